This is an optimization exercise on Yosys and OpenROAD, whose aim is small area and a short achievable clock period, not a production implementation.
Function was checked by simulation only, so behaviour that the tests miss may differ from the original.
Order is by start time. A run may have started before the one above it ended, and the first run may already hold edits.
The series may have gaps, and a smaller design here may also do less where the tests do not look.

**flow/run.sh**
```bash
#!/bin/bash
# synth_recipe.tcl (not shown) runs the flow's synth.tcl, then flattens the netlist and writes it again
# the make line also repeats each setting of config.mk as NAME=value (left out here)
make -C /OpenROAD-flow-scripts/flow DESIGN_CONFIG=/design/flow/config.mk WORK_HOME=/design/flow/orfs CLKGATE_MAP_FILE= SYNTH_SCRIPT=/design/flow/synth_recipe.tcl finish
```
**flow/config.mk**
```make
export PLATFORM = sky130hd
export DESIGN_NAME = circuit6
export DESIGN_NICKNAME = circuit6
export VERILOG_FILES = /design/flow/design.v
export SDC_FILE = /design/flow/constraint.sdc
export NUM_CORES = 4
export LEC_CHECK = 0
export CAP_MARGIN = 40
export CORE_MARGIN = 2
export CORE_UTILIZATION = 40
export SLEW_MARGIN = 20
```
**flow/constraint.sdc**
```tcl
create_clock -name core_clock -period 350.0 [get_ports {clk}]
set_input_delay 70.0000 -clock core_clock [delete_from_list [all_inputs] [get_ports {clk}]]
set_output_delay 70.0000 -clock core_clock [all_outputs]
set_load 0.01 [all_outputs]
```
**flow/design.v**
```verilog
`timescale 1ns/1ns
module DEC(a,d);
    parameter DATAWIDTH = 32;
    input [DATAWIDTH-1:0] a;
    output reg [DATAWIDTH-1:0] d;
    always @(a) begin
        d <= a-1;
    end
endmodule
`timescale 1ns/1ns
module INC(a,d);
    parameter DATAWIDTH = 32;
    input [DATAWIDTH-1:0] a;
    output reg [DATAWIDTH-1:0] d;
    always @(a) begin
        d <= a+1;
    end
endmodule
`timescale 1ns/1ns
module MOD(a, b, rem);
    parameter DATAWIDTH = 32;
    input [DATAWIDTH-1:0] a;
    input [DATAWIDTH-1:0] b;
    output reg [DATAWIDTH-1:0] rem;
    always @(a,b) begin
        rem <= a % b;
    end
endmodule
`timescale 1ns/1ns
module COMP(a,b,gt,lt,eq);
    parameter DATAWIDTH = 32;
    input [DATAWIDTH-1:0] a;
    input [DATAWIDTH-1:0] b;
    output reg gt,lt,eq;
    always @(a,b) begin
        gt <= 0; lt <= 0; eq <= 0;
        if (b>a) begin
            gt <= 1;
        end
        else if (b<a) begin
            lt <= 1;
        end
        else begin
            eq <= 1;
        end
    end
endmodule
`timescale 1ns/1ns
module MUX2x1(a,b,sel,d);
    parameter DATAWIDTH = 32;
    input [DATAWIDTH-1:0] a;
    input [DATAWIDTH-1:0] b;
    input sel;
    output reg [DATAWIDTH-1:0] d;
    always @(a,b,sel)
        d = sel ? b : a;
endmodule
`timescale 1ns/1ns
module REG(q, d, Clk, Rst);
    parameter   DATAWIDTH = 32;
    input Clk;
    input Rst;
    input [DATAWIDTH-1:0] d;
    output reg [DATAWIDTH-1:0] q;
    always @(posedge Clk) begin
        if (Rst == 1)
            q <= 0;
        else
            q <= d;
    end
endmodule
`timescale 1ns / 1ns
module circuit6(a, b, c, zero, z, clk, rst);
        input  clk, rst;
        input  [63:0] a, b, c, zero;
        output [63:0] z;
        wire   [63:0] e, f, g, zwire;
        wire   gEQz;
        DEC    #(.DATAWIDTH(64)) DEC_1(a, e);                  
        INC    #(.DATAWIDTH(64)) INC_1(c, f);                  
        MOD    #(.DATAWIDTH(64)) MOD_1(a, c, g);               
        COMP   #(.DATAWIDTH(64)) COMP_1(g, zero, , ,gEQz);     
        MUX2x1 #(.DATAWIDTH(64)) MUX2x1_1(f, e, gEQz, zwire);  
        REG    #(.DATAWIDTH(64)) REG_1(z, zwire, clk, rst);    
endmodule
```
==> flow_summary.ini, run 1 <==
[outcome]
outcome = timing/DRC/antenna clean

[critical_path]
path_delay_family = compound AO/OA/AOI/OAI gates
timing.critical_path.to = REG_1.q[19]
cpPeakStageDelay_ps = 1010
crit_arrival_ps = 305220
cpMostUsedCell = o21ai_0
cp.required_ps = 350170
worstPathMaxFanout = 88
end_kind = flop
cp_slowest_cell = a2111oi_0
crit_path_start_kind = primary input
startpoint = c[33]
worst-setup-path-type = primary input to flop
cp.depth = 1158
critPathBufInv = 133

[synth]
ys_seq_elements = 64
yosysTopAreaCellShare_pct = 20.6
avgSynthCellArea_um2 = 6.55
synth_cell_type_count = 105
yosysWarnings = 6
synthAdderAreaFrac_pct = 20.6
synth-edff-count = 0
ys_seq_area_share_pct = 0.983
synth_compound_area_share_pct = 34.3
synthCells = 19900
synth_top_family_by_area = compound AO/OA/AOI/OAI gates
syn_area_mm2 = 0.130
async_flop_share_pct = 0
synthMuxAreaShare_pct = 1.91
synthSimpleGateAreaFrac_pct = 26.6
yosys.area_share.xor_xnor_pct = 11.6
ys_top_cells_by_area = ha_1 (21%), a21oi_1 (7.4%), xnor2_1 (7.2%), nand2_1 (7.1%), nor2_1 (6.1%)
synth_ff_type = dfxtp_1
synth_top_area_cell = ha_1

[clocking]
root_buffer = clkbuf_16
clkSlewWorstSetupHoldPaths_ps = 50
clock-sinks = 64
cts_buffer_depth = 2
cts_tree = done
ctsResizeCount = 0
cts_buffers = 9
cts_setup_buffers = 0
ctsHtreeMaxLevel = 3
hold_buffers = 0

[final_layout]
syn_to_final_growth_pct = 8.62
multi_input_area_mm2 = 0.125
regArea_mm2 = 0.00128
largestRegisters = REG_1.q: 64 flops
drive_gt1_share_pct = 6.08
largest_reg_flops = 64
regMostFlops = REG_1.q
nFillCells = 34800
fin_nets = 22500

[routing]
via_count = 164000
drt-total-wl_mm = 750
vias_per_cell = 6.70
first_pass_iters = 9
drt_iter0_drc = 23200
drc = 0
wl_met3_mm = 99.0
dr_wl_met2_mm = 290
wl_per_cell_um = 30.6
postRouteAntennaNets = 0
top_layer = met5
drt-met1-wl_mm = 296

[grt]
grt_pass1_wl_mm = 1050
overflow = 0
antenna_found_initial = 59
grtUsageTotal_pct = 42.8
grt_max_degree = 90
first_global_vias = 146000

[hold_path]
hold_path_depth = 3
hp-start = rst
min_path_type = primary input to flop
worstHoldEndpoint = REG_1.q[1]

[die]
die_w_um = 575
fp.coreArea_mm2 = 0.324
pin_count = 322
fp.dieArea_mm2 = 0.330
dieHeight_um = 575
start_util_pct = 40.2
num_rows = 209

[place]
dp_hpwl_mm = 607
portBuffers = 257
routabilityCongestion = 1.09

[sta]
rsz0062_at_grt = no
drv_slew = 0
fmaxAchievable_ghz = 0.00328
fin_tns_setup_ps = 0
setup_viol = 0
tightestPinTransition_ps = 1080
fin_crit_ps = 305050
relSlewSlack_pct = 27.6
fin_crit_sh_pct = 87.2
hold_viol = 0

[run]
max-cap-violations = 0
-- cells in the final DEF, fill, tap and decap left out, types with 465 or more instances in the layout --
master and count:
nand2_1 2482, ha_1 2148, nor2_1 2121, a21oi_1 1919, o21ai_0 1203, xnor2_1 1068, a21o_1 813, xor2_1 658
inv_1 654, nand3_1 569, nor3_1 528, buf_4 522, o21a_1 465
-- layer usage --
metal  vias to the layer above  track usage [%]
li1                      74500                -
met1                     76600             55.4
met2                     10600             60.6
met3                      2395             11.7
met4                        32             30.8
met5                         -                0
-- final cells by class --
type	count	area share [%]
multi-input cells	18500	88.0
repair buffers	874	5.13
well taps	4325	3.82
inverters	697	1.89
flip-flops and latches	64	0.905
clock buffers	10	0.162
clock inverters	6	0.0592
diodes	32	0.0566
-- cells by family after synthesis --
logic type	Yosys count
AND/OR/NAND/NOR	7515
multiplexers	233
AO/OA/AOI/OAI	6855
adder cells (fa/ha/maj)	2149
XOR/XNOR	1726
buffers and inverters	1351
flip-flops	64
-- Yosys cell counts, types with 52 or more instances --
cell and count:
a21boi_0 76, a31o_2 61, or4_1 52, o21a_1 470, xor2_1 658, and3_1 147, a21o_1 815, a31oi_1 293
a211oi_1 265, xnor2_1 1068, mux2i_1 102, ha_1 2148, or3_1 210, o31ai_1 170, nor3_1 537, and2_1 147
nand4_1 295, o2111ai_1 66, nand2b_1 185, a311oi_1 65, a21oi_1 1928, o31a_1 56, o221ai_1 55, buf_1 109
a2111oi_0 71, nor2b_1 230, a211o_1 73, o21bai_1 229, a221oi_1 80, nand3_1 569, a22oi_1 53, nand2_1 2483
o22ai_1 68, dfxtp_1 64, and4_1 76, or2_2 154, inv_1 697, o211ai_1 212, clkbuf_1 516, mux2_2 131
nor2_1 2132, o21ai_0 1222, nor4_1 136
-- stage by stage --
step                area [µm²]  hold WS, ps  util [%]  setup slack, ps  cells
detailed placement      141000        70640      43.5            55180  24400
global placement        140000        70640      43.2            49900  24300
finish                  142000        70340      43.7            44950  24500
CTS                     141000        70330      43.6            54670  24400
floorplan               130000        70160         -            98180  19900
global route            142000        70380      43.6            40230  24500
Power of run 1 is not shown: the default activity estimate is doubtful for this run.
==> run 2, diff against run 1 <==
==> flow/design.v (replaced) <==
`timescale 1ns/1ns
module DEC(a,d);
    parameter DATAWIDTH = 32;
    input  [DATAWIDTH-1:0] a;
    output [DATAWIDTH-1:0] d;
    assign d = a - 1'b1;
endmodule
`timescale 1ns/1ns
module INC(a,d);
    parameter DATAWIDTH = 32;
    input  [DATAWIDTH-1:0] a;
    output [DATAWIDTH-1:0] d;
    assign d = a + 1'b1;
endmodule
`timescale 1ns/1ns
module MOD(a, c, zero, eq);
    parameter DATAWIDTH = 32;
    localparam N = DATAWIDTH;
    input  [N-1:0] a;
    input  [N-1:0] c;
    input  [N-1:0] zero;
    output eq;
    genvar i, j;
    wire [N:0]   sc;
    wire [N-1:0] x;
    assign sc[0] = 1'b1;
    generate for (j = 0; j < N; j = j + 1) begin : g_sub
        wire nz = ~zero[j];
        assign x[j]    = a[j] ^ nz ^ sc[j];
        assign sc[j+1] = (a[j] & nz) | (a[j] & sc[j]) | (nz & sc[j]);
    end endgenerate
    wire ge = sc[N];
    wire [N:0] lt;
    assign lt[0] = 1'b0;
    generate for (j = 0; j < N; j = j + 1) begin : g_lt
        assign lt[j+1] = (~zero[j] & c[j]) | (~(zero[j] ^ c[j]) & lt[j]);
    end endgenerate
    wire zlt = lt[N];
    wire [N-1:0] cz;    
    assign cz[0] = ~c[0];
    generate for (j = 1; j < N; j = j + 1) begin : g_cz
        assign cz[j] = cz[j-1] & ~c[j];
    end endgenerate
    wire lowok = ~|((a ^ zero) & cz);
    localparam L = (N > 32) ? 6 : (N > 16) ? 5 : (N > 8) ? 4 : (N > 4) ? 3 : (N > 2) ? 2 : (N > 1) ? 1 : 0;
    wire [N-1:0] v [0:L];
    assign v[L] = c;
    generate for (i = 0; i < L; i = i + 1) begin : g_norm
        localparam integer S = 1 << i;
        wire lowz = ~|v[i+1][S-1:0];
        assign v[i] = lowz ? (v[i+1] >> S) : v[i+1];
    end endgenerate
    wire [N-1:0] m = v[0];
    wire [N-1:0] ho;
    assign ho[N-1] = m[N-1];
    generate for (j = 0; j < N - 1; j = j + 1) begin : g_ho
        assign ho[j] = ho[j+1] | m[j];
    end endgenerate
    wire [N+1:0] r [0:N+1];
    wire [N+1:0] mx = {2'b00, m};
    assign r[0] = {2'b00, x};
    generate for (i = 0; i <= N; i = i + 1) begin : g_step
        localparam integer W = N + 2 - i;
        wire q = r[i][0];
        wire [W-1:0] nm;             
        wire [W:0]   cy;
        wire [W-1:0] s;
        assign cy[1] = 1'b1;
        assign s[0]  = 1'b0;
        for (j = 1; j < W; j = j + 1) begin : g_bit
            assign nm[j]   = ~(q & mx[j]);
            assign s[j]    = r[i][j] ^ nm[j] ^ cy[j];
            assign cy[j+1] = (r[i][j] & nm[j]) | (r[i][j] & cy[j]) | (nm[j] & cy[j]);
        end
        assign r[i+1] = {{(N+2-W+1){1'b0}}, s[W-1:1]};
    end endgenerate
    wire [N+1:0] bad;
    assign bad[0] = 1'b0;
    generate for (j = 1; j <= N; j = j + 1) begin : g_bad
        assign bad[j] = r[j][0] & ho[N-j];
    end endgenerate
    assign bad[N+1] = r[N+1][0];
    wire div = ~|bad;
    assign eq = zlt & ge & lowok & div;
endmodule
`timescale 1ns/1ns
module COMP(a,b,gt,lt,eq);
    parameter DATAWIDTH = 32;
    input [DATAWIDTH-1:0] a;
    input [DATAWIDTH-1:0] b;
    output reg gt,lt,eq;
    always @(a,b) begin
        gt <= 0; lt <= 0; eq <= 0;
        if (b>a) begin
            gt <= 1;
        end
        else if (b<a) begin
            lt <= 1;
        end
        else begin
            eq <= 1;
        end
    end
endmodule
`timescale 1ns/1ns
module MUX2x1(a,b,sel,d);
    parameter DATAWIDTH = 32;
    input [DATAWIDTH-1:0] a;
    input [DATAWIDTH-1:0] b;
    input sel;
    output [DATAWIDTH-1:0] d;
    assign d = sel ? b : a;
endmodule
`timescale 1ns/1ns
module REG(q, d, Clk, Rst);
    parameter   DATAWIDTH = 32;
    input Clk;
    input Rst;
    input [DATAWIDTH-1:0] d;
    output reg [DATAWIDTH-1:0] q;
    always @(posedge Clk) begin
        if (Rst == 1)
            q <= 0;
        else
            q <= d;
    end
endmodule
`timescale 1ns / 1ns
module circuit6(a, b, c, zero, z, clk, rst);
        input  clk, rst;
        input  [63:0] a, b, c, zero;
        output [63:0] z;
        wire   [63:0] e, f, zwire;
        wire   gEQz;
        DEC    #(.DATAWIDTH(64)) DEC_1(a, e);                   
        INC    #(.DATAWIDTH(64)) INC_1(c, f);                   
        MOD    #(.DATAWIDTH(64)) MOD_1(a, c, zero, gEQz);       
        MUX2x1 #(.DATAWIDTH(64)) MUX2x1_1(f, e, gEQz, zwire);   
        REG    #(.DATAWIDTH(64)) REG_1(z, zwire, clk, rst);     
endmodule
==> flow_summary.ini, run 2 <==
[critical_path]
path_delay_family = adder cells
cpMostUsedCell = fa_1
startpoint = c[26]
crit_arrival_ps = 139570
critPathBufInv = 17
cpPeakStageDelay_ps = 860
worst-setup-path-type = primary input to flop
cp.required_ps = 350130
cp_slowest_cell = or4_1
crit_path_start_kind = primary input
end_kind = flop
worstPathMaxFanout = 64

[clocking]
hold_buffers = 0
ctsResizeCount = 0
cts_setup_buffers = 0
cts_buffer_depth = 2
root_buffer = clkbuf_16
ctsHtreeMaxLevel = 3
clock-sinks = 64
cts_tree = done
cts_buffers = 9
clkSlewWorstSetupHoldPaths_ps = 70

[synth]
ys_seq_area_share_pct = 1.88
yosysWarnings = 2
async_flop_share_pct = 0
synth_top_area_cell = fa_1
synthCells = 6907
synthMuxAreaShare_pct = 1.88
yosysTopAreaCellShare_pct = 60.9
synthSimpleGateAreaFrac_pct = 16.8
synth_compound_area_share_pct = 7.15
synthAdderAreaFrac_pct = 64.5
synth_ff_type = dfxtp_1
ys_top_cells_by_area = fa_1 (61%), nor2_1 (12%), ha_1 (3.6%), clkbuf_1 (2.5%), xnor2_1 (2.0%)
syn_area_mm2 = 0.0683
synth_cell_type_count = 104
avgSynthCellArea_um2 = 9.89
yosys-top-cells-count = nor2_1 (2230), fa_1 (2078), clkbuf_1 (456)
ys_seq_elements = 64
yosysMostFrequentCell = nor2_1
synth-edff-count = 0
synth_top_family_by_area = adder cells
yosys.area_share.xor_xnor_pct = 3.20

[die]
pin_count = 322
fp.dieArea_mm2 = 0.174
num_rows = 151
die_w_um = 417
fp.coreArea_mm2 = 0.169
start_util_pct = 40.3
dieHeight_um = 417

[grt]
antenna_found_initial = 9
met1_usage_pct = 28.6
grt.busiest_layer = met2
overflow = 0
grtUsageTotal_pct = 23.1
groute.layer.met3.usage_pct = 2.92
grt_max_degree = 65
first_global_vias = 55900
gr-usage-met2_pct = 42.0
grt_pass1_wl_mm = 314

[final_layout]
drive_gt1_share_pct = 5.25
layout_common_cells = nor2_1 (2229), fa_1 (2078), clkdlybuf4s50_1 (256)
largestRegisters = REG_1.q: 64 flops
regMostFlops = REG_1.q
nFillCells = 16500
final_common_cell = nor2_1
syn_to_final_growth_pct = 7.47
fin_nets = 9274
largest_reg_flops = 64

[place]
routabilityCongestion = 0.944
portBuffers = 257
dp_hpwl_mm = 162

[sta]
rsz0062_at_grt = no
hold_viol = 0
fin_crit_sh_pct = 39.8
fin_tns_setup_ps = 0
fmaxAchievable_ghz = 0.00717
tightestPinTransition_ps = 984
relSlewSlack_pct = 34.4
setup_viol = 0
drv_slew = 0
fin_crit_ps = 139440

[run]
max-cap-violations = 0

[hold_path]
worstHoldEndpoint = REG_1.q[0]
hp-start = a[0]
hold_path_depth = 2
min_path_type = primary input to flop

[routing]
drt-total-wl_mm = 196
postRouteAntennaNets = 0
wl_per_cell_um = 21.9
vias_per_cell = 5.64
via_count = 50600
drt_iter0_drc = 3078
drc = 0
first_pass_iters = 6

[outcome]
outcome = timing/DRC/antenna clean
[run 2: cell count changes after synthesis, moves of 515 or more]
| cell | delta |
|---|---|
| nand2_1 | -2335 |
| fa_1 | +2077 |
| ha_1 | -1954 |
| a21oi_1 | -1772 |
| o21ai_0 | -1152 |
| xnor2_1 | -913 |
| a21o_1 | -784 |
| xor2_1 | -610 |
| inv_1 | -518 |
| nand3_1 | -515 |
[run 2: stage by stage]
step | std cells | instance area (µm²) | utilization [%] | hold slack, ps | worst slack [ps]
finish | 8974 | 73400 | 43.3 | 70360 | 210560
global route | 8969 | 73400 | 43.3 | 70360 | 207530
CTS | 8958 | 73200 | 43.2 | 70330 | 209820
detailed placement | 8942 | 72900 | 43.0 | 70710 | 209410
global placement | 8918 | 72600 | 42.9 | 70700 | 207660
floorplan | 6907 | 68300 | - | 70100 | 216220
[run 2: cells by family after synthesis]
| logic type | count (synthesis) |
|---|---|
| AOI/OAI and AO/OA | 678 |
| and+or+nand+nor | 2772 |
| adders and majority gates | 2272 |
| buffers and inverters | 791 |
| DFF | 64 |
| xor gates and xnor gates | 221 |
| muxes | 109 |
[run 2: worst max-delay path by stage]
stage               slack, ps           to  cells after the start
floorplan              216220   REG_1.q[3]                    172
global placement       207660  REG_1.q[58]                    168
detailed placement     209410  REG_1.q[61]                    166
CTS                    209820  REG_1.q[61]                    166
global route           207530  REG_1.q[41]                    168
finish                 210560  REG_1.q[61]                    166
[run 2: area by class of cell]
cell class                 count  area, µm²  share of cell area, %
multi-input combinational   6052      64200                   87.5
timing repair buffer         438       4120                   5.61
tap                         2218       2780                   3.78
sequential                    64       1280                   1.75
inverter                     179        672                  0.915
clock buffer                  10        239                  0.326
clock inverter                 6       90.1                  0.123
antenna                        7       17.5                 0.0239
[run 2: per-layer routing]
layer / vias to the layer above / part of all wire, %
met5: - / 0.023
met4: 6 / 3.3
li1: 21600 / -
met2: 1350 / 52
met1: 27400 / 39
met3: 282 / 5.5
Power of run 2 is left out: the tool's default activity adds up to more than one toggle a clock period on the data nets, which glitch-free logic cannot reach.
==> run 3, diff against run 2 <==
--- a/flow/design.v
+++ b/flow/design.v
@@ -53,31 +53,54 @@
     wire [N-1:0] m = v[0];
-    wire [N-1:0] ho;
-    assign ho[N-1] = m[N-1];
-    generate for (j = 0; j < N - 1; j = j + 1) begin : g_ho
+    wire [N:0] ho;
+    assign ho[N] = 1'b0;
+    generate for (j = 0; j < N; j = j + 1) begin : g_ho
         assign ho[j] = ho[j+1] | m[j];
     end endgenerate
-    wire [N+1:0] r [0:N+1];
-    wire [N+1:0] mx = {2'b00, m};
+    wire [N-1:0] par;
+    generate for (j = 0; j < N; j = j + 1) begin : g_par
+        if (((j + 1) % 2) == (N % 2)) begin : g_y
+            assign par[j] = ho[j] & ~ho[j+1];
+        end else begin : g_n
+            assign par[j] = 1'b0;
+        end
+    end endgenerate
+    wire P = |par;
+    wire [N+2:0] M1 = {3'b000, m};
+    wire [N+2:0] M2 = {2'b00, m, 1'b0};
+    wire [N+2:0] M3;
+    wire [N+3:0] c3;
+    assign c3[0] = 1'b0;
+    generate for (j = 0; j < N + 3; j = j + 1) begin : g_m3
+        assign M3[j]   = M1[j] ^ M2[j] ^ c3[j];
+        assign c3[j+1] = (M1[j] & M2[j]) | (M1[j] & c3[j]) | (M2[j] & c3[j]);
+    end endgenerate
+    localparam K = (N + 1) / 2;
+    wire [N+1:0] r [0:K];
     assign r[0] = {2'b00, x};
-    generate for (i = 0; i <= N; i = i + 1) begin : g_step
-        localparam integer W = N + 2 - i;
-        wire q = r[i][0];
-        wire [W-1:0] nm;             
+    generate for (i = 0; i < K; i = i + 1) begin : g_step
+        localparam integer W = N + 2 - 2 * i;
+        wire q0 = r[i][0];
+        wire q1 = r[i][1] ^ (r[i][0] & M1[1]);
+        wire s1 = q0 & ~q1;
+        wire s2 = ~q0 & q1;
+        wire s3 = q0 & q1;
+        wire [W-1:0] y;              
         wire [W:0]   cy;
         wire [W-1:0] s;
-        assign cy[1] = 1'b1;
-        assign s[0]  = 1'b0;
-        for (j = 1; j < W; j = j + 1) begin : g_bit
-            assign nm[j]   = ~(q & mx[j]);
-            assign s[j]    = r[i][j] ^ nm[j] ^ cy[j];
-            assign cy[j+1] = (r[i][j] & nm[j]) | (r[i][j] & cy[j]) | (nm[j] & cy[j]);
+        assign cy[2] = 1'b1;
+        for (j = 2; j < W; j = j + 1) begin : g_bit
+            assign y[j]    = ~((s1 & M1[j]) | (s2 & M2[j]) | (s3 & M3[j]));
+            assign s[j]    = r[i][j] ^ y[j] ^ cy[j];
+            assign cy[j+1] = (r[i][j] & y[j]) | (r[i][j] & cy[j]) | (y[j] & cy[j]);
         end
-        assign r[i+1] = {{(N+2-W+1){1'b0}}, s[W-1:1]};
+        assign r[i+1] = {{(N+2-W+2){1'b0}}, s[W-1:2]};
     end endgenerate
-    wire [N+1:0] bad;
-    assign bad[0] = 1'b0;
-    generate for (j = 1; j <= N; j = j + 1) begin : g_bad
-        assign bad[j] = r[j][0] & ho[N-j];
+    wire [2*K+1:0] bad;
+    generate for (i = 0; i <= K; i = i + 1) begin : g_bad
+        wire act = (N - 2 * i < 0) ? 1'b1 : ho[(N - 2 * i < 0) ? 0 : N - 2 * i];
+        wire n0  = (2 * i < N + 1) ? 1'b1 : (2 * i < N + 2) ? P : 1'b0;
+        wire n1  = (2 * i + 1 < N + 1) ? 1'b1 : (2 * i + 1 < N + 2) ? P : 1'b0;
+        assign bad[2*i]   = act & n0 & r[i][0];
+        assign bad[2*i+1] = act & n1 & r[i][1];
     end endgenerate
-    assign bad[N+1] = r[N+1][0];
     wire div = ~|bad;
==> flow_summary.ini, run 3 <==
[critical_path]
worstPathMaxFanout = 68
crit_path_start_kind = primary input
end_kind = flop
crit_arrival_ps = 130170
cp_slowest_cell = fa_1
cpPeakStageDelay_ps = 1130
cp.required_ps = 350230
worst-setup-path-type = primary input to flop
cpMostUsedCell = fa_1

[routing]
drt_iter0_drc = 6358
vias_per_cell = 6.23
via_count = 58200
wl_per_cell_um = 25.6
drc = 0
first_pass_iters = 7
drt-total-wl_mm = 239
postRouteAntennaNets = 0

[die]
fp.coreArea_mm2 = 0.148
die_w_um = 390
start_util_pct = 40.3
fp.dieArea_mm2 = 0.152
num_rows = 141
dieHeight_um = 390
pin_count = 322

[synth]
yosysMostFrequentCell = nor2_1
synth-edff-count = 0
ys_seq_elements = 64
yosysWarnings = 2
yosysTopAreaCellShare_pct = 37.4
avgSynthCellArea_um2 = 7.75
synth_ff_type = dfxtp_1
async_flop_share_pct = 0
syn_area_mm2 = 0.0596
ys_top_cells_by_area = fa_1 (37%), a21oi_1 (11%), nor2_1 (8.8%), a211oi_1 (7.8%), clkbuf_1 (4.5%)
yosys-top-cells-count = nor2_1 (1398), a21oi_1 (1300), fa_1 (1114)
ys_seq_area_share_pct = 2.15
synthCells = 7687
synth_top_area_cell = fa_1
synth_cell_type_count = 100

[sta]
hold_viol = 0
fin_crit_sh_pct = 37.1
rsz0062_at_grt = no
drv_slew = 0
setup_viol = 0
fin_crit_ps = 129940
fmaxAchievable_ghz = 0.00770
relSlewSlack_pct = 33.8
tightestPinTransition_ps = 983
fin_tns_setup_ps = 0
whs_ps = 70280

[place]
place_area_mm2 = 0.0642
dp_hpwl_mm = 192
routabilityCongestion = 0.985
portBuffers = 257

[outcome]
outcome = timing/DRC/antenna clean

[clocking]
cts_setup_buffers = 0
root_buffer = clkbuf_16
hold_buffers = 0
cts_buffer_depth = 2
ctsHtreeMaxLevel = 3
cts_tree = done
clkSlewWorstSetupHoldPaths_ps = 70
cts_buffers = 9
ctsResizeCount = 0
clock-sinks = 64

[final_layout]
regArea_mm2 = 0.00128
fin_nets = 8945
multi_input_area_mm2 = 0.0541
fin_area_mm2 = 0.0647
syn_to_final_growth_pct = 8.62
largest_reg_flops = 64
nFillCells = 14900
largestRegisters = REG_1.q: 64 flops
drive_gt1_share_pct = 6.88
regMostFlops = REG_1.q
layout_common_cells = nor2_1 (1392), a21oi_1 (1287), fa_1 (1110)
final_common_cell = nor2_1

[grt]
first_global_vias = 57300
grt_max_degree = 83
grtUsageTotal_pct = 31.0
overflow = 0
grt_pass1_wl_mm = 364
antenna_found_initial = 8

[run]
max-cap-violations = 0

[hold_path]
min_path_type = primary input to flop
[run 3: changes by cell type after synthesis, moves of 30 or more]
cell / before / now
a211oi_1: 110 / 618
a21oi_1: 156 / 1300
a22oi_1: 3 / 61
clkbuf_1: 456 / 708
fa_1: 2078 / 1114
inv_1: 179 / 378
mux2i_1: 74 / 186
nand2_1: 148 / 300
nor2_1: 2230 / 1398
o21ai_0: 70 / 162
o22ai_1: 12 / 90
xnor2_1: 155 / 125
xor2_1: 48 / 81
[run 3: metrics by stage]
stage,cells,setup WS [ps],utilization [%]
5_1_grt,9342,217430,43.8
6_report,9343,220060,43.8
3_5_place_dp,9313,220820,43.4
4_1_cts,9329,221110,43.7
3_3_place_gp,9286,219800,43.2
2_1_floorplan,7687,226710,-
[run 3: cells by family after synthesis]
| logic type | after synthesis | share of synthesized area, % |
|---|---|---|
| multiplexers | 235 | 4.09 |
| flip-flops | 64 | 2.15 |
| AND/OR/NAND/NOR | 2062 | 14.4 |
| XOR/XNOR | 222 | 3.57 |
| AO/OA/AOI/OAI | 2577 | 26.7 |
| adder cells (fa/ha/maj) | 1282 | 41.0 |
| buffers and inverters | 1245 | 8.14 |
[run 3: layout make-up]
type,instances,area share [%]
Antenna cell,3,0.0116
Clock inverter,6,0.180
Tap cell,1930,3.73
Multi-Input combinational cell,6378,83.7
Sequential cell,64,1.98
Timing Repair Buffer,564,7.77
Clock buffer,10,0.369
Inverter,388,2.26
[run 3: path summary, 6_finish.rpt]
| check | startpoint | to | slack [ps] | cells after the start |
|---|---|---|---|---|
| worst max-delay path | c[4] | REG_1.q[62] | 220060 | 187 |
| worst min-delay path | rst | REG_1.q[39] | 70280 | 3 |
[run 3: layer usage]
metal	up-vias	track usage (%)	wire length, µm
met4	6	10.8	10100
met5	-	0	40
li1	25900	-	-
met2	2608	50.9	111000
met1	29200	41.1	98100
met3	460	5.43	20300
[run 3: worst max-delay path: cells and delay by family]
family | cells | cell delay [ps]
and+or+nand+nor | 40 | 9370
adders and majority gates | 48 | 25000
muxes | 3 | 1780
AOI/OAI and AO/OA | 47 | 7770
xor gates and xnor gates | 11 | 2400
buffers and inverters | 38 | 13140
Power of run 3 is left out for the same reason.
==> run 4, diff against run 3 <==
--- a/flow/design.v
+++ b/flow/design.v
@@ -91,3 +91,3 @@
         for (j = 2; j < W; j = j + 1) begin : g_bit
-            assign y[j]    = ~((s1 & M1[j]) | (s2 & M2[j]) | (s3 & M3[j]));
+            SEL3 u_sel(.s1(s1), .s2(s2), .s3(s3), .a(M1[j]), .b(M2[j]), .c(M3[j]), .y(y[j]));
             assign s[j]    = r[i][j] ^ y[j] ^ cy[j];
@@ -107,2 +107,7 @@
     assign eq = zlt & ge & lowok & div;
+endmodule
+module SEL3(s1, s2, s3, a, b, c, y);
+    input  s1, s2, s3, a, b, c;
+    output y;
+    assign y = ~((s1 & a) | (s2 & b) | (s3 & c));
 endmodule
--- a/flow/config.mk
+++ b/flow/config.mk
@@ -11 +11,3 @@
 export SLEW_MARGIN = 20
+export SYNTH_HIERARCHICAL = 1
+export SYNTH_MINIMUM_KEEP_SIZE = 0
==> flow_summary.ini, run 4 <==
[outcome]
outcome = timing/DRC/antenna clean

[die]
fp.dieArea_mm2 = 0.131
dieHeight_um = 362
die_w_um = 362
fp.coreArea_mm2 = 0.127
pin_count = 322
start_util_pct = 40.2
num_rows = 131

[synth]
avgSynthCellArea_um2 = 10.9
yosys-top-cells-count = fa_1 (1114), a222oi_1 (1056), inv_1 (310)
syn_area_mm2 = 0.0512
yosysMostFrequentCell = fa_1
synth-edff-count = 0
yosys.area_share.xor_xnor_pct = 3.74
ys_seq_elements = 64
async_flop_share_pct = 0
synth_top_area_cell = fa_1
ys_seq_area_share_pct = 2.50
synth_compound_area_share_pct = 28.8
yosysWarnings = 8
yosysTopAreaCellShare_pct = 43.5
synth_top_family_by_area = adder cells
synthCells = 4692
synthAdderAreaFrac_pct = 47.6
synthMuxAreaShare_pct = 3.38
synth_cell_type_count = 113
synthSimpleGateAreaFrac_pct = 9.83
synth_ff_type = dfxtp_1
ys_top_cells_by_area = fa_1 (44%), a222oi_1 (21%), ha_1 (4.1%), xnor2_1 (2.5%), dfxtp_1 (2.5%)

[grt]
grt_max_degree = 67
first_global_vias = 50500
overflow = 0
antenna_found_initial = 10
grt_pass1_wl_mm = 324
grtUsageTotal_pct = 31.6

[critical_path]
crit_arrival_ps = 138840
cp_slowest_cell = fa_1
worstPathMaxFanout = 62
end_kind = flop
worst-setup-path-type = primary input to flop
cp.required_ps = 350240
crit_path_start_kind = primary input
path_delay_family = adder cells
cpPeakStageDelay_ps = 720
critPathBufInv = 89
cpMostUsedCell = inv_1

[routing]
postRouteAntennaNets = 0
drt_iter0_drc = 10400
via_count = 50100
vias_per_cell = 7.43
drt-total-wl_mm = 213
first_pass_iters = 20
wl_per_cell_um = 31.6
drc = 0

[sta]
fin_crit_ps = 138600
setup_viol = 0
fmaxAchievable_ghz = 0.00721
tightestPinTransition_ps = 1010
rsz0062_at_grt = no
fin_crit_sh_pct = 39.6
drv_slew = 0
relSlewSlack_pct = 32.5
fin_tns_setup_ps = 0
hold_viol = 0

[final_layout]
fin_area_mm2 = 0.0581
fin_nets = 6613
final_common_cell = fa_1
layout_common_cells = fa_1 (1114), a222oi_1 (1056), inv_1 (307)
largest_reg_flops = 64
drive_gt1_share_pct = 11.8
fin_util_pct = 45.6
syn_to_final_growth_pct = 13.4
largestRegisters = REG_1.q: 64 flops
regMostFlops = REG_1.q
nFillCells = 12000

[hold_path]
hp-start = rst
hold_path_depth = 2
min_path_type = primary input to flop
worstHoldEndpoint = REG_1.q[44]

[place]
portBuffers = 257
routabilityCongestion = 0.962
dp_hpwl_mm = 162
place_area_mm2 = 0.0577

[clocking]
ctsResizeCount = 0
cts_setup_buffers = 0
clkSlewWorstSetupHoldPaths_ps = 70
ctsHtreeMaxLevel = 3
root_buffer = clkbuf_16
hold_buffers = 0
cts_tree = done
cts_buffers = 9
cts_buffer_depth = 2
clock-sinks = 64

[run]
max-cap-violations = 0
==> run 4: cell types whose count changed in the layout (fill, tap and decap cells not counted), moves of 57 or more <==
cell | before | now
nor2_1 | 1392 | 153
a21oi_1 | 1287 | 92
a222oi_1 | 1 | 1056
a211oi_1 | 616 | 24
mux2i_1 | 182 | 47
nand2_1 | 299 | 175
inv_1 | 378 | 307
o22ai_1 | 90 | 19
mux2_4 | 0 | 60
nor2b_2 | 6 | 65
a22oi_1 | 61 | 4
==> run 4: worst max path at each step <==
stage	from	to	slack, ps	cells past startpoint
global placement	c[0]	REG_1.q[63]	206810	257
global route	c[12]	REG_1.q[61]	207200	264
finish	c[12]	REG_1.q[61]	211400	266
floorplan	c[4]	REG_1.q[10]	197590	250
detailed placement	c[0]	REG_1.q[25]	211510	264
CTS	c[0]	REG_1.q[25]	211680	265
==> run 4: cell type report <==
class	instances	area (µm²)	share of cell area (%)
diodes	2	5.00	0.00861
clock buffers	11	243	0.418
clock inverters	5	56.3	0.0969
inverters	310	1160	2.00
multi-input cells	4171	48500	83.4
flip-flops and latches	64	1280	2.20
well taps	1662	2080	3.58
repair buffers	518	4800	8.25
==> run 4: cells by family (layout without fill, tap and decap cells) <==
| family | Yosys count | in the layout |
|---|---|---|
| AOI/OAI and AO/OA | 1656 | 1656 |
| xor gates and xnor gates | 219 | 219 |
| adders and majority gates | 1281 | 1281 |
| buffers and inverters | 459 | 844 |
| DFF | 64 | 64 |
| muxes | 141 | 141 |
| other | 1 | 5 |
| and+or+nand+nor | 871 | 871 |
==> run 4: through the flow <==
step	worst slack, ps	hold slack, ps	instances
finish	211400	70030	6743
floorplan	197590	70230	4694
global route	207200	70050	6741
CTS	211680	70020	6734
global placement	206810	70400	6687
detailed placement	211510	70410	6718
==> run 4: per-layer routing <==
| layer | vias to the layer above | wire, µm | global-route usage (%) | part of all wire, % |
|---|---|---|---|---|
| met3 | 453 | 20500 | 4.74 | 9.6 |
| met1 | 26000 | 81700 | 41.1 | 38 |
| met5 | - | 52 | 0 | 0.024 |
| li1 | 20400 | - | - | - |
| met2 | 3241 | 99800 | 52.1 | 47 |
| met4 | 8 | 11000 | 14.3 | 5.2 |
Power of run 4 is left out for the same reason.
==> run 5, diff against run 4 <==
--- a/flow/design.v
+++ b/flow/design.v
@@ -80,16 +80,17 @@
     generate for (i = 0; i < K; i = i + 1) begin : g_step
-        localparam integer W = N + 2 - 2 * i;
-        wire q0 = r[i][0];
-        wire q1 = r[i][1] ^ (r[i][0] & M1[1]);
-        wire s1 = q0 & ~q1;
-        wire s2 = ~q0 & q1;
-        wire s3 = q0 & q1;
-        wire [W-1:0] y;              
+        localparam integer W  = N + 2 - 2 * i;
+        localparam integer NB = (W - 2 < 4) ? W - 2 : 4;    
+        wire [W-1:0] s;
         wire [W:0]   cy;
-        wire [W-1:0] s;
-        assign cy[2] = 1'b1;
-        for (j = 2; j < W; j = j + 1) begin : g_bit
-            SEL3 u_sel(.s1(s1), .s2(s2), .s3(s3), .a(M1[j]), .b(M2[j]), .c(M3[j]), .y(y[j]));
-            assign s[j]    = r[i][j] ^ y[j] ^ cy[j];
-            assign cy[j+1] = (r[i][j] & y[j]) | (r[i][j] & cy[j]) | (y[j] & cy[j]);
+        wire s1, s2, s3;
+        assign s[1:0] = 2'b00;
+        ROWLO #(.NB(NB)) u_lo(.r(r[i][NB+1:0]), .m1(M1[1]),
+            .a(M1[NB+1:2]), .b(M2[NB+1:2]), .c(M3[NB+1:2]),
+            .d(s[NB+1:2]), .co(cy[NB+2]));
+        ROWSEL u_sel(.r0(r[i][0]), .r1(r[i][1]), .m1(M1[1]), .s1(s1), .s2(s2), .s3(s3));
+        for (j = NB + 2; j < W; j = j + 1) begin : g_bit
+            wire y;                  
+            SEL3 u_y(.s1(s1), .s2(s2), .s3(s3), .a(M1[j]), .b(M2[j]), .c(M3[j]), .y(y));
+            assign s[j]    = r[i][j] ^ y ^ cy[j];
+            assign cy[j+1] = (r[i][j] & y) | (r[i][j] & cy[j]) | (y & cy[j]);
         end
@@ -112,2 +113,33 @@
     assign y = ~((s1 & a) | (s2 & b) | (s3 & c));
+endmodule
+module ROWSEL(r0, r1, m1, s1, s2, s3);
+    input  r0, r1, m1;
+    output s1, s2, s3;
+    wire q0 = r0;
+    wire q1 = r1 ^ (r0 & m1);
+    assign s1 = q0 & ~q1;
+    assign s2 = ~q0 & q1;
+    assign s3 = q0 & q1;
+endmodule
+module ROWLO(r, m1, a, b, c, d, co);
+    parameter NB = 4;
+    input  [NB+1:0] r;
+    input  m1;
+    input  [NB+1:2] a, b, c;     
+    output [NB+1:2] d;
+    output co;
+    genvar j;
+    wire q0 = r[0];
+    wire q1 = r[1] ^ (r[0] & m1);
+    wire s1 = q0 & ~q1;
+    wire s2 = ~q0 & q1;
+    wire s3 = q0 & q1;
+    wire [NB+2:2] cy;
+    assign cy[2] = 1'b1;         
+    generate for (j = 2; j < NB + 2; j = j + 1) begin : g_bit
+        wire y = ~((s1 & a[j]) | (s2 & b[j]) | (s3 & c[j]));
+        assign d[j]    = r[j] ^ y ^ cy[j];
+        assign cy[j+1] = (r[j] & y) | (r[j] & cy[j]) | (y & cy[j]);
+    end endgenerate
+    assign co = cy[NB+2];
 endmodule
==> flow_summary.ini, run 5 <==
[critical_path]
cp.required_ps = 350260
critPathBufInv = 38
cp_slowest_cell = or4_4
cpPeakStageDelay_ps = 960
crit_path_start_kind = primary input
end_kind = flop
worst-setup-path-type = primary input to flop
worstPathMaxFanout = 45
crit_arrival_ps = 129070
path_delay_family = adder cells
cpMostUsedCell = mux2i_1

[clocking]
hold_buffers = 0
cts_setup_buffers = 0
ctsResizeCount = 0
clock-sinks = 64
root_buffer = clkbuf_16
cts_tree = done
clkSlewWorstSetupHoldPaths_ps = 60
cts_buffer_depth = 2
ctsHtreeMaxLevel = 3
cts_buffers = 9

[sta]
fin_tns_setup_ps = 0
drv_slew = 0
setup_viol = 0
rsz0062_at_grt = no
tightestPinTransition_ps = 970
fin_crit_sh_pct = 36.8
fmaxAchievable_ghz = 0.00776
hold_viol = 0
relSlewSlack_pct = 34.9
fin_crit_ps = 128810

[place]
routabilityCongestion = 0.977
dp_hpwl_mm = 158
portBuffers = 257
place_area_mm2 = 0.0597

[final_layout]
largestRegisters = REG_1.q: 64 flops
final_common_cell = fa_1
syn_to_final_growth_pct = 13.1
drive_gt1_share_pct = 11.7
fin_nets = 6992
largest_reg_flops = 64
layout_common_cells = fa_1 (1116), a222oi_1 (930), inv_1 (532)
fin_area_mm2 = 0.0602
regMostFlops = REG_1.q

[synth]
yosysWarnings = 8
syn_area_mm2 = 0.0532
synthCells = 5074
avgSynthCellArea_um2 = 10.5

[grt]
overflow = 0
grt_max_degree = 61
grtUsageTotal_pct = 30.8
antenna_found_initial = 6
grt_pass1_wl_mm = 327
first_global_vias = 51800

[die]
pin_count = 322
die_w_um = 369
fp.dieArea_mm2 = 0.136
num_rows = 133
dieHeight_um = 369
fp.coreArea_mm2 = 0.132
start_util_pct = 40.4

[routing]
drt-total-wl_mm = 213
first_pass_iters = 15
drc = 0
vias_per_cell = 7.06
wl_per_cell_um = 29.6
postRouteAntennaNets = 0
drt_iter0_drc = 10700
via_count = 50900

[hold_path]
min_path_type = primary input to flop

[run]
max-cap-violations = 0

[outcome]
outcome = timing/DRC/antenna clean
[run 5: final cells by class]
class / count / area, µm²
Tap cell: 1755 / 2200
Multi-Input combinational cell: 4334 / 49700
Antenna cell: 1 / 2.50
Fill cell: 12700 / 71600
Clock inverter: 6 / 115
Sequential cell: 64 / 1280
Inverter: 535 / 2010
Timing Repair Buffer: 507 / 4680
Clock buffer: 10 / 239
[run 5: metrics by stage]
stage | hold slack, ps | worst slack [ps] | instances | utilization, %
floorplan | 70230 | 221960 | 5076 | -
detailed placement | 70490 | 221240 | 7184 | 45.3
CTS | 70080 | 221570 | 7200 | 45.6
global placement | 70680 | 222000 | 7156 | 45.0
global route | 70110 | 217570 | 7211 | 45.7
finish | 70080 | 221190 | 7212 | 45.7
[run 5: path summary, 6_finish.rpt]
kind / slack (ps) / startpoint / cells past startpoint / endpoint
max: 221190 / c[10] / 207 / REG_1.q[54]
min: 70080 / rst / 2 / REG_1.q[31]
[run 5: metal layers]
| metal | vias to the layer above | wire, µm | GRT usage [%] | share of wire, % |
|---|---|---|---|---|
| met5 | - | 46 | 0 | 0.022 |
| met3 | 484 | 21600 | 4.89 | 10 |
| met1 | 26100 | 80200 | 40.2 | 38 |
| li1 | 20900 | - | - | - |
| met4 | 6 | 8910 | 11.7 | 4.2 |
| met2 | 3381 | 102000 | 51.3 | 48 |
Power of run 5 is left out for the same reason.
==> run 6, diff against run 5 <==
--- a/flow/design.v
+++ b/flow/design.v
@@ -81,3 +81,3 @@
         localparam integer W  = N + 2 - 2 * i;
-        localparam integer NB = (W - 2 < 4) ? W - 2 : 4;    
+        localparam integer NB = (W - 2 < 2) ? W - 2 : 2;    
         wire [W-1:0] s;
@@ -194,7 +194,22 @@
         wire   gEQz;
-        DEC    #(.DATAWIDTH(64)) DEC_1(a, e);                   
-        INC    #(.DATAWIDTH(64)) INC_1(c, f);                   
         MOD    #(.DATAWIDTH(64)) MOD_1(a, c, zero, gEQz);       
-        MUX2x1 #(.DATAWIDTH(64)) MUX2x1_1(f, e, gEQz, zwire);   
-        REG    #(.DATAWIDTH(64)) REG_1(z, zwire, clk, rst);     
-endmodule
+        wire   [64:0] az, c1;
+        assign az[0] = 1'b1;
+        assign c1[0] = 1'b1;
+        genvar j;
+        generate for (j = 0; j < 64; j = j + 1) begin : g_incdec
+            assign az[j+1] = az[j] & ~a[j];
+            assign c1[j+1] = c1[j] & c[j];
+        end endgenerate
+        assign e = a ^ az[63:0];
+        assign f = c ^ c1[63:0];
+        assign zwire = gEQz ? e : f;                            
+        reg    [63:0] z_q;                                      
+        always @(posedge clk) begin
+            if (rst == 1)
+                z_q <= 0;
+            else
+                z_q <= zwire;
+        end
+        assign z = z_q;
+endmodule
==> flow_summary.ini, run 6 <==
[critical_path]
crit_arrival_ps = 128440
worstPathMaxFanout = 90
cpMostUsedCell = mux2i_1
worst-setup-path-type = primary input to flop
path_delay_family = adder cells
cp.required_ps = 350260
cpPeakStageDelay_ps = 840
critPathBufInv = 42
end_kind = flop
cp_slowest_cell = nor4_1
crit_path_start_kind = primary input

[final_layout]
largestRegisters = z_q: 64 flops
final_common_cell = fa_1
syn_to_final_growth_pct = 13.5
regMostFlops = z_q
drive_gt1_share_pct = 7.96
fin_nets = 6785
layout_common_cells = fa_1 (1115), a222oi_1 (995), inv_1 (467)
largest_reg_flops = 64
stdcell_count = 6779

[sta]
hold_viol = 0
rsz0062_at_grt = no
tightestPinTransition_ps = 1030
fin_crit_sh_pct = 36.6
setup_viol = 0
fmaxAchievable_ghz = 0.00780
fin_crit_ps = 128180
relSlewSlack_pct = 31.5
drv_slew = 0
fin_tns_setup_ps = 0

[grt]
grt_max_degree = 91
antenna_found_initial = 3
grt.busiest_layer = met2
gr-usage-met2_pct = 49.6
met1_usage_pct = 39.4
grtUsageTotal_pct = 30.4
groute.layer.met3.usage_pct = 5.40
overflow = 0
first_global_vias = 49700
grt_pass1_wl_mm = 313

[place]
dp.cells = 6753
routabilityCongestion = 0.977
portBuffers = 257
dp_hpwl_mm = 154

[routing]
first_pass_iters = 22
postRouteAntennaNets = 0
drc = 0
wl_per_cell_um = 29.6
vias_per_cell = 7.19
drt_iter0_drc = 9990
drt-total-wl_mm = 201
via_count = 48800

[clocking]
root_buffer = clkbuf_16
ctsHtreeMaxLevel = 3
ctsResizeCount = 0
cts_buffer_depth = 2
clkSlewWorstSetupHoldPaths_ps = 60
clock-sinks = 64
cts_tree = done
cts_setup_buffers = 0
hold_buffers = 0
cts_buffers = 9

[synth]
synthCells = 4747
avgSynthCellArea_um2 = 10.7
syn_area_mm2 = 0.0508
yosysWarnings = 8

[die]
fp.coreArea_mm2 = 0.126
start_util_pct = 40.4
pin_count = 322
fp.dieArea_mm2 = 0.130
num_rows = 130
die_w_um = 360
dieHeight_um = 360

[hold_path]
min_path_type = primary input to flop

[run]
max-cap-violations = 0

[outcome]
outcome = timing/DRC/antenna clean
run 6: final timing paths:
path / startpoint / endpoint / slack, ps / depth (start not counted)
setup / recovery: c[42] / z_q[56] / 221820 / 217
hold / removal: rst / z_q[1] / 70290 / 3
run 6: layout make-up:
cell class / instances / area (µm²)
Fill cell: 12000 / 68200
Multi-Input combinational cell: 4089 / 47700
Timing Repair Buffer: 490 / 4520
Tap cell: 1650 / 2060
Inverter: 469 / 1760
Sequential cell: 64 / 1280
Clock buffer: 10 / 239
Clock inverter: 6 / 67.6
Antenna cell: 1 / 2.50
run 6: worst min-delay path, delay by kind of cell:
kind	cells	cell delay [ps]
compound gates	1	190
buf+inv	2	410
run 6: per-stage QoR:
stage | instance area, µm² | setup slack (ps) | hold slack [ps] | utilization [%]
3_5_place_dp | 57300 | 221740 | 70660 | 45.5
6_report | 57700 | 221820 | 70290 | 45.8
5_1_grt | 57700 | 218090 | 70290 | 45.8
4_1_cts | 57600 | 221960 | 70270 | 45.7
3_3_place_gp | 56800 | 221600 | 70660 | 45.2
2_1_floorplan | 50800 | 213010 | 70100 | -
run 6: metal layers:
metal / up-vias / part of all wire (%) / wire [µm]
li1: 20200 / - / -
met3: 385 / 9.6 / 19300
met5: - / 0.011 / 23
met4: 4 / 5.0 / 10000
met1: 25300 / 39 / 77300
met2: 2886 / 47 / 94000
Power of run 6 is left out for the same reason.
==> run 7, diff against run 6 <==
==> flow/flow/run.sh (new file) <==
#!/bin/bash
# Layout flow: the standard synthesis and layout (standard.sh) with two
# changes in how the layout is made:
#  - every input and output port still gets its own buffer, but a plain
#    buf_1 (BUFFER_PORTS_ARGS) instead of the delay buffer buffer_ports picks;
#  - the timing repair after clock tree synthesis aims at a setup slack above
#    zero (SETUP_SLACK_MARGIN), so that it upsizes the long combinational path.
# Routing and the rest run as standard; the clock and constraints are the standard flow's.
set -euo pipefail
PORTS="BUFFER_PORTS_ARGS=-buffer_cell sky130_fd_sc_hd__buf_1"
bash standard.sh synth > synth.log 2>&1
bash standard.sh "$PORTS" SETUP_SLACK_MARGIN=228 cts > cts.log 2>&1
bash standard.sh "$PORTS" finish > finish.log 2>&1
==> flow/standard.sh (new file) <==
#!/bin/bash
# synth_recipe.tcl (not shown) runs the flow's synth.tcl, then flattens the netlist and writes it again
# the make line also repeats each setting of config.mk as NAME=value (left out here)
make -C /OpenROAD-flow-scripts/flow DESIGN_CONFIG=/design/flow/config.mk WORK_HOME=/design/flow/orfs CLKGATE_MAP_FILE= SYNTH_SCRIPT=/design/flow/synth_recipe.tcl "${@:-finish}"
removed: flow/run.sh
==> flow_summary.ini, run 7 <==
[outcome]
outcome = timing/DRC/antenna clean

[sta]
tightestPinTransition_ps = 999
fmaxAchievable_ghz = 0.00818
fin_tns_setup_ps = 0
rsz0062_at_grt = no
fin_crit_sh_pct = 34.9
hold_viol = 0
setup_viol = 0
relSlewSlack_pct = 32.5
drv_slew = 0
fin_crit_ps = 122250

[critical_path]
crit_path_start_kind = primary input
cp.required_ps = 350210
cp_slowest_cell = nor2_1
cpMostUsedCell = mux2i_1
crit_arrival_ps = 122460
worst-setup-path-type = primary input to flop
end_kind = flop
worstPathMaxFanout = 44
cpPeakStageDelay_ps = 680

[clocking]
cts_buffer_depth = 2
ctsHtreeMaxLevel = 3
root_buffer = clkbuf_16
clkSlewWorstSetupHoldPaths_ps = 60
hold_buffers = 0
clock-sinks = 64
cts_tree = done
cts_buffers = 9

[routing]
drt-total-wl_mm = 205
vias_per_cell = 7.20
first_pass_iters = 20
postRouteAntennaNets = 0
drc = 0
drt_iter0_drc = 10100
via_count = 49200
wl_per_cell_um = 30.0

[grt]
grtUsageTotal_pct = 30.8
antenna_found_initial = 2
grt_pass1_wl_mm = 316
grt_max_degree = 66
first_global_vias = 49800
grt.busiest_layer = met2
overflow = 0
groute.layer.met3.usage_pct = 5.01
met1_usage_pct = 40.1
gr-usage-met2_pct = 51.0

[hold_path]
hold_path_depth = 2
min_path_type = primary input to flop

[final_layout]
layout_common_cells = fa_1 (1092), a222oi_1 (995), inv_1 (458)
drive_gt1_share_pct = 10.4
fin_util_pct = 45.4
largestRegisters = z_q: 64 flops
regMostFlops = z_q
fin_nets = 6833
syn_to_final_growth_pct = 12.4
final_common_cell = fa_1
largest_reg_flops = 64

[die]
pin_count = 322
die_w_um = 360
dieHeight_um = 360
start_util_pct = 40.4
fp.coreArea_mm2 = 0.126
num_rows = 130
fp.dieArea_mm2 = 0.130

[place]
routabilityCongestion = 0.999
portBuffers = 257
dp_hpwl_mm = 154

[synth]
synthCells = 4747
avgSynthCellArea_um2 = 10.7
yosysWarnings = 8
syn_area_mm2 = 0.0508

[run]
max-cap-violations = 0
-- run 7: path summary, 6_finish.rpt --
| path | start | end | slack (ps) |
|---|---|---|---|
| max | c[7] | z_q[22] | 227750 |
| min | a[0] | z_q[0] | 69920 |
-- run 7: per-stage QoR --
stage / std cells / hold WS, ps / worst slack (ps) / area (µm²)
final: 6829 / 69920 / 227750 / 57100
after CTS: 6821 / 69890 / 228010 / 57100
after global placement: 6740 / 70280 / 222000 / 55400
after floorplan: 4749 / 70100 / 228110 / 51000
after global routing: 6826 / 69910 / 224410 / 57100
after detailed placement: 6772 / 70290 / 222290 / 55800
-- run 7: final cells by class --
type	count	area, µm²
Multi-Input combinational cell	4090	48200
Sequential cell	64	1280
Inverter	469	1760
Clock inverter	6	42.5
Timing Repair Buffer	537	3510
Antenna cell	3	7.51
Tap cell	1650	2060
Clock buffer	10	239
Fill cell	12200	68800
-- run 7: timing repair --
item,CTS,global route
setup buffers,27,0
resized for setup,148,0
hold endpoints to repair,0,0
setup endpoints to repair,64,0
-- run 7: layer usage --
metal | up-vias | routed length, µm | share of wire [%]
met5 | - | 10 | 0.0049
met4 | 2 | 9330 | 4.6
met3 | 362 | 19900 | 9.7
met2 | 2964 | 96800 | 47
met1 | 25500 | 78600 | 38
li1 | 20300 | - | -
-- run 7: critical path, delay by kind of cell --
family,cells,cell delay [ps]
AO/OA/AOI/OAI,9,3020
XOR/XNOR,30,7500
adder cells (fa/ha/maj),62,20980
buffers and inverters,40,7600
multiplexers,59,9520
AND/OR/NAND/NOR,10,3660
Power of run 7 is left out for the same reason.
==> run 8, diff against run 7 <==
==> flow/flow/run.sh (replaced) <==
#!/bin/bash
# Layout flow: the standard synthesis and layout (standard.sh) with one
# change in how the layout is made: every input and output port still gets its
# own buffer, but a plain buf_1 (BUFFER_PORTS_ARGS) instead of the delay buffer
# that buffer_ports picks by default. The clock and constraints are the standard flow's.
set -euo pipefail
PORTS="BUFFER_PORTS_ARGS=-buffer_cell sky130_fd_sc_hd__buf_1"
bash standard.sh synth > synth.log 2>&1
bash standard.sh "$PORTS" finish > layout.log 2>&1
==> flow_summary.ini, run 8 <==
[outcome]
outcome = timing/DRC/antenna clean

[final_layout]
largest_reg_flops = 64
final_common_cell = fa_1
layout_common_cells = fa_1 (1115), a222oi_1 (995), inv_1 (467)
largestRegisters = z_q: 64 flops
regMostFlops = z_q
antennaDiodeCount = 0
syn_to_final_growth_pct = 10.7
fin_nets = 6804
drive_gt1_share_pct = 8.32

[synth]
syn_area_mm2 = 0.0508
avgSynthCellArea_um2 = 10.7
yosysWarnings = 8
synthCells = 4747

[routing]
vias_per_cell = 7.20
drc = 0
via_count = 48900
postRouteAntennaNets = 0
drt-total-wl_mm = 201
dr_wl_met2_mm = 95.9
wl_met3_mm = 19.7
drt_iter0_drc = 9905
wl_per_cell_um = 29.6
top_layer = met5
first_pass_iters = 14
drt-met1-wl_mm = 76.7

[critical_path]
worst-setup-path-type = primary input to flop
path_delay_family = adder cells
crit_path_start_kind = primary input
cp_slowest_cell = nand4_1
critPathBufInv = 44
cp.required_ps = 350250
end_kind = flop
crit_arrival_ps = 127410
cpPeakStageDelay_ps = 670
cpMostUsedCell = mux2i_1
worstPathMaxFanout = 90
startpoint = c[3]

[die]
start_util_pct = 40.4
dieHeight_um = 360
num_rows = 130
pin_count = 322
die_w_um = 360
fp.coreArea_mm2 = 0.126
fp.dieArea_mm2 = 0.130

[sta]
relSlewSlack_pct = 29.3
tightestPinTransition_ps = 1060
setup_viol = 0
hold_viol = 0
fin_crit_sh_pct = 36.3
fmaxAchievable_ghz = 0.00786
rsz0062_at_grt = no
drv_slew = 0
fin_tns_setup_ps = 0
fin_crit_ps = 127160

[clocking]
cts_setup_buffers = 0
cts_tree = done
cts_buffers = 9
cts_buffer_depth = 2
ctsHtreeMaxLevel = 3
hold_buffers = 0
ctsResizeCount = 0
clock-sinks = 64
root_buffer = clkbuf_16
clkSlewWorstSetupHoldPaths_ps = 60

[grt]
grt_pass1_wl_mm = 311
antenna_found_initial = 5
first_global_vias = 49100
grt_max_degree = 91
grtUsageTotal_pct = 30.3
overflow = 0

[place]
portBuffers = 257
routabilityCongestion = 0.961
dp_hpwl_mm = 154

[hold_path]
hp-start = a[0]
min_path_type = primary input to flop

[run]
max-cap-violations = 0
[run 8: worst paths after layout]
kind              endpoint  slack, ps  cells past startpoint
setup / recovery   z_q[35]     222840                    219
hold / removal      z_q[0]      69920                      2
[run 8: layer usage]
metal | global-route usage (%) | up-vias
met2 | 51.0 | 2996
met4 | 11.3 | 6
met5 | 0 | -
met3 | 4.93 | 365
li1 | - | 20300
met1 | 39.0 | 25300
[run 8: through the flow]
stage                     utilization, %  cells  worst slack, ps  hold slack, ps  cell area, µm²
after global routing                44.7   6797           219170           69930           56300
after floorplan                        -   4749           213010           70100           50800
after global placement              44.0   6733           221920           70290           55300
after CTS                           44.6   6785           222760           69900           56100
final                               44.7   6797           222840           69920           56300
after detailed placement            44.3   6769           222570           70280           55800
[run 8: final cells by class]
type	count	area (µm²)
clock inverters	4	77.6
flip-flops and latches	64	1280
fillers	12200	69600
repair buffers	509	3080
inverters	469	1760
multi-input cells	4089	47800
well taps	1650	2060
clock buffers	12	246
Power of run 8 is left out for the same reason.
==> run 9, diff against run 8 <==
==> flow/flow/run.sh (replaced) <==
#!/bin/bash
# Layout flow: the standard synthesis and layout (standard.sh) with two
# changes in how the layout is made:
#  - every input and output port still gets its own buffer, but a plain
#    buf_1 (BUFFER_PORTS_ARGS) instead of the delay buffer buffer_ports picks;
#  - the timing repair after clock tree synthesis aims at a setup slack above
#    zero (SETUP_SLACK_MARGIN), using gate upsizing only (SETUP_MOVE_SEQUENCE),
#    so that the long combinational path gets faster cells without any change
#    to the netlist's structure.
# Floorplan, placement, routing and the rest run as standard; the clock and
# constraints are the standard flow's.
set -euo pipefail
PORTS="BUFFER_PORTS_ARGS=-buffer_cell sky130_fd_sc_hd__buf_1"
bash standard.sh synth > synth.log 2>&1
bash standard.sh "$PORTS" place > place.log 2>&1
bash standard.sh "$PORTS" SETUP_SLACK_MARGIN=228 SETUP_MOVE_SEQUENCE=sizeup cts > cts.log 2>&1
bash standard.sh "$PORTS" finish > finish.log 2>&1
==> flow_summary.ini, run 9 <==
[outcome]
outcome = timing/DRC/antenna clean

[final_layout]
largestRegisters = z_q: 64 flops
fin_util_pct = 45.2
syn_to_final_growth_pct = 12.0
final_common_cell = fa_1
drive_gt1_share_pct = 10.6
fin_nets = 6796
regMostFlops = z_q
largest_reg_flops = 64
layout_common_cells = fa_1 (1067), a222oi_1 (995), inv_1 (449)

[sta]
relSlewSlack_pct = 27.0
setup_viol = 0
fmaxAchievable_ghz = 0.00819
fin_tns_setup_ps = 0
hold_viol = 0
tightestPinTransition_ps = 1090
fin_crit_sh_pct = 34.9
drv_slew = 0
fin_crit_ps = 122100
rsz0062_at_grt = no

[synth]
syn_area_mm2 = 0.0508
synthCells = 4747
avgSynthCellArea_um2 = 10.7
yosysWarnings = 8

[critical_path]
cpPeakStageDelay_ps = 730
critPathBufInv = 41
end_kind = flop
path_delay_family = adder cells
worstPathMaxFanout = 90
cpMostUsedCell = mux2i_1
crit_path_start_kind = primary input
worst-setup-path-type = primary input to flop
crit_arrival_ps = 122370
cp_slowest_cell = o31ai_4
cp.required_ps = 350270

[die]
fp.dieArea_mm2 = 0.130
num_rows = 130
die_w_um = 360
start_util_pct = 40.4
dieHeight_um = 360
pin_count = 322
fp.coreArea_mm2 = 0.126

[grt]
first_global_vias = 49300
grt_pass1_wl_mm = 312
grt_max_degree = 91
grtUsageTotal_pct = 30.4
antenna_found_initial = 2
overflow = 0

[routing]
postRouteAntennaNets = 0
via_count = 48800
drt_iter0_drc = 10300
vias_per_cell = 7.18
drc = 0
first_pass_iters = 17
drt-total-wl_mm = 201
wl_per_cell_um = 29.7

[clocking]
hold_buffers = 0
clock-sinks = 64
cts_buffer_depth = 2
cts_buffers = 9
root_buffer = clkbuf_16
cts_tree = done
cts_setup_buffers = 0
clkSlewWorstSetupHoldPaths_ps = 60
ctsHtreeMaxLevel = 3

[hold_path]
min_path_type = primary input to flop

[place]
routabilityCongestion = 0.961
portBuffers = 257
dp_hpwl_mm = 154

[run]
max-cap-violations = 0
==> run 9: final timing paths <==
kind / start / to / slack, ps / depth (start not counted)
worst min-delay path: a[0] / z_q[0] / 69910 / 2
worst max-delay path: c[39] / z_q[38] / 227900 / 216
==> run 9: timing repair <==
action	in CTS	in global routing
gates resized for setup	206	0
setup endpoints to repair	64	0
hold endpoints to repair	0	0
==> run 9: cell type report <==
| class | instances | area [µm²] |
|---|---|---|
| fill | 12100 | 69000 |
| tap | 1650 | 2060 |
| inverter | 469 | 1760 |
| multi-input combinational | 4089 | 48300 |
| clock buffer | 12 | 246 |
| antenna | 1 | 2.50 |
| sequential | 64 | 1280 |
| timing repair buffer | 501 | 3250 |
| clock inverter | 4 | 77.6 |
==> run 9: through the flow <==
stage	setup slack, ps	area (µm²)	hold WS (ps)	std cells
after global routing	224570	56900	69930	6789
after CTS	228000	56900	69900	6785
after global placement	221920	55300	70290	6733
after floorplan	213010	50800	70100	4749
after detailed placement	222570	55800	70280	6769
final	227900	56900	69910	6790
==> run 9: metal layers <==
| metal | global-route usage [%] | share of wire (%) | vias up |
|---|---|---|---|
| met5 | 0 | 0.0074 | - |
| met4 | 11.5 | 4.3 | 2 |
| li1 | - | - | 20200 |
| met1 | 39.3 | 38 | 25200 |
| met3 | 4.78 | 9.7 | 352 |
| met2 | 51.0 | 48 | 2947 |
Power of run 9 is left out for the same reason.
==> run 10, diff against run 9 <==
--- a/flow/flow/run.sh
+++ b/flow/flow/run.sh
@@ -6,5 +6,4 @@
 #  - the timing repair after clock tree synthesis aims at a setup slack above
-#    zero (SETUP_SLACK_MARGIN), using gate upsizing only (SETUP_MOVE_SEQUENCE),
-#    so that the long combinational path gets faster cells without any change
-#    to the netlist's structure.
+#    zero (SETUP_SLACK_MARGIN),
+#    so that it sizes and buffers the long combinational path for speed.
 # Floorplan, placement, routing and the rest run as standard; the clock and
@@ -15,3 +14,3 @@
 bash standard.sh "$PORTS" place > place.log 2>&1
-bash standard.sh "$PORTS" SETUP_SLACK_MARGIN=228 SETUP_MOVE_SEQUENCE=sizeup cts > cts.log 2>&1
+bash standard.sh "$PORTS" SETUP_SLACK_MARGIN=228 cts > cts.log 2>&1
 bash standard.sh "$PORTS" finish > finish.log 2>&1
==> flow_summary.ini, run 10 <==
[grt]
met1_usage_pct = 39.5
grt.busiest_layer = met2
first_global_vias = 49800
grt_pass1_wl_mm = 316
gr-usage-met2_pct = 51.4
overflow = 0
groute.layer.met3.usage_pct = 5.08
grt_max_degree = 66
grtUsageTotal_pct = 30.8
antenna_found_initial = 3

[die]
dieHeight_um = 360
fp.coreArea_mm2 = 0.126
fp.dieArea_mm2 = 0.130
start_util_pct = 40.4
die_w_um = 360
pin_count = 322
num_rows = 130

[clocking]
cts_buffers = 9
clock-sinks = 64
cts_buffer_depth = 2
cts_tree = done
hold_buffers = 0
root_buffer = clkbuf_16
ctsHtreeMaxLevel = 3
clkSlewWorstSetupHoldPaths_ps = 60

[critical_path]
startpoint = c[3]
worstPathMaxFanout = 50
cp.required_ps = 350200
crit_arrival_ps = 122210
crit_path_start_kind = primary input
cpMostUsedCell = mux2i_1
worst-setup-path-type = primary input to flop
cpPeakStageDelay_ps = 570
end_kind = flop
cp_slowest_cell = a222oi_1

[final_layout]
syn_to_final_growth_pct = 12.9
antennaDiodeCount = 0
fin_nets = 6844
final_common_cell = fa_1
largest_reg_flops = 64
fin_area_mm2 = 0.0574
largestRegisters = z_q: 64 flops
regMostFlops = z_q
drive_gt1_share_pct = 10.7
layout_common_cells = fa_1 (1093), a222oi_1 (995), inv_1 (456)

[place]
routabilityCongestion = 0.961
place_area_mm2 = 0.0558
portBuffers = 257
dp_hpwl_mm = 154

[routing]
wl_per_cell_um = 29.9
drc = 0
via_count = 49200
vias_per_cell = 7.19
first_pass_iters = 19
drt_iter0_drc = 10300
drt-total-wl_mm = 205
postRouteAntennaNets = 0

[synth]
avgSynthCellArea_um2 = 10.7
synthCells = 4747
syn_area_mm2 = 0.0508
yosysWarnings = 8

[sta]
relSlewSlack_pct = 27.6
fin_crit_ps = 122010
fin_tns_setup_ps = 0
drv_slew = 0
fin_crit_sh_pct = 34.9
rsz0062_at_grt = no
tightestPinTransition_ps = 1090
hold_viol = 0
fmaxAchievable_ghz = 0.00820
setup_viol = 0

[run]
max-cap-violations = 0

[hold_path]
min_path_type = primary input to flop
hp-start = a[0]

[outcome]
outcome = timing/DRC/antenna clean
## run 10: area by class of cell
class | count | area, µm²
Clock buffer | 12 | 246
Clock inverter | 4 | 77.6
Fill cell | 12100 | 68500
Inverter | 469 | 1760
Multi-Input combinational cell | 4089 | 48200
Sequential cell | 64 | 1280
Tap cell | 1650 | 2060
Timing Repair Buffer | 549 | 3770
## run 10: through the flow
stage	utilization (%)	cells	hold WS (ps)	setup slack (ps)
after floorplan	-	4749	70100	213010
after global placement	44.0	6733	70290	221920
after detailed placement	44.3	6769	70280	222570
after CTS	45.6	6831	69900	228030
after global routing	45.6	6837	69930	224470
final	45.6	6837	69910	227990
## run 10: path summary, 6_finish.rpt
path,to,cells after the start
max,z_q[20],210
min,z_q[0],2
## run 10: metal layers
metal | share of wire (%) | wire length [µm]
met4 | 4.8 | 9820
met3 | 9.9 | 20200
met5 | 0.015 | 31
met1 | 38 | 77400
met2 | 47 | 97200
## run 10: what timing repair did
action,4_1_cts,5_1_grt
setup endpoints to repair,64,0
resized for setup,155,0
setup buffers,36,0
## run 10: critical path, delay by kind of cell
kind                     cells  cell delay [ps]
adder cells (fa/ha/maj)     63            22260
multiplexers                52             8460
buffers and inverters       44             7800
XOR/XNOR                    27             7000
AO/OA/AOI/OAI               13             3760
AND/OR/NAND/NOR             11             2770
Power of run 10 is left out for the same reason.
==> run 11, diff against run 10 <==
--- a/flow/flow/run.sh
+++ b/flow/flow/run.sh
@@ -6,4 +6,5 @@
 #  - the timing repair after clock tree synthesis aims at a setup slack above
-#    zero (SETUP_SLACK_MARGIN),
-#    so that it sizes and buffers the long combinational path for speed.
+#    zero (SETUP_SLACK_MARGIN), using gate upsizing only (SETUP_MOVE_SEQUENCE),
+#    so that the long combinational path gets faster cells without any change
+#    to the netlist's structure.
 # Floorplan, placement, routing and the rest run as standard; the clock and
@@ -14,3 +15,3 @@
 bash standard.sh "$PORTS" place > place.log 2>&1
-bash standard.sh "$PORTS" SETUP_SLACK_MARGIN=228 cts > cts.log 2>&1
+bash standard.sh "$PORTS" SETUP_SLACK_MARGIN=231 SETUP_MOVE_SEQUENCE=sizeup cts > cts.log 2>&1
 bash standard.sh "$PORTS" finish > finish.log 2>&1
==> flow_summary.ini, run 11 <==
[routing]
vias_per_cell = 7.19
drc = 0
postRouteAntennaNets = 0
drt-total-wl_mm = 202
via_count = 48800
drt_iter0_drc = 10100
first_pass_iters = 17
wl_per_cell_um = 29.8

[clocking]
cts_buffer_depth = 2
clock-sinks = 64
ctsHtreeMaxLevel = 3
ctsResizeCount = 649
hold_buffers = 0
clkSlewWorstSetupHoldPaths_ps = 60
cts_tree = done
cts_buffers = 9
cts_setup_buffers = 0
root_buffer = clkbuf_16

[grt]
first_global_vias = 49700
antenna_found_initial = 2
grt_max_degree = 91
overflow = 0
grtUsageTotal_pct = 30.5
grt_pass1_wl_mm = 313

[die]
start_util_pct = 40.4
pin_count = 322
fp.coreArea_mm2 = 0.126
fp.dieArea_mm2 = 0.130
die_w_um = 360
num_rows = 130
dieHeight_um = 360

[outcome]
outcome = timing/DRC/antenna clean

[sta]
relSlewSlack_pct = 26.8
fin_crit_ps = 120490
rsz0062_at_grt = no
drv_slew = 0
hold_viol = 0
tightestPinTransition_ps = 1100
fin_crit_sh_pct = 34.4
fmaxAchievable_ghz = 0.00830
setup_viol = 0
fin_tns_setup_ps = 0

[final_layout]
largestRegisters = z_q: 64 flops
layout_common_cells = a222oi_1 (995), fa_1 (729), inv_1 (432)
final_common_cell = a222oi_1
fin_nets = 6796
drive_gt1_share_pct = 18.1
regMostFlops = z_q
syn_to_final_growth_pct = 14.5
largest_reg_flops = 64
antennaDiodeCount = 0

[critical_path]
cpMostUsedCell = fa_1
end_kind = flop
worst-setup-path-type = primary input to flop
crit_path_start_kind = primary input
cpPeakStageDelay_ps = 710
crit_arrival_ps = 120700
cp_slowest_cell = nand4_1
worstPathMaxFanout = 90
cp.required_ps = 350210

[hold_path]
hold_path_depth = 2
worstHoldEndpoint = z_q[0]
hp-start = a[0]
min_path_type = primary input to flop

[synth]
syn_area_mm2 = 0.0508
synthCells = 4747
avgSynthCellArea_um2 = 10.7
yosysWarnings = 8

[run]
max-cap-violations = 0

[place]
routabilityCongestion = 0.961
dp_hpwl_mm = 154
portBuffers = 257
## run 11: stage by stage
stage	util [%]	hold WS (ps)	cell area, µm²	worst slack (ps)	instances
final	46.2	69920	58200	229510	6789
after global routing	46.2	69930	58200	226650	6789
after CTS	46.2	69900	58200	229740	6785
after detailed placement	44.3	70280	55800	222570	6769
after global placement	44.0	70290	55300	221920	6733
after floorplan	-	70100	50800	213010	4749
## run 11: routing by layer
layer  routed length (µm)  global-route usage [%]
met3                19100                    5.05
met5                   15                       0
met2                96900                    51.1
met4                 8990                    12.4
met1                77300                    39.1
## run 11: worst max-delay path: cells and delay by family
kind | cells | cell delay, ps
AND/OR/NAND/NOR | 12 | 4170
multiplexers | 32 | 5040
XOR/XNOR | 17 | 3500
adder cells (fa/ha/maj) | 73 | 29370
AO/OA/AOI/OAI | 12 | 3370
buffers and inverters | 42 | 5040
## run 11: worst max-delay path by stage
stage / startpoint / endpoint / slack [ps] / depth (start not counted)
4_1_cts: c[39] / z_q[56] / 229740 / 134
6_report: c[1] / z_q[56] / 229510 / 188
3_5_place_dp: c[4] / z_q[56] / 222570 / 135
2_1_floorplan: c[39] / z_q[63] / 213010 / 195
5_1_grt: c[29] / z_q[37] / 226650 / 210
3_3_place_gp: c[4] / z_q[24] / 221920 / 199
## run 11: layout make-up
cell class / instances / area [µm²]
inverters: 469 / 1770
flip-flops and latches: 64 / 1280
multi-input cells: 4089 / 49300
fillers: 12000 / 67700
repair buffers: 501 / 3430
well taps: 1650 / 2060
clock inverters: 4 / 77.6
clock buffers: 12 / 246
Power of run 11 is left out for the same reason.

==> re-timing with driven ports <==
How much do the figures lean on ideal ports? The routed layouts below were timed once more, with nothing changed but the port constraints.
Step 1 (the two cells are an assumption about what drives the block):
set clk [get_ports {clk}]
set_driving_cell -lib_cell sky130_fd_sc_hd__clkbuf_16 $clk
set_driving_cell -lib_cell sky130_fd_sc_hd__buf_2 [delete_from_list [all_inputs] $clk]
Step 2 times the ports against the registers' clock, not the clock port: input delays grow and output delays shrink by t, the midpoint of the rising clock arrivals with the driver on.
a / b / c = ideal / step 1 / step 2; a / b = the first two.
run	t (ns)	setup WS [ns]	clock arrival spread, ns	worst slew at a driven data input, ns
run 1	0.355	44.954 / 44.958 / 44.603	0.008 / 0.008	0.21
run 2	0.414	210.562 / 210.592 / 210.177	0.015 / 0.015	0.13
run 3	0.409	220.062 / 220.090 / 219.681	0.019 / 0.018	0.09
run 4	0.417	211.398 / 211.419 / 211.001	0.019 / 0.019	0.13
run 5	0.441	221.194 / 221.232 / 220.791	0.016 / 0.016	0.07
run 6	0.414	221.822 / 221.824 / 221.409	0.019 / 0.019	0.08
run 7	0.412	227.752 / 227.762 / 227.349	0.014 / 0.013	0.07
run 8	0.410	222.844 / 222.844 / 222.434	0.014 / 0.014	0.08
run 9	0.409	227.903 / 227.912 / 227.503	0.015 / 0.014	0.09
run 10	0.412	227.992 / 227.995 / 227.583	0.015 / 0.014	0.08
run 11	0.408	229.511 / 229.538 / 229.130	0.014 / 0.014	0.09
After both steps every run listed still meets setup and hold. The setup slack of run 6, which loses most, moves by +0.002 ns with the drivers and by -0.413 ns with both steps.
